Background: an optimization exercise with open tools, aiming at small area. Do not read the settings as production practice. At most, simulation tests tie the RTL to the original design; equivalence was not proved. Order is by start time. A run may have started before the one above it ended, and the first run may already hold edits. The series may have gaps, and a smaller design here may also do less where the tests do not look. No functional check of the RTL was part of run 9. In runs 5 to 12 the design's own scripts or RTL, not TritonCTS, make the clock network. The flow treats the clock pin as an ideal source. Dropping or thinning the clock tree relies on that and would not hold on a real chip.

[config.mk]
export PLATFORM = sky130hd
export DESIGN_NAME = top
export DESIGN_NICKNAME = top
export VERILOG_FILES = /design/flow/design.v
export SDC_FILE = /design/flow/constraint.sdc
export NUM_CORES = 4
export LEC_CHECK = 0
export CAP_MARGIN = 20
export CORE_MARGIN = 2
export CORE_UTILIZATION = 40
export SLEW_MARGIN = 20
[constraint.sdc]
create_clock -name core_clock -period 16.0 [get_ports {clk}]
set_input_delay 3.2000 -clock core_clock [delete_from_list [all_inputs] [get_ports {clk}]]
set_output_delay 3.2000 -clock core_clock [all_outputs]
set_load 0.01 [all_outputs]
[design.v]
module counter(input clk, input rst, output reg[15:0] led, output reg[15:0] display_number);
    reg [31:0] clk_counter;
    always @(posedge clk) begin
        if (rst) begin
            clk_counter <= 0;
            led <= 16'h4888;
            display_number <= 1234;
        end
        else if (clk_counter == 50) begin
            clk_counter <= 0;
            led <= led + 1;
            if (display_number == 9999)
                display_number <= 0;
            else
                display_number <= display_number + 1;
        end
        else begin
            clk_counter <= clk_counter + 1;
        end
    end
endmodule
module print_num(input clk, input rst, output reg[0:3] digit, output reg[0:7] Seven_Seg, input [15:0] display_number);
    wire [7:0] digit_0;
    wire [7:0] digit_1;
    wire [7:0] digit_2;
    wire [7:0] digit_3;
    reg [15:0] clk_counter;
    function [7:0] digit_to_seg(input [3:0] d);
        case(d)
            4'h0: digit_to_seg = 8'b00000011;
            4'h1: digit_to_seg = 8'b10011111;
            4'h2: digit_to_seg = 8'b00100101;
            4'h3: digit_to_seg = 8'b00001101;
            4'h4: digit_to_seg = 8'b10011001;
            4'h5: digit_to_seg = 8'b01001001;
            4'h6: digit_to_seg = 8'b01000001;
            4'h7: digit_to_seg = 8'b00011111;
            4'h8: digit_to_seg = 8'b00000001;
            4'h9: digit_to_seg = 8'b00001001;
            default: digit_to_seg = 0;    
        endcase 
    endfunction 
    assign digit_0 = (display_number % 10);
    assign digit_1 = (display_number % 100) / 10;
    assign digit_2 = (display_number % 1000) / 100;
    assign digit_3 = (display_number / 1000) % 10;
    always @(posedge clk) begin
        if (rst) begin
            digit <= 4'b0000;
            Seven_Seg <= 8'b11111111;
        end
        else if (clk_counter < 1) begin
            digit <= 4'b1000;
            Seven_Seg <= digit_to_seg(digit_3);
        end
        else if (clk_counter < 2) begin
            digit <= 4'b0100;
            Seven_Seg <= digit_to_seg(digit_2);
        end
        else if (clk_counter < 3) begin
            digit <= 4'b0010;
            Seven_Seg <= digit_to_seg(digit_1);
        end
        else begin
            digit <= 4'b0001;
            Seven_Seg <= digit_to_seg(digit_0);
        end
        if (rst)
            clk_counter <= 0;
        else if (clk_counter == 4)
            clk_counter <= 0;
        else
            clk_counter <= clk_counter + 1;
    end
endmodule
module top(clk, rst, led, digit, Seven_Seg);
    input clk;
    input rst;
    output [15:0] led;
    output [0:3] digit;
    output [0:7] Seven_Seg;
    wire [15:0] display_number;
    counter c(
        .clk(clk),
        .rst(rst),
        .led(led),
        .display_number(display_number)
    );
    print_num disp(
        .clk(clk),
        .rst(rst),
        .display_number(display_number),
        .digit(digit),
        .Seven_Seg(Seven_Seg)
    );
endmodule
[run.sh]
#!/bin/bash
# synth_recipe.tcl (not shown) runs the flow's synth.tcl, then flattens the netlist and writes it again
# the make line also repeats each setting of config.mk as NAME=value (left out here)
make -C /OpenROAD-flow-scripts/flow DESIGN_CONFIG=/design/flow/config.mk WORK_HOME=/design/flow/orfs CLKGATE_MAP_FILE= SYNTH_SCRIPT=/design/flow/synth_recipe.tcl finish
==> results.sh, run 1 <==
export IMPL_die_area_um2=40500
export IMPL_drcViolationCount=0
export IMPL_synthDistinctLibCells=133
export IMPL_synthCells=2233
export IMPL_grt_pass1_wl_um=78900
export IMPL_grt_pass1_vias=16000
export IMPL_r2r_end="disp.Seven_Seg[4]"
export IMPL_worstSkewPairLatency_ns=0.36
export IMPL_synth_area_um2=15500
export IMPL_ioPinCount=30
export IMPL_final_util_pct=42.8
export IMPL_portBuffers=29
export IMPL_synth_ff_type="dfxtp_1"
export IMPL_worst_slew_pin_slew_ns=1.04
export IMPL_min_path_cells=1
export IMPL_tns_ns=0
export IMPL_drt_iter0_drc=1367
export IMPL_cp_required_ns=16.29
export IMPL_avgSynthCellArea_um2=6.96
export IMPL_fp_dieW_um=201
export IMPL_yosys_area_share_adder_pct=4.00
export IMPL_hold_buffers=0
export IMPL_start_util_pct=40.4
export IMPL_clkSlewWorstSetupHoldPaths_ns=0.08
export IMPL_rows=72
export IMPL_postRouteAntennaNets=0
export IMPL_drv_slew=0
export IMPL_synth_edf_count=0
export IMPL_wire_per_inst_um=17.1
export IMPL_dp_hpwl_um=35400
export IMPL_via_per_inst=6.29
export IMPL_antenna_cells=0
export IMPL_final_nets=2230
export IMPL_hold_start="disp.clk_counter[0]"
export IMPL_relSlewSlack_pct=29.8
export IMPL_holdCritPathClass="flop to flop"
export IMPL_synth_xor_area_share_pct=9.57
export IMPL_setup_violations=0
export IMPL_synth_compound_area_share_pct=34.3
export IMPL_reg2reg_from="c.display_number[14]"
export IMPL_synth_seq_cells=92
export IMPL_worstPathMaxFanout=27
export IMPL_cts_htree_levels=3
export IMPL_synth_top_family_by_area="compound AO/OA/AOI/OAI gates"
export IMPL_max_freq_mhz=70.7
export IMPL_area_growth_pct=5.88
export IMPL_yosysWarnings=2
export IMPL_postSynth_asyncResetShare_pct=0
export IMPL_gr_total_overflow=0
export IMPL_rr_worst_depth=46
export IMPL_cp_data_arrival_time_ns=14.44
export IMPL_reg2reg_slack_ns=1.85
export IMPL_drt_total_wl_um=46500
export IMPL_fin_crit_sh_pct=88.4
export IMPL_final_hold_violation_count=0
export IMPL_antenna_found_initial=0
export IMPL_numCtsBuffers=9
export IMPL_end_kind="flop"
export IMPL_outcome="finished clean"
export IMPL_post_cts_setup_buffer_count=0
export IMPL_layout_commonest_cell="nor2_1"
export IMPL_root_buffer="clkbuf_16"
export IMPL_rsz0062_at_grt="no"
export IMPL_final_cell_mix="nor2_1 (236), nand2_1 (217), o21ai_0 (134), a21oi_1 (120), nand3_1 (107)"
export IMPL_fin_crit_ns=14.15
export IMPL_ys_seq_area_share_pct=11.8
export IMPL_grt_total_usage_pct=22.4
export IMPL_critPathKind="flop to flop"
export IMPL_routabilityCongestion=0.928
export IMPL_dieHeight_um=201
export IMPL_cts_resized=0
export IMPL_worst_clock_skew_ns=0.0124
export IMPL_muxShareOfSynthArea_pct=3.11
export IMPL_num_vias=17100
export IMPL_yosys_area_share_simple_pct=32.3
export IMPL_first_pass_iters=5
export IMPL_cp_slowest_stage_delay_ns=0.86
export IMPL_min_to="disp.clk_counter[0]"
export IMPL_coreArea_um2=38500
export IMPL_cpMaxStageDelayCell="dfxtp_1"
export IMPL_cap_violations=0
export IMPL_clkSinkCount=92
export IMPL_grt_max_degree=49
export IMPL_start_kind="flop"
export IMPL_cts_tree="yes"
export IMPL_syn_nets=2275
export IMPL_clockBufferDepth=2
export IMPL_final_layout_size_suffix_gt1_share_pct=8.12
==> cell usage after synthesis, types with 16 or more instances <==
cell	n	area, um^2
nor2_1	236	886
nand2_1	217	815
o21ai_0	134	671
a21oi_1	122	611
nand3_1	107	536
xnor2_1	103	902
dfxtp_1	92	1840
nor3_1	89	445
clkbuf_1	63	236
xor2_1	60	526
inv_1	59	221
ha_1	40	500
or3_1	40	250
a211oi_1	39	293
nand4_1	39	244
nor4_1	38	238
a31oi_1	37	231
mux2i_1	36	360
and3_1	31	194
o211ai_1	30	225
nand2b_1	28	175
o31ai_1	24	180
and2_1	23	144
o21a_1	22	165
o22ai_1	22	138
o21ai_1	19	95.1
or2_2	18	113
buf_2	17	85.1
a21o_1	16	120
a22oi_1	16	120
==> flip-flops by register name (all words and copies together) (netlist names) <==
| signal | flops |
|---|---|
| c.clk_counter | 32 |
| c.display_number | 16 |
| c.led | 16 |
| disp.Seven_Seg | 8 |
| disp.clk_counter | 16 |
| disp.digit | 4 |
==> cell families after synthesis <==
kind of cell    Yosys count
simple gates            973
compound gates          728
buf+inv                 175
xor+xnor                166
flops                    92
fa+ha+maj                52
mux                      47
==> layer usage <==
layer	track usage [%]	up-vias	wire, um
met5	0	-	0
met4	5.63	0	703
met3	1.94	59	2050
met2	38.4	459	21800
met1	30.3	8113	21900
li1	-	8424	-
==> critical path, delay by kind of cell, from the launching register on <==
| kind | cells | cell delay, ns |
|---|---|---|
| flip-flops | 1 | 0.86 |
| adder cells (fa/ha/maj) | 3 | 0.74 |
| AND/OR/NAND/NOR | 14 | 3.73 |
| AO/OA/AOI/OAI | 20 | 6.43 |
| buffers and inverters | 6 | 1.50 |
| multiplexers | 3 | 0.79 |
==> final cells by class <==
| cell class | count | area, um^2 |
|---|---|---|
| fillers | 3996 | 22000 |
| repair buffers | 49 | 440 |
| clock buffers | 9 | 225 |
| inverters | 70 | 263 |
| clock inverters | 7 | 67.6 |
| flip-flops and latches | 92 | 1840 |
| well taps | 518 | 648 |
| multi-input cells | 1966 | 13000 |
==> metrics by stage <==
stage | setup WS [ns] | std cells | cell area [um^2] | hold slack (ns)
final | 1.85 | 2711 | 16500 | 0.473
after global routing | 0.373 | 2711 | 16500 | 0.505
after CTS | 1.71 | 2711 | 16400 | 0.480
after detailed placement | 1.77 | 2695 | 16200 | 0.462
after global placement | 1.96 | 2695 | 16200 | 0.461
after floorplan | 3.95 | 2233 | 15500 | 0.437
==> how the worst max path moves through the flow <==
stage / from / to / slack (ns)
detailed placement: c.display_number[14] / disp.Seven_Seg[4] / 1.77
global route: c.display_number[14] / disp.Seven_Seg[4] / 0.37
floorplan: c.display_number[14] / disp.Seven_Seg[2] / 3.95
CTS: c.display_number[14] / disp.Seven_Seg[4] / 1.71
global placement: c.display_number[14] / disp.Seven_Seg[4] / 1.96
finish: c.display_number[14] / disp.Seven_Seg[4] / 1.85
Power of run 1 is not shown: the default activity estimate is doubtful for this run.
==> inputs of run 2 (changes only) <==
==> design.v (replaced) <==
module counter(input clk, input rst, output [15:0] led, output [15:0] nq, output step);
    reg [5:0] p;
    reg [15:0] n;
    reg [15:1] l;
    assign step = p[5] & p[4] & p[1] & p[0];
    function [3:0] bcd_inc(input [3:0] d, input c);
        bcd_inc = {d[3] ^ (c & d[0] & ((d[2] & d[1]) | d[3])),
                   d[2] ^ (c & d[0] & d[1]),
                   d[1] ^ (c & d[0] & ~d[3]),
                   d[0] ^ c};
    endfunction
    wire c1 = step & n[0] & n[3];
    wire c2 = c1 & n[4] & n[7];
    wire c3 = c2 & n[8] & n[11];
    assign led = {l, n[0]} + step;
    assign nq = n;
    always @(posedge clk) begin
        if (rst) begin
            p <= 6'd0;
            n <= 16'h1234;
            l <= 15'h2444;
        end else begin
            p <= step ? 6'd1 : p + 6'd1;
            n <= {bcd_inc(n[15:12], c3), bcd_inc(n[11:8], c2),
                  bcd_inc(n[7:4], c1), bcd_inc(n[3:0], step)};
            l <= led[15:1];
        end
    end
endmodule
module print_num(input clk, input rst, input [15:0] nq, output reg [0:3] digit, output [0:7] Seven_Seg);
    reg z;
    always @(posedge clk) begin
        if (rst) begin
            digit <= 4'b0000;
            z <= 1'b1;
        end else begin
            digit <= {z, digit[0], digit[1], digit[2] | (digit[3] & ~z)};
            z <= digit[3] & ~z;
        end
    end
    wire [3:0] m = ~(({4{digit[0]}} & ~nq[15:12]) | ({4{digit[1]}} & ~nq[11:8]) |
                     ({4{digit[2]}} & ~nq[7:4])   | ({4{digit[3]}} & ~nq[3:0]));
    reg [0:6] s;
    always @(*) begin
        case (m)
            4'd0: s = 7'b0000001;
            4'd1: s = 7'b1001111;
            4'd2: s = 7'b0010010;
            4'd3: s = 7'b0000110;
            4'd4: s = 7'b1001100;
            4'd5: s = 7'b0100100;
            4'd6: s = 7'b0100000;
            4'd7: s = 7'b0001111;
            4'd8: s = 7'b0000000;
            4'd9: s = 7'b0000100;
            default: s = 7'b1111111;
        endcase
    end
    assign Seven_Seg = {s, 1'b1};
endmodule
module top(clk, rst, led, digit, Seven_Seg);
    input clk;
    input rst;
    output [15:0] led;
    output [0:3] digit;
    output [0:7] Seven_Seg;
    wire [15:0] nq;
    wire step;
    counter c(
        .clk(clk),
        .rst(rst),
        .led(led),
        .nq(nq),
        .step(step)
    );
    print_num disp(
        .clk(clk),
        .rst(rst),
        .nq(nq),
        .digit(digit),
        .Seven_Seg(Seven_Seg)
    );
endmodule
==> run 2 against run 1 <==
Net effect: still clean; synthesized cell count down 90%; sequential cell count down 50; area after synthesis down 87%; critical path depth down 38; routed wire length down 92%; count of clock-buffer cells in the layout down 3; utilization up 7.8 points; fmax up 130%; cell count down 88%; design area down 84%; sequential share of layout area up 22 points; via count down 91%; critical endpoint is now led[14].
==> results.sh, run 2 <==
export IMPL_outcome="finished clean"
export IMPL_cpMaxStageDelayCell="clkdlybuf4s50_1"
export IMPL_rows=26
export IMPL_synth_top_area_share_pct=40.9
export IMPL_fin_area_um2=2550
export IMPL_grt_max_degree=42
export IMPL_clkSlewWorstSetupHoldPaths_ns=0.08
export IMPL_synthDistinctLibCells=34
export IMPL_grt_pass1_wl_um=6190
export IMPL_cts_htree_levels=2
export IMPL_coreArea_um2=5040
export IMPL_final_hold_violation_count=0
export IMPL_top_regs="c.n: 16 flops, c.l: 15 flops, c.p: 6 flops"
export IMPL_synth_top_area_cell="dfxtp_1"
export IMPL_setup_violations=0
export IMPL_cp_data_arrival_time_ns=2.84
export IMPL_post_cts_setup_buffer_count=0
export IMPL_syn_nets=237
export IMPL_hold_buffers=0
export IMPL_cts_tree="yes"
export IMPL_worstSkewPairLatency_ns=0.29
export IMPL_synth_ff_type="dfxtp_1"
export IMPL_holdCritPathClass="flop to flop"
export IMPL_start_kind="flop"
export IMPL_fp_dieW_um=75.7
export IMPL_clkSinkCount=42
export IMPL_final_cell_mix="dfxtp_1 (42), clkdlybuf4s50_1 (28), nor2_1 (20), nor2b_1 (18), nand2b_1 (14)"
export IMPL_synth_seq_cells=42
export IMPL_via_per_inst=4.75
export IMPL_crit_buf_inv=1
export IMPL_grt_total_usage_pct=14.4
export IMPL_fin_crit_sh_pct=37.7
export IMPL_drt_total_wl_um=3700
export IMPL_final_layout_size_suffix_gt1_share_pct=8.98
export IMPL_crit_start="c.p[1]"
export IMPL_num_vias=1548
export IMPL_dp_hpwl_um=2640
export IMPL_area_growth_pct=24.1
export IMPL_crit_family="simple AND/OR/NAND/NOR gates"
export IMPL_cp_required_ns=12.80
export IMPL_drcViolationCount=0
export IMPL_reg2reg_slack_ns=13.60
export IMPL_synthTopCellsByArea="dfxtp_1 (41%), ha_1 (6.7%), xor2_1 (5.5%)"
export IMPL_antenna_cells=0
export IMPL_cts_resized=0
export IMPL_cap_violations=0
export IMPL_max_freq_mhz=166
export IMPL_synth_commonest_cells="dfxtp_1 (42), nor2_1 (20), nor2b_1 (18)"
export IMPL_reg2reg_from="c.p[0]"
export IMPL_worstPathMaxFanout=7
export IMPL_synth_edf_count=0
export IMPL_root_buffer="clkbuf_8"
export IMPL_layout_commonest_cell="dfxtp_1"
export IMPL_end_kind="primary output"
export IMPL_ioPinCount=30
export IMPL_die_area_um2=5730
export IMPL_regMostFlops="c.n"
export IMPL_final_nets=268
export IMPL_routabilityCongestion=0.792
export IMPL_grt_pass1_vias=1414
export IMPL_crit_top_cell="ha_1"
export IMPL_ys_seq_area_share_pct=40.9
export IMPL_first_pass_iters=4
export IMPL_antenna_found_initial=0
export IMPL_synthCells=224
export IMPL_drv_slew=0
export IMPL_start_util_pct=40.8
export IMPL_cp_slowest_stage_delay_ns=0.55
export IMPL_r2r_end="c.n[13]"
export IMPL_wire_per_inst_um=11.3
export IMPL_synth_area_um2=2060
export IMPL_fin_crit_ns=6.04
export IMPL_post_synth_top_count_cell="dfxtp_1"
export IMPL_dieHeight_um=75.7
export IMPL_relSlewSlack_pct=65.5
export IMPL_worst_clock_skew_ns=0.00501
export IMPL_rr_worst_depth=11
export IMPL_worst_path_stages=8
export IMPL_avgSynthCellArea_um2=9.18
export IMPL_numCtsBuffers=5
export IMPL_portBuffers=28
export IMPL_postRouteAntennaNets=0
export IMPL_drt_iter0_drc=68
export IMPL_rsz0062_at_grt="no"
export IMPL_yosysWarnings=2
export IMPL_critPathKind="flop to primary output"
export IMPL_endpoint="led[14]"
export IMPL_tns_ns=0
export IMPL_postSynth_asyncResetShare_pct=0
export IMPL_worst_slew_pin_slew_ns=0.518
export IMPL_largest_register_ffs=16
export IMPL_placed_area_um2=2410
export IMPL_clockBufferDepth=2
export IMPL_gr_total_overflow=0
export IMPL_cp_cell_sequence="and4_1, ha_1, ha_1, and2_1, nand3_1, nor3_1, xor2_1, clkdlybuf4s50_1"
==> run 2: cell types whose count changed in the layout (fill, tap and decap cells not counted), sizes merged, moves of 43 or more <==
cell,previous run,this run
nand2,219,10
xnor2,104,11
a21oi,126,13
nor4,45,2
dfxtp,92,42
nand3,107,11
xor2,62,13
nor2,240,20
o21ai,157,1
inv,69,10
nor3,98,5
==> run 2: worst min-delay path: stages (launching register included) <==
cell and delay, ns:
dfxtp_1 0.30, inv_1 0.07, nor2_1 0.04
==> run 2: how the worst min path moves through the flow <==
stage / start / cells after the start / endpoint / slack, ns
2_1_floorplan: disp.z / 2 / disp.digit[0] / 0.43
3_3_place_gp: disp.z / 2 / disp.digit[0] / 0.45
3_5_place_dp: disp.z / 2 / disp.digit[0] / 0.45
4_1_cts: disp.z / 2 / disp.digit[0] / 0.47
5_1_grt: disp.z / 2 / disp.digit[0] / 0.48
6_report: disp.z / 2 / disp.digit[0] / 0.46
==> run 2: cell type report <==
class	count	area, um^2
Fill cell	491	2490
Timing Repair Buffer	29	288
Tap cell	70	87.6
Multi-Input combinational cell	167	1160
Clock buffer	6	82.6
Clock inverter	2	60.1
Inverter	10	37.5
Sequential cell	42	841
==> run 2: routing by layer <==
| metal | up-vias | track usage (%) | part of all wire (%) |
|---|---|---|---|
| met5 | - | 0 | 0 |
| met4 | 0 | 5.26 | 1.8 |
| met3 | 6 | 4.63 | 5.2 |
| met2 | 32 | 24.1 | 46 |
| met1 | 709 | 17.3 | 47 |
| li1 | 801 | - | - |
==> run 2: per-stage QoR <==
step | hold WS (ns) | util [%] | instances | setup WS, ns
2_1_floorplan | 0.429 | - | 224 | 10.95
3_3_place_gp | 0.453 | 47.8 | 318 | 10.31
3_5_place_dp | 0.453 | 47.8 | 318 | 10.26
4_1_cts | 0.466 | 50.6 | 326 | 9.91
5_1_grt | 0.475 | 50.6 | 326 | 9.73
6_report | 0.456 | 50.6 | 326 | 9.96
==> run 2: cell families after synthesis <==
logic type / Yosys count / share of synthesized area (%)
AO/OA/AOI/OAI: 23 / 7.72
adder cells (fa/ha/maj): 11 / 6.69
buffers and inverters: 15 / 2.92
XOR/XNOR: 24 / 10.2
multiplexers: 8 / 4.01
AND/OR/NAND/NOR: 100 / 27.4
other: 1 / 0.182
flip-flops: 42 / 40.9
Power of run 2 is not shown: the default activity estimate is doubtful for this run.
==> inputs of run 3 (changes only) <==
==> flow/run.sh (new file) <==
#!/bin/bash
# Own layout flow: the standard synthesis, then a stronger area-oriented
# re-mapping of the combinational cells (flip-flops kept as they are), then the
# standard layout with small port buffers and a small clock tree.
set -euo pipefail
W=$(pwd)
R=$W/orfs/results/$FLOW_PLATFORM/top/base
YOSYS=$(command -v yosys || echo $FLOW_HOME/../tools/install/yosys/bin/yosys)
LIB=$FLOW_HOME/platforms/$FLOW_PLATFORM/lib/sky130_fd_sc_hd__tt_025C_1v80.lib

# 1. standard synthesis up to the flattened netlist
bash standard.sh $R/1_2_yosys.v > $W/synth_standard.log 2>&1
cp $R/1_2_yosys.v $W/yosys_standard.v

# 2. re-map the combinational logic
DU=""
for c in $(sed -n '/^export DONT_USE_CELLS/,/^#/p' $FLOW_HOME/platforms/$FLOW_PLATFORM/config.mk | grep -o 'sky130_fd_sc_hd__[a-z0-9_]*'); do
  DU="$DU -dont_use $c"
done
cat > $W/remap.ys <<EOT
read_liberty -ignore_miss_func $LIB
blackbox sky130_fd_sc_hd__df* sky130_fd_sc_hd__edf* sky130_fd_sc_hd__sdf* sky130_fd_sc_hd__dl* sky130_fd_sc_hd__sedf*
read_verilog $W/yosys_standard.v
hierarchy -top $FLOW_TOP
flatten
rename -hide w:_*_.*
opt_clean -purge
abc -liberty $LIB $DU -script $W/flow/remap.abc
rename -hide w:_*_.*
opt_clean -purge
hilomap -singleton -hicell sky130_fd_sc_hd__conb_1 HI -locell sky130_fd_sc_hd__conb_1 LO
insbuf -buf sky130_fd_sc_hd__buf_1 A X
stat -liberty $LIB
write_verilog -noattr -noexpr -nohex -nodec $W/yosys_remapped.v
EOT
$YOSYS -s $W/remap.ys > $W/remap.log 2>&1
# the re-mapped netlist must read back cleanly
$YOSYS -p "read_liberty -lib $LIB; read_verilog $W/yosys_remapped.v; hierarchy -top $FLOW_TOP; check -assert" > $W/remap_check.log 2>&1
cp $W/yosys_remapped.v $R/1_2_yosys.v

# 3. the rest of the standard layout
export BUFFER_PORTS_ARGS="-buffer_cell sky130_fd_sc_hd__buf_1"
export CTS_ARGS="-sink_clustering_enable -repair_clock_nets -dont_use_dummy_load -root_buf sky130_fd_sc_hd__clkbuf_4 -buf_list sky130_fd_sc_hd__clkbuf_4 -sink_clustering_size 30 -sink_clustering_max_diameter 100"
bash standard.sh > $W/layout.log 2>&1
==> flow/remap.abc (new file) <==
strash
&get -n
&deepsyn -T 30
&put
dch -f
amap
==> standard.sh (new file) <==
#!/bin/bash
# synth_recipe.tcl (not shown) runs the flow's synth.tcl, then flattens the netlist and writes it again
# the make line also repeats each setting of config.mk as NAME=value (left out here)
make -C /OpenROAD-flow-scripts/flow DESIGN_CONFIG=/design/flow/config.mk WORK_HOME=/design/flow/orfs CLKGATE_MAP_FILE= SYNTH_SCRIPT=/design/flow/synth_recipe.tcl "${@:-finish}"
removed: run.sh
==> run 3 against run 2 <==
Net effect: worst setup slack got worse by 0.79 ns; non-clock buffer count unchanged; area after synthesis decreased by 19%; routed wire length fell by 16%; utilization down 3.8 points; count of clock-buffer cells in the layout down 1; die area decreased by 18%; still clean; cell count shrank 6.4%; sequential share of layout area grew 12 points.
==> results.sh, run 3 <==
export IMPL_outcome="finished clean"
export IMPL_grt_busiest_layer="met2"
export IMPL_grt_met3_usage_pct=6.01
export IMPL_rsz0062_at_grt="no"
export IMPL_fp_dieW_um=68.5
export IMPL_min_to="c.p[0]"
export IMPL_cts_htree_levels=2
export IMPL_layout_commonest_cell="nor2_1"
export IMPL_cp_required_ns=12.80
export IMPL_start_util_pct=41.6
export IMPL_drv_slew=0
export IMPL_min_path_cells=1
export IMPL_final_layout_size_suffix_gt1_share_pct=2.35
export IMPL_largest_register_ffs=16
export IMPL_post_cts_setup_buffer_count=0
export IMPL_fin_crit_ns=6.83
export IMPL_final_nets=259
export IMPL_postRouteAntennaNets=0
export IMPL_syn_nets=224
export IMPL_start_kind="flop"
export IMPL_seq_area_um2=841
export IMPL_cp_data_arrival_time_ns=3.63
export IMPL_synth_area_um2=1660
export IMPL_via_per_inst=4.73
export IMPL_worstSkewPairLatency_ns=0.35
export IMPL_rr_worst_depth=24
export IMPL_cts_resized=0
export IMPL_synthCells=222
export IMPL_dieHeight_um=68.5
export IMPL_grtUsageMet2_pct=22.6
export IMPL_dp_hpwl_um=2250
export IMPL_fin_ws_ns=9.17
export IMPL_fin_crit_sh_pct=42.7
export IMPL_hold_buffers=0
export IMPL_drt_iter0_drc=40
export IMPL_portBuffers=28
export IMPL_grt_use_met1_pct=18.3
export IMPL_end_kind="primary output"
export IMPL_root_buffer="clkbuf_4"
export IMPL_num_vias=1444
export IMPL_first_pass_iters=4
export IMPL_setup_violations=0
export IMPL_antenna_cells=0
export IMPL_grt_pass1_wl_um=5110
export IMPL_gr_total_overflow=0
export IMPL_area_growth_pct=12.6
export IMPL_avgSynthCellArea_um2=7.50
export IMPL_clockBufferDepth=2
export IMPL_dpl_worst_slack_ns=9.53
export IMPL_clkSlewWorstSetupHoldPaths_ns=0.10
export IMPL_grt_max_degree=33
export IMPL_reg2reg_slack_ns=12.67
export IMPL_max_freq_mhz=146
export IMPL_tns_ns=0
export IMPL_grt_pass1_vias=1236
export IMPL_reg2reg_from="c.p[0]"
export IMPL_rows=23
export IMPL_top_regs="c.n: 16 flops, c.l: 15 flops, c.p: 6 flops"
export IMPL_critPathKind="flop to primary output"
export IMPL_cts_tree="yes"
export IMPL_regMostFlops="c.n"
export IMPL_cap_violations=0
export IMPL_yosysWarnings=2
export IMPL_drcViolationCount=0
export IMPL_numCtsBuffers=5
export IMPL_worstPathMaxFanout=5
export IMPL_coreArea_um2=4000
export IMPL_final_cell_mix="nor2_1 (46), dfxtp_1 (42), clkinv_1 (35), buf_1 (28), o21ai_0 (25)"
export IMPL_hold_start="c.p[0]"
export IMPL_wire_per_inst_um=10.1
export IMPL_multi_input_area_um2=688
export IMPL_clkSinkCount=42
export IMPL_routabilityCongestion=0.802
export IMPL_grt_total_usage_pct=15.0
export IMPL_ioPinCount=30
export IMPL_holdCritPathClass="flop to flop"
export IMPL_final_hold_violation_count=0
export IMPL_n_fill_cell=431
export IMPL_die_area_um2=4690
export IMPL_r2r_end="c.l[14]"
export IMPL_drt_total_wl_um=3100
export IMPL_worst_clock_skew_ns=0.0209
export IMPL_antenna_found_initial=0
==> run 3: worst max-delay path by stage <==
stage | from | to | slack, ns | depth (start not counted)
3_3_place_gp | c.p[0] | led[15] | 9.61 | 26
5_1_grt | c.p[0] | led[15] | 8.51 | 26
3_5_place_dp | c.p[0] | led[15] | 9.53 | 26
6_report | c.p[0] | led[15] | 9.17 | 26
2_1_floorplan | c.p[0] | led[15] | 9.97 | 25
4_1_cts | c.p[0] | led[15] | 9.12 | 26
==> run 3: layer usage <==
| layer | part of all wire [%] | vias up | routed length, um |
|---|---|---|---|
| li1 | - | 796 | - |
| met1 | 49 | 612 | 1520 |
| met2 | 43 | 29 | 1340 |
| met3 | 5.3 | 7 | 163 |
| met4 | 2.2 | 0 | 67 |
| met5 | 0 | - | 0 |
==> run 3: cell type report <==
type / count / area share, %
Multi-Input combinational cell: 144 / 36.7
Sequential cell: 42 / 44.9
Inverter: 35 / 7.01
Clock buffer: 5 / 2.00
Tap cell: 50 / 3.34
Timing Repair Buffer: 29 / 6.01
==> run 3: metrics by stage <==
stage          std cells  hold WS, ns  instance area (um^2)  util, %
2_1_floorplan        222        0.418                  1660        -
3_3_place_gp         300        0.447                  1840     45.9
3_5_place_dp         300        0.449                  1840     45.9
4_1_cts              305        0.465                  1870     46.8
5_1_grt              305        0.494                  1870     46.8
6_report             305        0.460                  1870     46.8
==> run 3: critical path: stages, from the launching register on <==
cell	delay, ns
dfxtp_1	0.33
and2_0	0.20
nand3_1	0.16
clkinv_1	0.09
nand2_1	0.14
clkinv_1	0.12
nand2_1	0.11
clkinv_1	0.11
and3_1	0.21
nand2_1	0.09
clkinv_1	0.07
nand2_1	0.08
clkinv_1	0.10
and3_1	0.21
nand2_1	0.09
clkinv_1	0.08
nand2_1	0.08
clkinv_1	0.10
and3_1	0.21
nand2_1	0.09
clkinv_1	0.07
nand2_1	0.08
clkinv_1	0.07
nand2_1	0.10
nand2_1	0.05
o21ai_0	0.09
buf_1	0.18
Power of run 3 is not shown: the default activity estimate is doubtful for this run.
==> inputs of run 4 (changes only) <==
--- a/design.v
+++ b/design.v
@@ -1,8 +1,8 @@
-module counter(input clk, input rst, output [15:0] led, output [15:0] nq, output step);
+module counter(input clk, input rst, input r0, output [15:0] led, output [15:0] nq, output step);
     reg [5:0] p;
     reg [15:0] n;
     reg [15:1] l;
-    assign step = p[5] & p[4] & p[1] & p[0];
+    assign step = (&p[3:0]) & ~r0;
     function [3:0] bcd_inc(input [3:0] d, input c);
         bcd_inc = {d[3] ^ (c & d[0] & ((d[2] & d[1]) | d[3])),
                    d[2] ^ (c & d[0] & d[1]),
@@ -16,28 +16,27 @@
     assign nq = n;
     always @(posedge clk) begin
         if (rst) begin
-            p <= 6'd0;
+            p <= 6'b001111;
             n <= 16'h1234;
             l <= 15'h2444;
         end else begin
-            p <= step ? 6'd1 : p + 6'd1;
+            p <= {p[4:0], p[0] ^ p[5] ^ (p[1] & p[3])};
             n <= {bcd_inc(n[15:12], c3), bcd_inc(n[11:8], c2),
                   bcd_inc(n[7:4], c1), bcd_inc(n[3:0], step)};
             l <= led[15:1];
         end
     end
 endmodule
-module print_num(input clk, input rst, input [15:0] nq, output reg [0:3] digit, output [0:7] Seven_Seg);
-    reg z;
+module print_num(input clk, input rst, input [15:0] nq, output [0:3] digit, output [0:7] Seven_Seg, output r0);
+    reg [2:0] q;
     always @(posedge clk) begin
-        if (rst) begin
-            digit <= 4'b0000;
-            z <= 1'b1;
-        end else begin
-            digit <= {z, digit[0], digit[1], digit[2] | (digit[3] & ~z)};
-            z <= digit[3] & ~z;
-        end
+        if (rst)
+            q <= 3'b000;
+        else
+            q <= {q[1], q[0], ~(q[2] & (q[1] | q[0]))};
     end
+    assign digit = {q[0] & ~q[1], q[1] & ~q[2], q[2] & q[0], q[2] & ~q[0]};
+    assign r0 = ~(q[2] | q[0]);
     wire [3:0] m = ~(({4{digit[0]}} & ~nq[15:12]) | ({4{digit[1]}} & ~nq[11:8]) |
                      ({4{digit[2]}} & ~nq[7:4])   | ({4{digit[3]}} & ~nq[3:0]));
     reg [0:6] s;
@@ -66,9 +65,11 @@
     output [0:7] Seven_Seg;
     wire [15:0] nq;
     wire step;
+    wire r0;
     counter c(
         .clk(clk),
         .rst(rst),
+        .r0(r0),
         .led(led),
         .nq(nq),
         .step(step)
@@ -78,6 +79,7 @@
         .rst(rst),
         .nq(nq),
         .digit(digit),
-        .Seven_Seg(Seven_Seg)
+        .Seven_Seg(Seven_Seg),
+        .r0(r0)
     );
 endmodule
--- a/flow/run.sh
+++ b/flow/run.sh
@@ -40,5 +40,5 @@
 
 # 3. the rest of the standard layout
 export BUFFER_PORTS_ARGS="-buffer_cell sky130_fd_sc_hd__buf_1"
-export CTS_ARGS="-sink_clustering_enable -repair_clock_nets -dont_use_dummy_load -root_buf sky130_fd_sc_hd__clkbuf_4 -buf_list sky130_fd_sc_hd__clkbuf_4 -sink_clustering_size 30 -sink_clustering_max_diameter 100"
+export CTS_ARGS="-sink_clustering_enable -repair_clock_nets -dont_use_dummy_load -root_buf sky130_fd_sc_hd__clkbuf_8 -buf_list sky130_fd_sc_hd__clkbuf_8 -sink_clustering_size 50 -sink_clustering_max_diameter 500"
 bash standard.sh > $W/layout.log 2>&1
==> run 4 against run 3 <==
Net effect: hold slack got worse by 0.018 ns; routed wire length fell by 4.2%; via count fell by 2.4%; critical path depth fell by 1; first-iteration DRC count rose by 65%; critical endpoint unchanged; non-clock buffer count did not move; clock skew fell by 0.0066 ns; still clean on timing, DRC and antenna; utilization rose by 0.21 points; cell count fell by 2.0%; design area fell by 0.27%; sequential cell count fell by 2; count of clock-buffer cells in the layout did not move.
==> results.sh, run 4 <==
export IMPL_max_freq_mhz=155
export IMPL_grt_max_degree=34
export IMPL_largest_register_ffs=16
export IMPL_end_kind="primary output"
export IMPL_final_nets=253
export IMPL_fin_crit_sh_pct=40.3
export IMPL_final_hold_violation_count=0
export IMPL_hold_buffers=0
export IMPL_grt_pass1_vias=1155
export IMPL_cts_tree="yes"
export IMPL_fin_crit_ns=6.44
export IMPL_worstSkewPairLatency_ns=0.28
export IMPL_clkSinkCount=40
export IMPL_crit_family="simple AND/OR/NAND/NOR gates"
export IMPL_setup_violations=0
export IMPL_regMostFlops="c.n"
export IMPL_first_pass_iters=4
export IMPL_grt_use_met1_pct=18.9
export IMPL_crit_buf_inv=10
export IMPL_crit_top_cell="nand2_1"
export IMPL_cap_violations=0
export IMPL_area_growth_pct=14.8
export IMPL_multi_input_area_um2=684
export IMPL_postRouteAntennaNets=0
export IMPL_seq_area_um2=801
export IMPL_ioPinCount=30
export IMPL_cts_htree_levels=2
export IMPL_grt_pass1_wl_um=4940
export IMPL_worstPathMaxFanout=4
export IMPL_gr_total_overflow=0
export IMPL_grt_met3_usage_pct=4.50
export IMPL_via_per_inst=4.72
export IMPL_cp_required_ns=12.80
export IMPL_wire_per_inst_um=9.91
export IMPL_top_regs="c.n: 16 flops, c.l: 15 flops, c.p: 6 flops"
export IMPL_antenna_cells=0
export IMPL_cts_resized=0
export IMPL_routabilityCongestion=0.747
export IMPL_clockBufferDepth=2
export IMPL_start_kind="flop"
export IMPL_portBuffers=28
export IMPL_n_fill_cell=439
export IMPL_fp_dieW_um=67.8
export IMPL_worst_clock_skew_ns=0.0144
export IMPL_synth_area_um2=1630
export IMPL_cpMaxStageDelayCell="dfxtp_1"
export IMPL_drv_slew=0
export IMPL_synthCells=216
export IMPL_drt_iter0_drc=66
export IMPL_dp_hpwl_um=2200
export IMPL_die_area_um2=4600
export IMPL_grtUsageMet2_pct=21.9
export IMPL_final_layout_size_suffix_gt1_share_pct=2.41
export IMPL_critPathKind="flop to primary output"
export IMPL_avgSynthCellArea_um2=7.54
export IMPL_syn_nets=218
export IMPL_num_vias=1410
export IMPL_final_cell_mix="dfxtp_1 (40), clkinv_1 (37), nor2_1 (36), buf_1 (28), o21ai_0 (26)"
export IMPL_grt_busiest_layer="met2"
export IMPL_antenna_found_initial=0
export IMPL_clkSlewWorstSetupHoldPaths_ns=0.07
export IMPL_drt_total_wl_um=2960
export IMPL_outcome="finished clean"
export IMPL_layout_commonest_cell="dfxtp_1"
export IMPL_cp_slowest_stage_delay_ns=0.32
export IMPL_grt_total_usage_pct=14.5
export IMPL_holdCritPathClass="flop to flop"
export IMPL_tns_ns=0
export IMPL_yosysWarnings=2
export IMPL_cp_data_arrival_time_ns=3.24
export IMPL_root_buffer="clkbuf_8"
export IMPL_drcViolationCount=0
export IMPL_post_cts_setup_buffer_count=0
export IMPL_start_util_pct=41.0
export IMPL_rsz0062_at_grt="no"
export IMPL_dieHeight_um=67.8
export IMPL_coreArea_um2=3970
export IMPL_rows=23
export IMPL_numCtsBuffers=5
## run 4: final cells by class
cell class,instances,share of cell area (%)
Clock buffer,5,3.68
Inverter,37,7.43
Multi-Input combinational cell,138,36.6
Sequential cell,40,42.9
Tap cell,50,3.35
Timing Repair Buffer,29,6.03
## run 4: metal layers
layer | vias to the layer above | wire [um]
met5 | - | 0
met4 | 0 | 57
met3 | 5 | 160
met2 | 32 | 1190
met1 | 597 | 1550
li1 | 776 | -
## run 4: worst paths after layout
kind	start	cells after the start	slack, ns	end
hold / removal	c.p[2]	1	0.44	c.p[3]
setup / recovery	disp.q[0]	25	9.56	led[15]
hold reg to reg	c.p[2]	1	0.44	c.p[3]
setup reg to reg	disp.q[0]	23	12.97	c.l[14]
## run 4: through the flow
step	instance area [um^2]	hold slack (ns)	worst slack, ns	instances	utilization [%]
after detailed placement	1800	0.425	9.83	294	45.3
after floorplan	1630	0.414	10.15	216	-
after CTS	1870	0.446	9.52	299	47.0
after global placement	1800	0.419	9.92	294	45.3
final	1870	0.442	9.56	299	47.0
after global routing	1870	0.463	9.07	299	47.0
Power of run 4 is not shown: the default activity estimate is doubtful for this run.
==> inputs of run 5 (changes only) <==
--- a/flow/run.sh
+++ b/flow/run.sh
@@ -40,5 +40,8 @@
 
 # 3. the rest of the standard layout
 export BUFFER_PORTS_ARGS="-buffer_cell sky130_fd_sc_hd__buf_1"
-export CTS_ARGS="-sink_clustering_enable -repair_clock_nets -dont_use_dummy_load -root_buf sky130_fd_sc_hd__clkbuf_8 -buf_list sky130_fd_sc_hd__clkbuf_8 -sink_clustering_size 50 -sink_clustering_max_diameter 500"
+export PRE_CTS_TCL=$W/flow/clock_buffers.tcl
+export CLOCK_BUFFERS=2
+export CLOCK_BUFFER_CELL=sky130_fd_sc_hd__clkbuf_8
+#export CTS_ARGS="-sink_clustering_enable -repair_clock_nets -dont_use_dummy_load -root_buf sky130_fd_sc_hd__clkbuf_4 -buf_list sky130_fd_sc_hd__clkbuf_4 -sink_clustering_size 30 -sink_clustering_max_diameter 100"
 bash standard.sh > $W/layout.log 2>&1
==> flow/clock_buffers.tcl (new file) <==
# Sourced by ORFS's cts.tcl before clock tree synthesis (PRE_CTS_TCL). In place of the
# H-tree that clock_tree_synthesis builds (a root buffer and four leaf buffers even for a few
# dozen flip-flops), the clock port drives CLOCK_BUFFERS buffers of type CLOCK_BUFFER_CELL,
# each placed at the centre of the flip-flops it drives; the flip-flops are split into groups
# by position. Every flip-flop sees the same single buffer stage.
set block [ord::get_db_block]
set db [ord::get_db]
set clk_net [$block findNet [get_name [get_ports clk]]]
set n $::env(CLOCK_BUFFERS)
set master [$db findMaster $::env(CLOCK_BUFFER_CELL)]

set sinks {}
foreach it [$clk_net getITerms] {
  set loc [[$it getInst] getLocation]
  lappend sinks [list [lindex $loc 0] [lindex $loc 1] $it]
}
set sinks [lsort -integer -index 0 $sinks]
set total [llength $sinks]
puts "clock_buffers: $total sinks, $n buffers of $::env(CLOCK_BUFFER_CELL)"

for {set i 0} {$i < $n} {incr i} {
  set first [expr {$i * $total / $n}]
  set last [expr {($i + 1) * $total / $n - 1}]
  set group [lrange $sinks $first $last]
  set inst [odb::dbInst_create $block $master "clkbuf_${i}_clk"]
  set net [odb::dbNet_create $block "clknet_${i}_clk"]
  $net setSigType CLOCK
  set sx 0
  set sy 0
  foreach s $group {
    set it [lindex $s 2]
    $it disconnect
    $it connect $net
    incr sx [lindex $s 0]
    incr sy [lindex $s 1]
  }
  [$inst findITerm A] connect $clk_net
  [$inst findITerm X] connect $net
  set cnt [llength $group]
  $inst setLocation [expr {$sx / $cnt}] [expr {$sy / $cnt}]
  $inst setPlacementStatus PLACED
  puts "clock_buffers: clkbuf_${i}_clk drives $cnt flip-flops"
}
global_connect

# the buffers are in place: clock_tree_synthesis has nothing left to do
rename clock_tree_synthesis orfs_clock_tree_synthesis
proc clock_tree_synthesis { args } {
  puts "clock_buffers: clock_tree_synthesis skipped, the clock buffers are already in place"
}
--- a/config.mk
+++ b/config.mk
@@ -6,6 +6,6 @@
 export NUM_CORES = 4
 export LEC_CHECK = 0
 export CAP_MARGIN = 20
-export CORE_MARGIN = 2
-export CORE_UTILIZATION = 40
+export CORE_AREA = 2 2 60 60
+export DIE_AREA = 0 0 62 62
 export SLEW_MARGIN = 20
==> run 5 against run 4 <==
Net effect: critical path depth fell by 1; area after synthesis did not move; design area fell by 2.5%; first-iteration DRC count rose by 9.1%; sequential share of layout area rose by 1.1 points; hold slack improved by 0.015 ns; cell count fell by 2.3%; still clean; largest cell class unchanged; utilization rose by 8.4 points; routed wire length rose by 3.6%.
==> results.sh, run 5 <==
export IMPL_cp_data_arrival_time_ns=3.24
export IMPL_end_kind="primary output"
export IMPL_grt_busiest_layer="met2"
export IMPL_die_area_um2=3840
export IMPL_layout_commonest_cell="dfxtp_1"
export IMPL_avgSynthCellArea_um2=7.54
export IMPL_reg2reg_from="disp.q[2]"
export IMPL_start_kind="flop"
export IMPL_top_regs="c.n: 16 flops, c.l: 15 flops, c.p: 6 flops"
export IMPL_final_cell_mix="dfxtp_1 (40), clkinv_1 (37), nor2_1 (36), buf_1 (28), o21ai_0 (26)"
export IMPL_post_cts_setup_buffer_count=0
export IMPL_worstPathMaxFanout=4
export IMPL_ioPinCount=30
export IMPL_grt_max_degree=34
export IMPL_final_nets=250
export IMPL_via_per_inst=4.98
export IMPL_cp_cell_sequence="clkinv_1, a211oi_1, nand2_1, clkinv_1, nand2_1, clkinv_1, and3_1, nand2_1, clkinv_1, nand2_1, clkinv_1, and3_1, nand2_1, clkinv_1, nand2_1, clkinv_1, and3_1, nand2_1, clkinv_1, nand2_1, clkinv_1, nand2_1, o21ai_0, buf_1"
export IMPL_cpMaxStageDelayCell="dfxtp_1"
export IMPL_antenna_found_initial=0
export IMPL_largest_register_ffs=16
export IMPL_regMostFlops="c.n"
export IMPL_hold_buffers=0
export IMPL_grt_pass1_vias=1206
export IMPL_first_pass_iters=4
export IMPL_holdCritPathClass="flop to flop"
export IMPL_grtUsageMet2_pct=30.7
export IMPL_yosysWarnings=2
export IMPL_crit_buf_inv=10
export IMPL_outcome="finished clean"
export IMPL_synthCells=216
export IMPL_synth_area_um2=1630
export IMPL_drv_slew=0
export IMPL_dieHeight_um=62
export IMPL_endpoint="led[15]"
export IMPL_portBuffers=28
export IMPL_area_growth_pct=11.9
export IMPL_max_freq_mhz=155
export IMPL_fp_dieW_um=62
export IMPL_rr_worst_depth=24
export IMPL_crit_start="disp.q[2]"
export IMPL_final_layout_size_suffix_gt1_share_pct=1.22
export IMPL_r2r_end="c.l[15]"
export IMPL_cp_slowest_stage_delay_ns=0.38
export IMPL_seq_area_um2=801
export IMPL_rsz0062_at_grt="no"
export IMPL_num_vias=1453
export IMPL_dp_hpwl_um=2390
export IMPL_grt_use_met1_pct=21.5
export IMPL_critPathKind="flop to primary output"
export IMPL_worst_clock_skew_ns=0.00553
export IMPL_worst_path_stages=24
export IMPL_rows=21
export IMPL_final_hold_violation_count=0
export IMPL_syn_nets=218
export IMPL_n_fill_cell=329
export IMPL_cts_resized=0
export IMPL_coreArea_um2=3280
export IMPL_drcViolationCount=0
export IMPL_crit_family="simple AND/OR/NAND/NOR gates"
export IMPL_grt_pass1_wl_um=5040
export IMPL_postRouteAntennaNets=0
export IMPL_multi_input_area_um2=684
export IMPL_grt_total_usage_pct=16.5
export IMPL_tns_ns=0
export IMPL_wire_per_inst_um=10.5
export IMPL_setup_violations=0
export IMPL_routabilityCongestion=0.747
export IMPL_clkSlewWorstSetupHoldPaths_ns=0.11
export IMPL_reg2reg_slack_ns=12.87
export IMPL_cp_required_ns=12.80
export IMPL_fin_crit_ns=6.44
export IMPL_drt_total_wl_um=3070
export IMPL_gr_total_overflow=0
export IMPL_start_util_pct=49.6
export IMPL_cap_violations=0
export IMPL_worstSkewPairLatency_ns=0.17
export IMPL_grt_met3_usage_pct=1.24
export IMPL_antenna_cells=0
export IMPL_drt_iter0_drc=72
export IMPL_fin_crit_sh_pct=40.3
[run 5: how the worst min path moves through the flow]
stage	startpoint	to	slack (ns)	cells past startpoint
floorplan	c.p[4]	c.p[5]	0.41	1
global placement	c.p[4]	c.p[5]	0.43	1
detailed placement	disp.q[1]	disp.q[2]	0.44	2
CTS	c.p[1]	c.p[2]	0.44	1
global route	disp.q[1]	disp.q[2]	0.47	2
finish	c.p[1]	c.p[2]	0.46	1
[run 5: cell type report]
class,count,area share (%)
inverters,37,7.62
repair buffers,29,6.18
plain buffers,2,1.51
well taps,46,3.16
multi-input cells,138,37.6
flip-flops and latches,40,44.0
[run 5: layer usage]
| metal | vias up | wire length (um) |
|---|---|---|
| li1 | 778 | - |
| met2 | 22 | 1540 |
| met3 | 3 | 102 |
| met4 | 0 | 29 |
| met5 | - | 0 |
| met1 | 650 | 1400 |
[run 5: worst register-to-register path, cell delays in order, from the launching register on]
cell and delay [ns]:
dfxtp_1 0.38, clkinv_1 0.11, a211oi_1 0.32, nand2_1 0.18, clkinv_1 0.12, nand2_1 0.07
clkinv_1 0.07, and3_1 0.20, nand2_1 0.08, clkinv_1 0.05, nand2_1 0.06, clkinv_1 0.07
and3_1 0.21, nand2_1 0.08, clkinv_1 0.05, nand2_1 0.06, clkinv_1 0.07, and3_1 0.20
nand2_1 0.08, clkinv_1 0.05, nand2_1 0.06, clkinv_1 0.05, nand2_1 0.07, o21ai_0 0.19
nor2b_1 0.16
[run 5: stage by stage]
step | area [um^2] | worst slack (ns) | hold slack, ns | utilization [%] | cells
6_report | 1820 | 9.56 | 0.457 | 55.5 | 292
5_1_grt | 1820 | 9.01 | 0.474 | 55.5 | 292
4_1_cts | 1820 | 9.72 | 0.441 | 55.5 | 292
3_5_place_dp | 1790 | 9.72 | 0.441 | 54.6 | 290
3_3_place_gp | 1790 | 9.90 | 0.430 | 54.6 | 290
2_1_floorplan | 1630 | 10.15 | 0.414 | - | 216
Power of run 5 is not shown: the default activity estimate is doubtful for this run.
==> inputs of run 6 (changes only) <==
--- a/flow/run.sh
+++ b/flow/run.sh
@@ -39,7 +39,8 @@
 cp $W/yosys_remapped.v $R/1_2_yosys.v
 
 # 3. the rest of the standard layout
-export BUFFER_PORTS_ARGS="-buffer_cell sky130_fd_sc_hd__buf_1"
+export PRE_GLOBAL_PLACE_TCL=$W/flow/input_buffers.tcl
+export BUFFER_PORTS_ARGS="-outputs -buffer_cell sky130_fd_sc_hd__buf_1"
 export PRE_CTS_TCL=$W/flow/clock_buffers.tcl
 export CLOCK_BUFFERS=2
 export CLOCK_BUFFER_CELL=sky130_fd_sc_hd__clkbuf_8
==> flow/input_buffers.tcl (new file) <==
# Sourced by ORFS's global_place.tcl before port buffering (PRE_GLOBAL_PLACE_TCL). The input
# ports get a buffer strong enough for the reset net's fanout; buffer_ports then buffers the
# outputs (BUFFER_PORTS_ARGS -outputs) with the smallest buffer.
buffer_ports -inputs -buffer_cell sky130_fd_sc_hd__buf_2
--- a/config.mk
+++ b/config.mk
@@ -8,4 +8,5 @@
 export CAP_MARGIN = 20
 export CORE_AREA = 2 2 60 60
 export DIE_AREA = 0 0 62 62
+export GPL_TIMING_DRIVEN = 0
 export SLEW_MARGIN = 20
==> run 6 against run 5 <==
Net effect: global-route usage increased by 0.057 points; clock skew decreased by 0.0014 ns; routed wire length increased by 2.0%; utilization decreased by 0.076 points; via count decreased by 1.1%; fmax increased by 0.21%; register-to-register slack about the same; design area decreased by 0.14%; still clean on timing, DRC and antenna; first-iteration DRC count decreased by 44%; critical path depth increased by 1; critical path type unchanged; die area unchanged; area after synthesis unchanged.
==> results.sh, run 6 <==
export IMPL_relSlewSlack_pct=61.6
export IMPL_cap_violations=0
export IMPL_cp_required_ns=12.80
export IMPL_drt_total_wl_um=3130
export IMPL_postRouteAntennaNets=0
export IMPL_final_layout_size_suffix_gt1_share_pct=1.22
export IMPL_dieHeight_um=62
export IMPL_num_vias=1437
export IMPL_die_area_um2=3840
export IMPL_grt_use_met1_pct=20.5
export IMPL_holdCritPathClass="flop to flop"
export IMPL_worstSkewPairLatency_ns=0.17
export IMPL_grt_total_usage_pct=16.5
export IMPL_grt_pass1_wl_um=5040
export IMPL_grt_busiest_layer="met2"
export IMPL_largest_register_ffs=16
export IMPL_cts_resized=0
export IMPL_drcViolationCount=0
export IMPL_n_fill_cell=354
export IMPL_synth_area_um2=1630
export IMPL_final_hold_violation_count=0
export IMPL_final_nets=250
export IMPL_grt_max_degree=34
export IMPL_layout_commonest_cell="dfxtp_1"
export IMPL_grt_pass1_vias=1216
export IMPL_max_freq_mhz=155
export IMPL_final_cell_mix="dfxtp_1 (40), clkinv_1 (37), nor2_1 (36), buf_1 (28), o21ai_0 (26)"
export IMPL_hold_buffers=0
export IMPL_ioPinCount=30
export IMPL_end_kind="primary output"
export IMPL_critPathKind="flop to primary output"
export IMPL_clkSlewWorstSetupHoldPaths_ns=0.11
export IMPL_fin_crit_ns=6.43
export IMPL_routabilityCongestion=0.760
export IMPL_rows=21
export IMPL_worst_clock_skew_ns=0.00411
export IMPL_worst_slew_pin_slew_ns=0.576
export IMPL_rsz0062_at_grt="no"
export IMPL_area_growth_pct=11.8
export IMPL_post_cts_setup_buffer_count=0
export IMPL_start_kind="flop"
export IMPL_worstPathMaxFanout=4
export IMPL_start_util_pct=49.6
export IMPL_synthCells=216
export IMPL_fp_dieW_um=62
export IMPL_grt_met3_usage_pct=1.24
export IMPL_drv_slew=0
export IMPL_yosysWarnings=2
export IMPL_avgSynthCellArea_um2=7.54
export IMPL_cp_data_arrival_time_ns=3.23
export IMPL_gr_total_overflow=0
export IMPL_regMostFlops="c.n"
export IMPL_antenna_cells=0
export IMPL_fin_crit_sh_pct=40.2
export IMPL_coreArea_um2=3280
export IMPL_outcome="finished clean"
export IMPL_first_pass_iters=4
export IMPL_top_regs="c.n: 16 flops, c.l: 15 flops, c.p: 6 flops"
export IMPL_dp_hpwl_um=2440
export IMPL_wire_per_inst_um=10.7
export IMPL_portBuffers=28
export IMPL_setup_violations=0
export IMPL_syn_nets=218
export IMPL_tns_ns=0
export IMPL_grtUsageMet2_pct=32.1
export IMPL_drt_iter0_drc=40
export IMPL_via_per_inst=4.92
export IMPL_antenna_found_initial=0
## run 6: per-layer routing
layer  wire length (um)  vias to the layer above  part of all wire (%)
li1                   -                      769                     -
met5                  0                        -                     0
met2               1570                       16                    50
met4                 19                        0                  0.61
met3                 86                        2                   2.7
met1               1460                      650                    46
## run 6: layout make-up
| class | instances | area, um^2 | share of cell area, % |
|---|---|---|---|
| multi-input combinational | 138 | 684 | 37.6 |
| inverter | 37 | 139 | 7.63 |
| tap | 46 | 57.6 | 3.16 |
| buffer | 3 | 31.3 | 1.72 |
| timing repair buffer | 28 | 106 | 5.85 |
| sequential | 40 | 801 | 44.0 |
## run 6: critical path, cell delays in order, from the launching register on
cell	delay (ns)
dfxtp_1	0.33
clkinv_1	0.08
a211oi_1	0.08
nand2_1	0.15
clkinv_1	0.15
nand2_1	0.11
clkinv_1	0.10
and3_1	0.21
nand2_1	0.09
clkinv_1	0.07
nand2_1	0.09
clkinv_1	0.12
and3_1	0.22
nand2_1	0.09
clkinv_1	0.07
nand2_1	0.08
clkinv_1	0.11
and3_1	0.22
nand2_1	0.09
clkinv_1	0.07
nand2_1	0.08
clkinv_1	0.07
nand2_1	0.10
nand2_1	0.05
o21ai_0	0.08
buf_1	0.17
## run 6: worst paths after layout
path,start,to,slack (ns),cells after the start
setup / recovery,disp.q[0],led[15],9.57,25
hold / removal,c.p[4],c.p[5],0.46,1
setup reg to reg,disp.q[0],c.l[14],12.87,23
hold reg to reg,c.p[4],c.p[5],0.46,1
## run 6: through the flow
| stage | util, % | instances | worst slack [ns] | hold slack [ns] | cell area, um^2 |
|---|---|---|---|---|---|
| after floorplan | - | 216 | 10.15 | 0.414 | 1630 |
| after global placement | 54.6 | 290 | 9.86 | 0.429 | 1790 |
| after detailed placement | 54.6 | 290 | 9.75 | 0.444 | 1790 |
| after CTS | 55.4 | 292 | 9.75 | 0.447 | 1820 |
| after global routing | 55.4 | 292 | 9.10 | 0.482 | 1820 |
| final | 55.4 | 292 | 9.57 | 0.461 | 1820 |
Power of run 6 is not shown: the default activity estimate is doubtful for this run.
==> inputs of run 7 (changes only) <==
==> flow/input_buffers.tcl (replaced) <==
# Sourced by ORFS's global_place.tcl before port buffering (PRE_GLOBAL_PLACE_TCL). Removes the
# buffers synthesis left (as timing-driven global placement does), then gives the input ports
# a buffer strong enough for the reset net's fanout; buffer_ports then buffers the outputs
# (BUFFER_PORTS_ARGS -outputs) with the smallest buffer.
remove_buffers
buffer_ports -inputs -buffer_cell sky130_fd_sc_hd__buf_2
==> run 7 against run 6 <==
Net effect: routed wire length shrank 1.6%; sequential cell count is the same; first-iteration DRC count grew 13%; critical endpoint unchanged; still clean.
==> results.sh, run 7 <==
export IMPL_syn_nets=218
export IMPL_rows=21
export IMPL_fin_crit_ns=6.53
export IMPL_worst_slew_pin_slew_ns=0.558
export IMPL_final_cell_mix="dfxtp_1 (40), clkinv_1 (37), nor2_1 (36), buf_1 (27), o21ai_0 (26)"
export IMPL_antenna_found_initial=0
export IMPL_cp_required_ns=12.80
export IMPL_cap_violations=0
export IMPL_end_kind="primary output"
export IMPL_dieHeight_um=62
export IMPL_cp_slowest_stage_delay_ns=0.39
export IMPL_hold_buffers=0
export IMPL_placed_area_um2=1790
export IMPL_crit_start="disp.q[2]"
export IMPL_largest_register_ffs=16
export IMPL_top_regs="c.n: 16 flops, c.l: 15 flops, c.p: 6 flops"
export IMPL_drt_total_wl_um=3080
export IMPL_n_fill_cell=322
export IMPL_first_pass_iters=4
export IMPL_setup_violations=0
export IMPL_holdCritPathClass="flop to flop"
export IMPL_gr_total_overflow=0
export IMPL_reg2reg_from="disp.q[2]"
export IMPL_wire_per_inst_um=10.6
export IMPL_worstPathMaxFanout=4
export IMPL_synthCells=216
export IMPL_avgSynthCellArea_um2=7.54
export IMPL_outcome="finished clean"
export IMPL_num_vias=1421
export IMPL_fin_area_um2=1820
export IMPL_cp_cell_sequence="clkinv_1, a211oi_1, nand2_1, clkinv_1, nand2_1, clkinv_1, and3_1, nand2_1, clkinv_1, nand2_1, clkinv_1, and3_1, nand2_1, clkinv_1, nand2_1, clkinv_1, and3_1, nand2_1, clkinv_1, nand2_1, clkinv_1, nand2_1, o21ai_0, buf_1"
export IMPL_grt_pass1_wl_um=4880
export IMPL_reg2reg_slack_ns=12.79
export IMPL_grt_total_usage_pct=16.2
export IMPL_drcViolationCount=0
export IMPL_antenna_cells=0
export IMPL_rr_worst_depth=25
export IMPL_r2r_end="c.l[15]"
export IMPL_portBuffers=28
export IMPL_worst_clock_skew_ns=0.00637
export IMPL_cpMaxStageDelayCell="dfxtp_1"
export IMPL_critPathKind="flop to primary output"
export IMPL_regMostFlops="c.n"
export IMPL_via_per_inst=4.88
export IMPL_final_layout_size_suffix_gt1_share_pct=1.22
export IMPL_coreArea_um2=3280
export IMPL_fp_dieW_um=62
export IMPL_rsz0062_at_grt="no"
export IMPL_dp_hpwl_um=2370
export IMPL_drt_iter0_drc=45
export IMPL_relSlewSlack_pct=62.8
export IMPL_die_area_um2=3840
export IMPL_start_kind="flop"
export IMPL_area_growth_pct=11.5
export IMPL_ioPinCount=30
export IMPL_final_nets=249
export IMPL_cts_resized=0
export IMPL_worstSkewPairLatency_ns=0.17
export IMPL_clkSlewWorstSetupHoldPaths_ns=0.12
export IMPL_min_path_cells=2
export IMPL_drv_slew=0
export IMPL_max_freq_mhz=153
export IMPL_synth_area_um2=1630
export IMPL_routabilityCongestion=0.758
export IMPL_cp_data_arrival_time_ns=3.33
export IMPL_yosysWarnings=2
export IMPL_fin_crit_sh_pct=40.8
export IMPL_start_util_pct=49.6
export IMPL_layout_commonest_cell="dfxtp_1"
export IMPL_grt_max_degree=34
export IMPL_post_cts_setup_buffer_count=0
export IMPL_tns_ns=0
export IMPL_grt_pass1_vias=1111
export IMPL_postRouteAntennaNets=0
export IMPL_final_hold_violation_count=0
export IMPL_endpoint="led[15]"
run 7: final cells by class:
class | count | area [um^2] | share of cell area [%]
buffer | 2 | 27.5 | 1.52
timing repair buffer | 28 | 106 | 5.86
sequential | 40 | 801 | 44.1
tap | 46 | 57.6 | 3.17
inverter | 37 | 139 | 7.65
multi-input combinational | 138 | 684 | 37.7
run 7: worst min path at each step:
| stage | to | slack [ns] | from |
|---|---|---|---|
| finish | disp.q[2] | 0.45 | disp.q[1] |
| global route | c.p[5] | 0.49 | c.p[4] |
| CTS | c.p[3] | 0.44 | c.p[2] |
| detailed placement | c.p[3] | 0.44 | c.p[2] |
| global placement | c.p[5] | 0.43 | c.p[4] |
| floorplan | c.p[5] | 0.41 | c.p[4] |
run 7: stage by stage:
| stage | setup WS (ns) | utilization (%) | std cells | hold slack, ns |
|---|---|---|---|---|
| 4_1_cts | 9.69 | 55.3 | 291 | 0.437 |
| 3_5_place_dp | 9.70 | 54.4 | 289 | 0.442 |
| 6_report | 9.47 | 55.3 | 291 | 0.454 |
| 2_1_floorplan | 10.15 | - | 216 | 0.414 |
| 3_3_place_gp | 9.86 | 54.4 | 289 | 0.432 |
| 5_1_grt | 8.95 | 55.3 | 291 | 0.493 |
run 7: per-layer routing:
layer	up-vias	track usage (%)	wire length, um	share of wire (%)
met5	-	0	0	0
met4	0	1.22	29	0.94
met3	3	1.24	154	5.0
met2	25	28.4	1460	47
met1	626	22.6	1440	47
li1	767	-	-	-
run 7: critical path: cells and delay by family, from the launching register on:
family,cells,cell delay (ns)
compound gates,2,0.53
buf+inv,10,0.85
flops,1,0.39
simple gates,12,1.38
Power of run 7 is not shown: the default activity estimate is doubtful for this run.
==> inputs of run 8 (changes only) <==
--- a/flow/run.sh
+++ b/flow/run.sh
@@ -17,7 +17,12 @@
 for c in $(sed -n '/^export DONT_USE_CELLS/,/^#/p' $FLOW_HOME/platforms/$FLOW_PLATFORM/config.mk | grep -o 'sky130_fd_sc_hd__[a-z0-9_]*'); do
   DU="$DU -dont_use $c"
 done
-cat > $W/remap.ys <<EOT
+# one re-mapping per ABC script in flow/remap_*.abc, run side by side; the smallest is kept
+best=""
+best_area=""
+for abc in $W/flow/remap_*.abc; do
+  k=$(basename $abc .abc)
+  cat > $W/$k.ys <<EOT
 read_liberty -ignore_miss_func $LIB
 blackbox sky130_fd_sc_hd__df* sky130_fd_sc_hd__edf* sky130_fd_sc_hd__sdf* sky130_fd_sc_hd__dl* sky130_fd_sc_hd__sedf*
 read_verilog $W/yosys_standard.v
@@ -25,15 +30,29 @@
 flatten
 rename -hide w:_*_.*
 opt_clean -purge
-abc -liberty $LIB $DU -script $W/flow/remap.abc
+abc -liberty $LIB $DU -script $abc
 rename -hide w:_*_.*
 opt_clean -purge
 hilomap -singleton -hicell sky130_fd_sc_hd__conb_1 HI -locell sky130_fd_sc_hd__conb_1 LO
 insbuf -buf sky130_fd_sc_hd__buf_1 A X
-stat -liberty $LIB
-write_verilog -noattr -noexpr -nohex -nodec $W/yosys_remapped.v
+tee -o $W/$k.stat stat -liberty $LIB
+write_verilog -noattr -noexpr -nohex -nodec $W/$k.v
 EOT
-$YOSYS -s $W/remap.ys > $W/remap.log 2>&1
+  $YOSYS -s $W/$k.ys > $W/$k.log 2>&1 &
+done
+wait
+for abc in $W/flow/remap_*.abc; do
+  k=$(basename $abc .abc)
+  area=$(grep -s "Chip area" $W/$k.stat | awk '{print $NF}' || true)
+  echo "$k $area" >> $W/remap_areas.txt
+  [[ -n "$area" && -s $W/$k.v ]] || continue
+  if [[ -z "$best" ]] || awk -v a=$area -v b=$best_area 'BEGIN { exit !(a < b) }'; then
+    best=$k
+    best_area=$area
+  fi
+done
+echo "kept $best" >> $W/remap_areas.txt
+cp $W/$best.v $W/yosys_remapped.v
 # the re-mapped netlist must read back cleanly
 $YOSYS -p "read_liberty -lib $LIB; read_verilog $W/yosys_remapped.v; hierarchy -top $FLOW_TOP; check -assert" > $W/remap_check.log 2>&1
 cp $W/yosys_remapped.v $R/1_2_yosys.v
@@ -44,5 +63,4 @@
 export PRE_CTS_TCL=$W/flow/clock_buffers.tcl
 export CLOCK_BUFFERS=2
 export CLOCK_BUFFER_CELL=sky130_fd_sc_hd__clkbuf_8
-#export CTS_ARGS="-sink_clustering_enable -repair_clock_nets -dont_use_dummy_load -root_buf sky130_fd_sc_hd__clkbuf_4 -buf_list sky130_fd_sc_hd__clkbuf_4 -sink_clustering_size 30 -sink_clustering_max_diameter 100"
 bash standard.sh > $W/layout.log 2>&1
==> flow/remap_a.abc (new file) <==
strash
&get -n
&deepsyn -T 30
&put
dch -f
amap
==> flow/remap_b.abc (new file) <==
strash
&get -n
&deepsyn -T 30
&put
strash
dch -f -p
amap
==> flow/remap_c.abc (new file) <==
strash
&get -n
&deepsyn -T 30 -S 13
&put
dch -f
amap
==> flow/remap_d.abc (new file) <==
strash
&get -n
&deepsyn -T 60
&put
dch -f
amap
&get -n
&deepsyn -T 60
&put
dch -f
amap
removed: flow/remap.abc
==> run 8 against run 7 <==
Net effect: highest routed layer unchanged; sequential share of layout area increased by 0.18 points; synthesized cell count unchanged; critical path depth unchanged; sequential cell count unchanged; critical path type unchanged; die area unchanged; area after synthesis decreased by 0.46%; global-route usage decreased by 0.53 points; register-to-register slack improved by 0.17 ns; utilization decreased by 0.23 points.
==> results.sh, run 8 <==
export IMPL_grt_total_usage_pct=15.6
export IMPL_cap_violations=0
export IMPL_antenna_found_initial=0
export IMPL_crit_start="disp.q[2]"
export IMPL_hold_buffers=0
export IMPL_grt_pass1_vias=1136
export IMPL_clkSlewWorstSetupHoldPaths_ns=0.11
export IMPL_relSlewSlack_pct=63.1
export IMPL_via_per_inst=4.89
export IMPL_dieHeight_um=62
export IMPL_worst_slew_pin_slew_ns=0.554
export IMPL_drt_total_wl_um=2970
export IMPL_hold_start="c.p[2]"
export IMPL_portBuffers=28
export IMPL_fp_dieW_um=62
export IMPL_holdCritPathClass="flop to flop"
export IMPL_synthCells=216
export IMPL_rows=21
export IMPL_gr_total_overflow=0
export IMPL_end_kind="primary output"
export IMPL_start_util_pct=49.3
export IMPL_worstSkewPairLatency_ns=0.16
export IMPL_first_pass_iters=4
export IMPL_critPathKind="flop to primary output"
export IMPL_outcome="finished clean"
export IMPL_synth_area_um2=1620
export IMPL_worstPathMaxFanout=4
export IMPL_area_growth_pct=11.6
export IMPL_max_freq_mhz=158
export IMPL_largest_register_ffs=16
export IMPL_avgSynthCellArea_um2=7.50
export IMPL_final_cell_mix="nor2_1 (42), dfxtp_1 (40), clkinv_1 (34), buf_1 (27), o21ai_0 (26)"
export IMPL_final_nets=249
export IMPL_worst_clock_skew_ns=0.00272
export IMPL_drcViolationCount=0
export IMPL_start_kind="flop"
export IMPL_setup_violations=0
export IMPL_crit_buf_inv=10
export IMPL_num_vias=1423
export IMPL_cp_required_ns=12.80
export IMPL_tns_ns=0
export IMPL_regMostFlops="c.n"
export IMPL_crit_family="simple AND/OR/NAND/NOR gates"
export IMPL_top_regs="c.n: 16 flops, c.l: 15 flops, c.p: 6 flops"
export IMPL_yosysWarnings=2
export IMPL_postRouteAntennaNets=0
export IMPL_rsz0062_at_grt="no"
export IMPL_coreArea_um2=3280
export IMPL_layout_commonest_cell="nor2_1"
export IMPL_final_layout_size_suffix_gt1_share_pct=1.22
export IMPL_post_cts_setup_buffer_count=0
export IMPL_antenna_cells=0
export IMPL_final_hold_violation_count=0
export IMPL_drv_slew=0
export IMPL_ioPinCount=30
export IMPL_wire_per_inst_um=10.2
export IMPL_cp_slowest_stage_delay_ns=0.35
export IMPL_fin_crit_ns=6.35
export IMPL_routabilityCongestion=0.805
export IMPL_syn_nets=218
export IMPL_cpMaxStageDelayCell="dfxtp_1"
export IMPL_reg2reg_from="disp.q[0]"
export IMPL_fin_crit_sh_pct=39.7
export IMPL_grt_pass1_wl_um=4760
export IMPL_grt_max_degree=34
export IMPL_cts_resized=0
export IMPL_dp_hpwl_um=2280
export IMPL_hold_slack_ns=0.453
export IMPL_drt_iter0_drc=52
export IMPL_die_area_um2=3840
export IMPL_cp_cell_sequence="clkinv_1, a211oi_1, nand2_1, clkinv_1, nand2_1, clkinv_1, and3_1, nand2_1, clkinv_1, nand2_1, clkinv_1, and3_1, nand2_1, clkinv_1, nand2_1, clkinv_1, and3_1, nand2_1, clkinv_1, nand2_1, clkinv_1, nand2_1, o21ai_0, buf_1"
export IMPL_cp_data_arrival_time_ns=3.15
[run 8: worst paths after layout]
check	to	slack, ns	cells after the start
max	led[15]	9.65	24
min	c.p[3]	0.45	1
max reg2reg	c.l[14]	12.96	23
min reg2reg	c.p[3]	0.45	1
[run 8: worst reg2reg max path, delay by kind of cell (launching register included)]
| family | cells | cell delay, ns |
|---|---|---|
| flops | 1 | 0.33 |
| simple gates | 12 | 1.56 |
| buf+inv | 9 | 0.79 |
| compound gates | 2 | 0.27 |
[run 8: routing by layer]
layer  part of all wire [%]  vias to the layer above  GRT usage [%]
met3                    4.2                        2           1.66
met2                     47                       30           28.4
met5                      0                        -              0
met4                   0.71                        0           2.43
met1                     48                      624           20.3
li1                       -                      767              -
[run 8: stage by stage]
step | instances | utilization, % | area [um^2] | setup slack, ns
after CTS | 291 | 55.0 | 1810 | 9.83
after global routing | 291 | 55.0 | 1810 | 9.18
after floorplan | 216 | - | 1620 | 10.16
after global placement | 289 | 54.2 | 1780 | 9.89
after detailed placement | 289 | 54.2 | 1780 | 9.84
final | 291 | 55.0 | 1810 | 9.65
[run 8: cell type report]
cell class              count  area [um^2]
repair buffers             28          106
multi-input cells         141          688
flip-flops and latches     40          801
well taps                  46         57.6
inverters                  34          128
plain buffers               2         27.5
fillers                   329         1480
Power of run 8 is not shown: the default activity estimate is doubtful for this run.
==> inputs of run 9 (changes only) <==
--- a/design.v
+++ b/design.v
@@ -1,4 +1,4 @@
-module counter(input clk, input rst, input r0, output [15:0] led, output [15:0] nq, output step);
+module counter(input clk, input r0, output [15:0] led, output [15:0] nq, output step);
     reg [5:0] p;
     reg [15:0] n;
     reg [15:1] l;
@@ -12,19 +12,18 @@
     wire c1 = step & n[0] & n[3];
     wire c2 = c1 & n[4] & n[7];
     wire c3 = c2 & n[8] & n[11];
-    assign led = {l, n[0]} + step;
+    assign led = r0 ? 16'h4888 : {l, n[0]} + step;
     assign nq = n;
     always @(posedge clk) begin
-        if (rst) begin
-            p <= 6'b001111;
+        if (r0) begin
+            p <= 6'b011110;
             n <= 16'h1234;
-            l <= 15'h2444;
         end else begin
             p <= {p[4:0], p[0] ^ p[5] ^ (p[1] & p[3])};
             n <= {bcd_inc(n[15:12], c3), bcd_inc(n[11:8], c2),
                   bcd_inc(n[7:4], c1), bcd_inc(n[3:0], step)};
-            l <= led[15:1];
         end
+        l <= led[15:1];
     end
 endmodule
 module print_num(input clk, input rst, input [15:0] nq, output [0:3] digit, output [0:7] Seven_Seg, output r0);
@@ -68,7 +67,6 @@
     wire r0;
     counter c(
         .clk(clk),
-        .rst(rst),
         .r0(r0),
         .led(led),
         .nq(nq),
==> run 9 against run 8 <==
Net effect: design area fell by 2.6%; via count fell by 1.5%; synthesized cell count fell by 9.7%; sequential share of layout area rose by 1.2 points; critical path depth fell by 10; critical path type unchanged; clock skew rose by 0.0035 ns; critical endpoint unchanged; routed wire length rose by 3.8%; hold slack got worse by 0.00095 ns; global-route usage rose by 0.69 points.
==> results.sh, run 9 <==
export IMPL_synth_area_um2=1560
export IMPL_end_kind="primary output"
export IMPL_reg2reg_slack_ns=13.32
export IMPL_start_util_pct=47.5
export IMPL_hold_buffers=0
export IMPL_postRouteAntennaNets=0
export IMPL_syn_nets=197
export IMPL_area_growth_pct=12.9
export IMPL_worstSkewPairLatency_ns=0.17
export IMPL_via_per_inst=5.19
export IMPL_regMostFlops="c.n"
export IMPL_drt_total_wl_um=3080
export IMPL_rr_worst_depth=13
export IMPL_coreArea_um2=3280
export IMPL_final_nets=228
export IMPL_tns_ns=0
export IMPL_dp_cells=268
export IMPL_fin_area_um2=1760
export IMPL_fin_crit_ns=6.14
export IMPL_grt_max_degree=21
export IMPL_num_vias=1401
export IMPL_rsz0062_at_grt="no"
export IMPL_fin_crit_sh_pct=38.4
export IMPL_drt_iter0_drc=78
export IMPL_cp_data_arrival_time_ns=2.94
export IMPL_hold_start="c.p[4]"
export IMPL_final_hold_violation_count=0
export IMPL_worst_clock_skew_ns=0.00617
export IMPL_fp_dieW_um=62
export IMPL_rows=21
export IMPL_grt_pass1_wl_um=4930
export IMPL_r2r_end="c.l[15]"
export IMPL_drcViolationCount=0
export IMPL_cap_violations=0
export IMPL_grt_pass1_vias=1166
export IMPL_clkSlewWorstSetupHoldPaths_ns=0.12
export IMPL_routabilityCongestion=0.783
export IMPL_final_cells=270
export IMPL_antenna_found_initial=0
export IMPL_cp_required_ns=12.80
export IMPL_gr_total_overflow=0
export IMPL_dieHeight_um=62
export IMPL_antenna_cells=0
export IMPL_final_cell_mix="dfxtp_1 (40), nor2_1 (37), buf_1 (27), nor3_1 (19), clkinv_1 (17)"
export IMPL_drv_slew=0
export IMPL_start_kind="flop"
export IMPL_max_freq_mhz=163
export IMPL_setup_violations=0
export IMPL_synthCells=195
export IMPL_first_pass_iters=4
export IMPL_die_area_um2=3840
export IMPL_grt_total_usage_pct=16.3
export IMPL_final_layout_size_suffix_gt1_share_pct=2.23
export IMPL_top_regs="c.n: 16 flops, c.l: 15 flops, c.p: 6 flops"
export IMPL_min_path_cells=1
export IMPL_min_to="c.p[5]"
export IMPL_critPathKind="flop to primary output"
export IMPL_reg2reg_from="c.p[1]"
export IMPL_final_util_pct=53.6
export IMPL_outcome="finished clean"
export IMPL_placed_area_um2=1730
export IMPL_ioPinCount=30
export IMPL_layout_commonest_cell="dfxtp_1"
export IMPL_yosysWarnings=2
export IMPL_largest_register_ffs=16
export IMPL_worstPathMaxFanout=6
export IMPL_wire_per_inst_um=11.4
export IMPL_post_cts_setup_buffer_count=0
export IMPL_portBuffers=28
export IMPL_holdCritPathClass="flop to flop"
export IMPL_dp_hpwl_um=2430
export IMPL_cts_resized=0
export IMPL_avgSynthCellArea_um2=8.00
-- run 9: routing by layer --
| layer | wire, um | GRT usage, % |
|---|---|---|
| met2 | 1520 | 31.7 |
| met5 | 0 | 0 |
| met1 | 1430 | 20.5 |
| met3 | 110 | 1.04 |
| met4 | 21 | 0.912 |
-- run 9: worst max path at each step --
stage,from,to,slack [ns],cells past startpoint
floorplan,c.p[1],led[14],10.50,13
global placement,disp.q[0],led[3],9.91,4
detailed placement,c.p[1],led[15],10.07,14
CTS,c.p[1],led[15],10.06,14
global route,c.p[3],led[15],9.58,14
finish,c.p[1],led[15],9.86,14
-- run 9: area by class of cell --
type	instances	area, um^2
plain buffers	2	27.5
fillers	337	1520
inverters	17	63.8
multi-input cells	136	691
flip-flops and latches	40	801
well taps	46	57.6
repair buffers	29	121
-- run 9: critical path, stage by stage (launching register included) --
cell      delay [ns]
dfxtp_1         0.34
nand2_1         0.09
nor2_1          0.15
nand2_1         0.15
clkinv_1        0.15
and3_1          0.22
and3_1          0.21
and3_1          0.20
and3_1          0.20
and3_1          0.21
and3_1          0.22
and3_1          0.20
o21ai_0         0.08
a21oi_1         0.18
buf_1           0.17
-- run 9: per-stage QoR --
stage / hold WS [ns] / setup slack (ns)
floorplan: 0.414 / 10.50
global placement: 0.418 / 9.91
detailed placement: 0.430 / 10.07
CTS: 0.430 / 10.06
global route: 0.486 / 9.58
finish: 0.452 / 9.86
Power of run 9 is not shown: the default activity estimate is doubtful for this run.
==> inputs of run 10 (changes only) <==
--- a/design.v
+++ b/design.v
@@ -1,4 +1,4 @@
-module counter(input clk, input r0, output [15:0] led, output [15:0] nq, output step);
+module counter(input clk, input rst, input r0, output [15:0] led, output [15:0] nq, output step);
     reg [5:0] p;
     reg [15:0] n;
     reg [15:1] l;
@@ -15,14 +15,15 @@
     assign led = r0 ? 16'h4888 : {l, n[0]} + step;
     assign nq = n;
     always @(posedge clk) begin
-        if (r0) begin
-            p <= 6'b011110;
+        if (rst)
+            p <= 6'b001111;
+        else
+            p <= {p[4:0], p[0] ^ p[5] ^ (p[1] & p[3])};
+        if (r0)
             n <= 16'h1234;
-        end else begin
-            p <= {p[4:0], p[0] ^ p[5] ^ (p[1] & p[3])};
+        else
             n <= {bcd_inc(n[15:12], c3), bcd_inc(n[11:8], c2),
                   bcd_inc(n[7:4], c1), bcd_inc(n[3:0], step)};
-        end
         l <= led[15:1];
     end
 endmodule
@@ -67,6 +68,7 @@
     wire r0;
     counter c(
         .clk(clk),
+        .rst(rst),
         .r0(r0),
         .led(led),
         .nq(nq),
==> run 10 against run 9 <==
Net effect: cell count is 2.2% lower; via count fell by 3.5%; hold slack improved by 0.0062 ns; area after synthesis is 0.32% lower; first-iteration DRC count shrank 12%; sequential share of layout area is 0.52 points higher; critical path depth stayed put; fmax up 1.2%; sequential cell count did not move; largest cell class unchanged.
==> results.sh, run 10 <==
export IMPL_rows=21
export IMPL_hold_slack_ns=0.458
export IMPL_portBuffers=28
export IMPL_wl_met3_um=71
export IMPL_worst_slew_pin_slew_ns=0.879
export IMPL_coreArea_um2=3280
export IMPL_postRouteAntennaNets=0
export IMPL_cp_slowest_stage_delay_ns=0.34
export IMPL_gr_total_overflow=0
export IMPL_ioPinCount=30
export IMPL_top_layer_used="met4"
export IMPL_drt_iter0_drc=69
export IMPL_yosysWarnings=2
export IMPL_met2_length_um=1550
export IMPL_antenna_cells=0
export IMPL_fp_dieW_um=62
export IMPL_cap_violations=0
export IMPL_dieHeight_um=62
export IMPL_cts_resized=0
export IMPL_max_freq_mhz=165
export IMPL_clkSlewWorstSetupHoldPaths_ns=0.11
export IMPL_routabilityCongestion=0.831
export IMPL_via_per_inst=5.12
export IMPL_worstSkewPairLatency_ns=0.17
export IMPL_grt_total_usage_pct=15.9
export IMPL_start_util_pct=47.4
export IMPL_cp_required_ns=12.80
export IMPL_final_cells=264
export IMPL_n_fill_cell=339
export IMPL_fin_crit_ns=6.07
export IMPL_cp_data_arrival_time_ns=2.87
export IMPL_avgSynthCellArea_um2=8.19
export IMPL_synthCells=190
export IMPL_die_area_um2=3840
export IMPL_relSlewSlack_pct=41.4
export IMPL_crit_family="simple AND/OR/NAND/NOR gates"
export IMPL_worstPathMaxFanout=5
export IMPL_drcViolationCount=0
export IMPL_dp_hpwl_um=2350
export IMPL_grt_max_degree=23
export IMPL_layout_commonest_cell="dfxtp_1"
export IMPL_rsz0062_at_grt="no"
export IMPL_critPathKind="flop to primary output"
export IMPL_end_kind="primary output"
export IMPL_crit_buf_inv=2
export IMPL_grt_pass1_wl_um=4860
export IMPL_worst_clock_skew_ns=0.0106
export IMPL_regMostFlops="c.n"
export IMPL_final_hold_violation_count=0
export IMPL_start_kind="flop"
export IMPL_tns_ns=0
export IMPL_final_cell_mix="dfxtp_1 (40), nor2_1 (30), buf_1 (27), o21ai_0 (18), clkinv_1 (17)"
export IMPL_m1WireLength_um=1380
export IMPL_post_cts_setup_buffer_count=0
export IMPL_setup_violations=0
export IMPL_largest_register_ffs=16
export IMPL_area_growth_pct=12.0
export IMPL_final_layout_size_suffix_gt1_share_pct=1.83
export IMPL_grt_pass1_vias=1179
export IMPL_num_vias=1352
export IMPL_final_nets=222
export IMPL_cpMaxStageDelayCell="dfxtp_1"
export IMPL_top_regs="c.n: 16 flops, c.l: 15 flops, c.p: 6 flops"
export IMPL_dp_cells=262
export IMPL_synth_area_um2=1560
export IMPL_drt_total_wl_um=3030
export IMPL_holdCritPathClass="flop to flop"
export IMPL_wire_per_inst_um=11.5
export IMPL_cp_cell_sequence="and2_0, and3_1, nand2_1, clkinv_1, and3_1, and3_1, and3_1, and3_1, and3_1, and3_1, and3_1, o21ai_0, a21oi_1, buf_1"
export IMPL_antenna_found_initial=0
export IMPL_syn_nets=192
export IMPL_crit_top_cell="and3_1"
export IMPL_fin_crit_sh_pct=37.9
export IMPL_hold_buffers=0
export IMPL_drv_slew=0
export IMPL_outcome="finished clean"
export IMPL_first_pass_iters=4
## run 10: path summary, 6_finish.rpt
check	slack [ns]	from	depth (start not counted)	end
worst max-delay path	9.93	c.p[3]	14	led[15]
worst min-delay path	0.46	c.p[1]	1	c.p[2]
worst max register to register	13.39	c.p[1]	13	c.l[15]
worst min register to register	0.46	c.p[1]	1	c.p[2]
## run 10: metal layers
layer | vias to the layer above | GRT usage, %
met5 | - | 0
met4 | 0 | 1.22
met3 | 3 | 1.04
met2 | 15 | 31.3
met1 | 626 | 19.5
li1 | 708 | -
## run 10: area by class of cell
| cell class | instances | area, um^2 | area share [%] |
|---|---|---|---|
| sequential | 40 | 801 | 46.0 |
| multi-input combinational | 131 | 686 | 39.4 |
| tap | 46 | 57.6 | 3.30 |
| inverter | 17 | 63.8 | 3.66 |
| buffer | 2 | 27.5 | 1.58 |
| timing repair buffer | 28 | 106 | 6.11 |
## run 10: through the flow
step,area [um^2],utilization (%),setup slack [ns]
floorplan,1560,-,10.39
global placement,1710,52.1,10.16
detailed placement,1710,52.2,10.12
CTS,1740,53.0,10.11
global route,1740,53.0,9.54
finish,1740,53.0,9.93
## run 10: worst register-to-register path, stage by stage (launching register included)
cell      delay [ns]
dfxtp_1         0.32
and2_0          0.16
and3_1          0.18
nand2_1         0.12
clkinv_1        0.15
and3_1          0.22
and3_1          0.19
and3_1          0.19
and3_1          0.19
and3_1          0.19
and3_1          0.20
and3_1          0.19
o21ai_0         0.14
a21oi_1         0.06
Power of run 10 is not shown: the default activity estimate is doubtful for this run.
==> inputs of run 11 (changes only) <==
--- a/flow/input_buffers.tcl
+++ b/flow/input_buffers.tcl
@@ -3,4 +3,4 @@
 # a buffer strong enough for the reset net's fanout; buffer_ports then buffers the outputs
 # (BUFFER_PORTS_ARGS -outputs) with the smallest buffer.
 remove_buffers
-buffer_ports -inputs -buffer_cell sky130_fd_sc_hd__buf_2
+buffer_ports -inputs -buffer_cell sky130_fd_sc_hd__buf_1
==> run 11 against run 10 <==
Net effect: still clean; die area unchanged; sequential share of layout area about the same; cell count unchanged; register-to-register slack got worse by 0.03 ns; design area about the same; worst setup slack got worse by 0.039 ns; critical path depth unchanged; synthesized cell count unchanged; sequential cell count unchanged; global-route usage decreased by 0.35 points; utilization about the same; routed wire length decreased by 0.36%; critical path type unchanged.
==> results.sh, run 11 <==
export IMPL_outcome="finished clean"
export IMPL_final_hold_violation_count=0
export IMPL_antenna_cells=0
export IMPL_largest_register_ffs=16
export IMPL_dpl_worst_slack_ns=10.12
export IMPL_relSlewSlack_pct=37.5
export IMPL_via_per_inst=5.25
export IMPL_drt_total_wl_um=3020
export IMPL_crit_buf_inv=2
export IMPL_hold_slack_ns=0.448
export IMPL_dieHeight_um=62
export IMPL_worstSkewPairLatency_ns=0.17
export IMPL_post_cts_setup_buffer_count=0
export IMPL_die_area_um2=3840
export IMPL_hold_buffers=0
export IMPL_worstPathMaxFanout=5
export IMPL_rsz0062_at_grt="no"
export IMPL_gr_total_overflow=0
export IMPL_coreArea_um2=3280
export IMPL_worst_slew_pin_slew_ns=0.937
export IMPL_cts_resized=0
export IMPL_final_cell_mix="dfxtp_1 (40), nor2_1 (30), buf_1 (28), o21ai_0 (18), clkinv_1 (17)"
export IMPL_first_pass_iters=4
export IMPL_rows=21
export IMPL_grt_total_usage_pct=15.6
export IMPL_regMostFlops="c.n"
export IMPL_fin_crit_ns=6.11
export IMPL_clkSlewWorstSetupHoldPaths_ns=0.11
export IMPL_grt_max_degree=23
export IMPL_drt_iter0_drc=79
export IMPL_drv_slew=0
export IMPL_fin_crit_sh_pct=38.2
export IMPL_num_vias=1387
export IMPL_area_growth_pct=11.9
export IMPL_cp_slowest_stage_delay_ns=0.34
export IMPL_ioPinCount=30
export IMPL_antenna_found_initial=0
export IMPL_start_kind="flop"
export IMPL_fin_ws_ns=9.89
export IMPL_grt_pass1_wl_um=4820
export IMPL_cp_cell_sequence="and2_0, and3_1, nand2_1, clkinv_1, and3_1, and3_1, and3_1, and3_1, and3_1, and3_1, and3_1, o21ai_0, a21oi_1, buf_1"
export IMPL_portBuffers=28
export IMPL_drcViolationCount=0
export IMPL_final_layout_size_suffix_gt1_share_pct=1.38
export IMPL_cpMaxStageDelayCell="dfxtp_1"
export IMPL_critPathKind="flop to primary output"
export IMPL_crit_top_cell="and3_1"
export IMPL_cp_required_ns=12.80
export IMPL_dp_hpwl_um=2300
export IMPL_cap_violations=0
export IMPL_tns_ns=0
export IMPL_synth_area_um2=1560
export IMPL_layout_commonest_cell="dfxtp_1"
export IMPL_postRouteAntennaNets=0
export IMPL_end_kind="primary output"
export IMPL_yosysWarnings=2
export IMPL_setup_violations=0
export IMPL_start_util_pct=47.4
export IMPL_synthCells=190
export IMPL_grt_pass1_vias=1181
export IMPL_avgSynthCellArea_um2=8.19
export IMPL_final_nets=222
export IMPL_max_freq_mhz=164
export IMPL_wire_per_inst_um=11.4
export IMPL_routabilityCongestion=0.817
export IMPL_crit_family="simple AND/OR/NAND/NOR gates"
export IMPL_worst_clock_skew_ns=0.00678
export IMPL_top_regs="c.n: 16 flops, c.l: 15 flops, c.p: 6 flops"
export IMPL_fp_dieW_um=62
export IMPL_syn_nets=192
export IMPL_holdCritPathClass="flop to flop"
export IMPL_cp_data_arrival_time_ns=2.91
-- run 11: final cells by class --
class                           instances  area [um^2]
Buffer                                  2         27.5
Tap cell                               46         57.6
Inverter                               17         63.8
Multi-Input combinational cell        131          686
Fill cell                             326         1540
Sequential cell                        40          801
Timing Repair Buffer                   28          105
-- run 11: metrics by stage --
| stage | instance area, um^2 | util, % | std cells |
|---|---|---|---|
| 3_3_place_gp | 1710 | 52.1 | 262 |
| 6_report | 1740 | 53.0 | 264 |
| 2_1_floorplan | 1560 | - | 190 |
| 4_1_cts | 1740 | 53.0 | 264 |
| 5_1_grt | 1740 | 53.0 | 264 |
| 3_5_place_dp | 1710 | 52.2 | 262 |
-- run 11: layer usage --
metal / GRT usage (%) / vias to the layer above / share of wire (%) / routed length, um
li1: - / 708 / - / -
met1: 20.7 / 650 / 46 / 1390
met2: 28.9 / 25 / 50 / 1500
met3: 1.04 / 4 / 3.4 / 103
met4: 0.912 / 0 / 0.63 / 19
met5: 0 / - / 0 / 0
-- run 11: worst register-to-register path, stage by stage, from the launching register on --
cell	delay, ns
dfxtp_1	0.32
and2_0	0.17
and3_1	0.19
nand2_1	0.12
clkinv_1	0.15
and3_1	0.23
and3_1	0.19
and3_1	0.19
and3_1	0.19
and3_1	0.19
and3_1	0.20
and3_1	0.19
o21ai_0	0.14
a21oi_1	0.07
-- run 11: final timing paths --
path,startpoint,endpoint,slack [ns],depth (start not counted)
worst min-delay path,c.p[4],c.p[5],0.45,1
worst max-delay path,c.p[1],led[15],9.89,14
worst max register to register,c.p[1],c.l[15],13.36,13
worst min register to register,c.p[4],c.p[5],0.45,1
Power of run 11 is not shown: the default activity estimate is doubtful for this run.
==> inputs of run 12 (changes only) <==
--- a/design.v
+++ b/design.v
@@ -1,7 +1,11 @@
 module counter(input clk, input rst, input r0, output [15:0] led, output [15:0] nq, output step);
-    reg [5:0] p;
-    reg [15:0] n;
+    localparam [5:0] PINV = 6'b001010;
+    localparam [15:0] NINV = 16'h0008;
+    reg [5:0] pr;    
+    reg [15:0] nr;   
     reg [15:1] l;
+    wire [5:0] p = pr ^ PINV;
+    wire [15:0] n = nr ^ NINV;
     assign step = (&p[3:0]) & ~r0;
     function [3:0] bcd_inc(input [3:0] d, input c);
         bcd_inc = {d[3] ^ (c & d[0] & ((d[2] & d[1]) | d[3])),
@@ -16,24 +20,25 @@
     assign nq = n;
     always @(posedge clk) begin
         if (rst)
-            p <= 6'b001111;
+            pr <= 6'b001111 ^ PINV;
         else
-            p <= {p[4:0], p[0] ^ p[5] ^ (p[1] & p[3])};
+            pr <= {p[4:0], p[0] ^ p[5] ^ (p[1] & p[3])} ^ PINV;
         if (r0)
-            n <= 16'h1234;
+            nr <= 16'h1234 ^ NINV;
         else
-            n <= {bcd_inc(n[15:12], c3), bcd_inc(n[11:8], c2),
-                  bcd_inc(n[7:4], c1), bcd_inc(n[3:0], step)};
+            nr <= {bcd_inc(n[15:12], c3), bcd_inc(n[11:8], c2),
+                   bcd_inc(n[7:4], c1), bcd_inc(n[3:0], step)} ^ NINV;
         l <= led[15:1];
     end
 endmodule
 module print_num(input clk, input rst, input [15:0] nq, output [0:3] digit, output [0:7] Seven_Seg, output r0);
-    reg [2:0] q;
+    reg [2:0] qr;
+    wire [2:0] q = qr ^ 3'b100;
     always @(posedge clk) begin
         if (rst)
-            q <= 3'b000;
+            qr <= 3'b100;
         else
-            q <= {q[1], q[0], ~(q[2] & (q[1] | q[0]))};
+            qr <= {~q[1], q[0], ~(q[2] & (q[1] | q[0]))};
     end
     assign digit = {q[0] & ~q[1], q[1] & ~q[2], q[2] & q[0], q[2] & ~q[0]};
     assign r0 = ~(q[2] | q[0]);
--- a/flow/run.sh
+++ b/flow/run.sh
@@ -20,7 +20,8 @@
 # one re-mapping per ABC script in flow/remap_*.abc, run side by side; the smallest is kept
 best=""
 best_area=""
-for abc in $W/flow/remap_*.abc; do
+remap_one() {
+  abc=$1
   k=$(basename $abc .abc)
   cat > $W/$k.ys <<EOT
 read_liberty -ignore_miss_func $LIB
@@ -38,9 +39,11 @@
 tee -o $W/$k.stat stat -liberty $LIB
 write_verilog -noattr -noexpr -nohex -nodec $W/$k.v
 EOT
-  $YOSYS -s $W/$k.ys > $W/$k.log 2>&1 &
-done
-wait
+  $YOSYS -s $W/$k.ys > $W/$k.log 2>&1 || true
+}
+export -f remap_one
+export W LIB DU YOSYS FLOW_TOP
+ls $W/flow/remap_*.abc | xargs -P ${NUM_CORES:-4} -I{} bash -c 'remap_one {}'
 for abc in $W/flow/remap_*.abc; do
   k=$(basename $abc .abc)
   area=$(grep -s "Chip area" $W/$k.stat | awk '{print $NF}' || true)
==> flow/remap_s1.abc (new file) <==
strash
&get -n
&deepsyn -T 10 -S 1
&put
dch -f
amap
==> flow/remap_s2.abc (new file) <==
strash
&get -n
&deepsyn -T 10 -S 2
&put
dch -f
amap
==> flow/remap_s3.abc (new file) <==
strash
&get -n
&deepsyn -T 10 -S 3
&put
dch -f
amap
==> flow/remap_s4.abc (new file) <==
strash
&get -n
&deepsyn -T 10 -S 4
&put
dch -f
amap
==> flow/remap_s5.abc (new file) <==
strash
&get -n
&deepsyn -T 10 -S 5
&put
dch -f
amap
==> flow/remap_s6.abc (new file) <==
strash
&get -n
&deepsyn -T 10 -S 6
&put
dch -f
amap
==> flow/remap_s7.abc (new file) <==
strash
&get -n
&deepsyn -T 10 -S 7
&put
dch -f
amap
==> flow/remap_s8.abc (new file) <==
strash
&get -n
&deepsyn -T 10 -S 8
&put
dch -f
amap
==> flow/remap_w1.abc (new file) <==
strash
&get -n
&deepsyn -T 30
&put
dch -f
amap
==> flow/remap_w3.abc (new file) <==
strash
&get -n
&deepsyn -T 30 -S 13
&put
dch -f
amap
==> flow/remap_w8.abc (new file) <==
strash
&get -n
&deepsyn -T 30
&put
strash
dch -f -p
amap
==> flow/remap_x3.abc (new file) <==
strash
&get -n
&deepsyn -T 60
&put
dch -f
amap
&get -n
&deepsyn -T 60
&put
dch -f
amap
removed: flow/remap_a.abc
removed: flow/remap_b.abc
removed: flow/remap_c.abc
removed: flow/remap_d.abc
==> run 12 against run 11 <==
Net effect: critical path depth unchanged; first-iteration DRC count decreased by 30%; highest routed layer unchanged; routed wire length increased by 1.1%; die area unchanged; hold slack got worse by 0.038 ns; via count decreased by 1.7%; design area decreased by 0.65%; critical path type unchanged; synthesized cell count increased by 0.53%; utilization decreased by 0.34 points; sequential share of layout area increased by 0.30 points; still clean on timing, DRC and antenna; cell count increased by 0.38%; register-to-register slack about the same.
==> results.sh, run 12 <==
export IMPL_outcome="finished clean"
export IMPL_grtUsageMet2_pct=31.4
export IMPL_crit_buf_inv=2
export IMPL_worst_clock_skew_ns=0.00914
export IMPL_grt_total_usage_pct=16.5
export IMPL_post_cts_setup_buffer_count=0
export IMPL_cpMaxStageDelayCell="dfxtp_1"
export IMPL_drv_slew=0
export IMPL_final_nets=223
export IMPL_num_vias=1363
export IMPL_crit_family="simple AND/OR/NAND/NOR gates"
export IMPL_grt_use_met1_pct=21.2
export IMPL_cts_resized=0
export IMPL_grt_busiest_layer="met2"
export IMPL_start_util_pct=47.0
export IMPL_die_area_um2=3840
export IMPL_via_per_inst=5.14
export IMPL_n_fill_cell=343
export IMPL_grt_met3_usage_pct=1.04
export IMPL_crit_top_cell="and3_1"
export IMPL_fin_ws_ns=9.89
export IMPL_portBuffers=28
export IMPL_critPathKind="flop to primary output"
export IMPL_yosysWarnings=2
export IMPL_drt_iter0_drc=55
export IMPL_antenna_found_initial=0
export IMPL_dp_hpwl_um=2340
export IMPL_final_hold_violation_count=0
export IMPL_grt_pass1_vias=1181
export IMPL_setup_violations=0
export IMPL_holdCritPathClass="flop to flop"
export IMPL_first_pass_iters=4
export IMPL_multi_input_area_um2=678
export IMPL_synth_area_um2=1540
export IMPL_cp_slowest_stage_delay_ns=0.33
export IMPL_antenna_cells=0
export IMPL_ioPinCount=30
export IMPL_fin_area_um2=1730
export IMPL_worstSkewPairLatency_ns=0.17
export IMPL_worstPathMaxFanout=5
export IMPL_cp_cell_sequence="nor2_1, and3_1, nand2_1, clkinv_1, and3_1, and3_1, and3_1, and3_1, and3_1, and3_1, and3_1, o21ai_0, a21oi_1, buf_1"
export IMPL_drt_total_wl_um=3050
export IMPL_routabilityCongestion=0.757
export IMPL_postRouteAntennaNets=0
export IMPL_dieHeight_um=62
export IMPL_gr_total_overflow=0
export IMPL_final_layout_size_suffix_gt1_share_pct=1.37
export IMPL_fin_crit_ns=6.11
export IMPL_cap_violations=0
export IMPL_coreArea_um2=3280
export IMPL_cp_required_ns=12.80
export IMPL_placed_area_um2=1700
export IMPL_worst_slew_pin_slew_ns=0.848
export IMPL_cp_data_arrival_time_ns=2.91
export IMPL_rows=21
export IMPL_rsz0062_at_grt="no"
export IMPL_relSlewSlack_pct=43.4
export IMPL_regMostFlops="c.nr"
export IMPL_grt_pass1_wl_um=4960
export IMPL_start_kind="flop"
export IMPL_largest_register_ffs=16
export IMPL_dpl_worst_slack_ns=10.09
export IMPL_grt_max_degree=21
export IMPL_top_regs="c.nr: 16 flops, c.l: 15 flops, c.pr: 6 flops"
export IMPL_avgSynthCellArea_um2=8.08
export IMPL_fin_crit_sh_pct=38.2
export IMPL_area_growth_pct=12.0
export IMPL_layout_commonest_cell="dfxtp_1"
export IMPL_tns_ns=0
export IMPL_hold_buffers=0
export IMPL_hold_slack_ns=0.409
export IMPL_wire_per_inst_um=11.5
export IMPL_syn_nets=193
export IMPL_synthCells=191
export IMPL_max_freq_mhz=164
export IMPL_fp_dieW_um=62
export IMPL_final_cell_mix="dfxtp_1 (40), nor2_1 (36), buf_1 (28)"
export IMPL_clkSlewWorstSetupHoldPaths_ns=0.11
export IMPL_seq_area_um2=801
export IMPL_end_kind="primary output"
export IMPL_drcViolationCount=0
run 12: cell type report:
type	instances	area share [%]
multi-input cells	133	39.2
repair buffers	28	6.08
inverters	16	3.47
plain buffers	2	1.59
well taps	46	3.33
flip-flops and latches	40	46.3
run 12: stage by stage:
step,cells,util [%]
2_1_floorplan,191,-
3_3_place_gp,263,51.7
3_5_place_dp,263,51.8
4_1_cts,265,52.6
5_1_grt,265,52.6
6_report,265,52.6
run 12: layer usage:
layer / share of wire, % / wire [um]
met1: 48 / 1470
met3: 2.2 / 66
met2: 49 / 1490
met4: 0.72 / 22
met5: 0 / 0
run 12: path summary, 6_finish.rpt:
check | from | to | slack (ns) | cells past startpoint
min reg2reg | c.pr[1] | c.pr[2] | 0.41 | 1
min | c.pr[1] | c.pr[2] | 0.41 | 1
max | c.pr[1] | led[15] | 9.89 | 14
max reg2reg | c.pr[1] | c.l[14] | 13.35 | 13
Power of run 12 is not shown: the default activity estimate is doubtful for this run.

-- static timing again, ports no longer ideal --
In the flow no input, the clock included, has a driving cell. The finished layouts below were timed again as built, in two steps. Step 1, drivers: a clkbuf_16 drives clk and a buf_2 each remaining input, both assumed. Step 2 moves the port delays by t, midway between the first and last clock arrival at a register: inputs arrive t later, outputs are due t later. That takes back most of the time a late clock gives input paths. Slacks: ideal / step 1 / step 2; pairs: ideal / step 1.
| run | t, ns | setup slack, ns | slew at the worst register clock pin (ns) |
|---|---|---|---|
| run 1 | 0.400 | 1.849 / 1.849 / 1.849 | 0.08 / 0.08 |
| run 2 | 0.319 | 9.963 / 9.937 / 10.255 | 0.08 / 0.08 |
| run 3 | 0.364 | 9.170 / 9.145 / 9.509 | 0.12 / 0.12 |
| run 4 | 0.302 | 9.556 / 9.529 / 9.831 | 0.07 / 0.07 |
| run 5 | 0.201 | 9.555 / 9.519 / 9.720 | 0.11 / 0.11 |
| run 6 | 0.200 | 9.569 / 9.534 / 9.733 | 0.11 / 0.11 |
| run 7 | 0.203 | 9.470 / 9.435 / 9.638 | 0.12 / 0.12 |
| run 8 | 0.196 | 9.654 / 9.621 / 9.816 | 0.11 / 0.11 |
| run 9 | 0.199 | 9.860 / 9.828 / 10.027 | 0.12 / 0.12 |
| run 10 | 0.201 | 9.934 / 9.900 / 10.100 | 0.12 / 0.12 |
| run 11 | 0.199 | 9.895 / 9.863 / 10.062 | 0.12 / 0.12 |
| run 12 | 0.196 | 9.886 / 9.854 / 10.049 | 0.11 / 0.11 |
After both steps every run listed still meets setup and hold.
